Background: an optimization exercise with open tools, aiming at small area, a short achievable clock period and few clock cycles. Do not read the settings as production practice.
The RTL was checked by simulation tests, not by an equivalence proof against the original design.
Order is by start time. A run may have started before the one above it ended, and the first run may already hold edits.
The series may have gaps, and a smaller design here may also do less where the tests do not look.
Power figures rest on the tool's default switching activity, not on a simulated workload.

==> flow/design.v <==
`timescale 1ns / 1ps
module ALU(a,b,aluop,instr_e,ao);
input [31:0] a,b,instr_e;
input [3:0] aluop;
output [31:0] ao;
wire [4:0] shamt;
assign shamt=instr_e[10:6];
wire [31:0] tmp[15:0];
assign tmp[0]=b;
assign tmp[1]=a+b;
assign tmp[2]=a-b;
assign tmp[3]=a|b;
assign tmp[4]=a&b;
assign tmp[5]=$unsigned(b)<<$unsigned(shamt);
assign tmp[6]=$unsigned(b)>>$unsigned(shamt);
assign tmp[7]=$signed(b)>>>$unsigned(shamt);
assign tmp[8]=$unsigned(b)<<$unsigned(a[4:0]);
assign tmp[9]=$unsigned(b)>>$unsigned(a[4:0]);
assign tmp[10]=$signed(b)>>>$unsigned(a[4:0]);
assign tmp[11]=a^b;
assign tmp[12]=~(a|b);
assign tmp[13]=($signed(a)<$signed(b))?32'b1:32'b0;
assign tmp[14]=($unsigned(a)<$unsigned(b))?32'b1:32'b0;
assign tmp[15]=b;
assign ao=tmp[aluop]; 
endmodule
`timescale 1ns / 1ps
module AT(instr_d,tuse_rs,tuse_rt,res_d);
input [31:0] instr_d;
output reg[1:0] tuse_rs,tuse_rt;
output reg [2:0] res_d;
wire [5:0] op,funct;
assign op=instr_d[31:26];
assign funct=instr_d[5:0];
always@(*)
	begin
		if(op==6'b000000&&(funct==6'b100001||funct==6'b100011||funct==6'b010011||funct==6'b010001
		||funct==6'b011000||funct==6'b011001||funct==6'b011010||funct==6'b011011||funct==6'b100000||funct==6'b100010
		||funct==6'b000100||funct==6'b000110||funct==6'b000111||funct==6'b100100||funct==6'b100101||funct==6'b100110||funct==6'b100111
		||funct==6'b101010||funct==6'b101011)
		||op==6'b001101||op==6'b100011||op==6'b101011||op==6'b100100||op==6'b100000||op==6'b100101||op==6'b100001||op==6'b101001||op==6'b101000||op==6'b001000||op==6'b001001||op==6'b001100||op==6'b001110
		||op==6'b001010||op==6'b001011)
			tuse_rs<=1;
		else if(op==6'b000000&&(funct==6'b001000||funct==6'b001001 )|| op==6'b000100||op==6'b000111||op==6'b000110||op==6'b000001||op==6'b000101)
			tuse_rs<=0;
		else
		   tuse_rs<=3;
		if(op==6'b000000&&(funct==6'b100001||funct==6'b100011||funct==6'b100000||funct==6'b100010
		||funct==6'b011000||funct==6'b011001||funct==6'b011010||funct==6'b011011
		||funct==6'b000000||funct==6'b000011||funct==6'b000010||funct==6'b000100||funct==6'b000110||funct==6'b000111
		||funct==6'b100100||funct==6'b100101||funct==6'b100110||funct==6'b100111||funct==6'b101010||funct==6'b101011))
			tuse_rt<=1;
		else if(op==6'b000100||op==6'b000101)
			tuse_rt<=0;
		else if(op==6'b101011||op==6'b101000||op==6'b101001)
			tuse_rt<=2;
		else
			tuse_rt<=3;
		if(op==6'b000000&&(funct==6'b100001||funct==6'b100011||funct==6'b010010||funct==6'b010000||funct==6'b100000||funct==6'b100010
		   ||funct==6'b000000||funct==6'b000011||funct==6'b000010||funct==6'b000100||funct==6'b000110||funct==6'b000111
			||funct==6'b100100||funct==6'b100101||funct==6'b100110||funct==6'b100111||funct==6'b101010||funct==6'b101011)
		||op==6'b001101||op==6'b001000||op==6'b001001||op==6'b001100||op==6'b001110||op==6'b001010||op==6'b001011)
			res_d<=1;
		else if(op==6'b000011||op==6'b000000&&funct==6'b001001)
			res_d<=3;
		else if(op==6'b100011||op==6'b100001||op==6'b100101||op==6'b100000||op==6'b100100)
			res_d<=2;
		else if(op==6'b001111)
			res_d<=4;
		else
			res_d<=0;
	end
endmodule
`timescale 1ns / 1ps
module CMP(a,b,cmpout,lez,ltz,gtz,gez);
input [31:0]a,b;
output [31:0] cmpout;
output lez,ltz,gtz,gez;
assign cmpout=(a==b)?32'h1:32'h0;
assign lez=$signed(a)<=0;
assign ltz=$signed(a)<0;
assign gtz=$signed(a)>0;
assign gez=$signed(a)>=0;
endmodule
`timescale 1ns / 1ps
module CTRL(instr,
				branch,npcop,extop,regdst,otherctrl,aluop,alusrc,memwrite,memtoreg,regwrite,isbeq,isbne,
				mdop,start,usemd,wordmode);
input [31:0] instr;
output [1:0] mdop;
output start,usemd;
output reg branch,memwrite,regwrite;
output reg[1:0] npcop,extop,regdst,otherctrl,alusrc,memtoreg;
output reg [3:0]aluop;
output isbeq,isbne;
output [2:0]wordmode;
wire [5:0] op,funct;
wire [4:0] rt;
assign rt=instr[20:16];
assign op=instr[31:26];
assign funct=instr[5:0];
assign isbeq=(op==6'b000100);
assign isbne=(op==6'b000101);
assign usemd=(op==6'b000000&&(funct==6'b010000||funct==6'b010010||funct==6'b010001||funct==6'b010011
              ||funct==6'b011000||funct==6'b011001||funct==6'b011010||funct==6'b011011));
assign start=(op==6'b000000&&(funct==6'b011000||funct==6'b011001||funct==6'b011010||funct==6'b011011));
assign  mdop=((op==6'b000000)&&funct==6'b011011)?3:
				  ((op==6'b000000)&&funct==6'b011010)?2:
				  ((op==6'b000000)&&funct==6'b011001)?1:
				  0;
assign wordmode=(op==6'b100011||op==6'b101011)?0:
                (op==6'b100001||op==6'b101001)?1:
					 (op==6'b100101)?2:
					 (op==6'b100000||op==6'b101000)?3:
					 4;
always @(*)
	begin
		branch<=0; npcop<=0; extop<=0; regdst<=0; otherctrl<=0; aluop<=0;
		alusrc=0; memwrite<=0; memtoreg<=0; regwrite<=0;
		if(op==6'b000000 &&(funct==6'b100001||funct==6'b100000))
			begin
				branch<=0; npcop<=0; extop<=0; regdst<=0; otherctrl<=0; aluop<=1; 
				alusrc=0; memwrite<=0; memtoreg<=2; regwrite<=1;
			end
		else if(op==6'b000000 && (funct==6'b100011||funct==6'b100010))
			begin
				branch<=0; npcop<=0; extop<=0; regdst<=0; otherctrl<=0; aluop<=2; 
				alusrc=0; memwrite<=0; memtoreg<=2; regwrite<=1;
			end
		else if(op==6'b000000&&(funct==6'b100100||funct==6'b100101||funct==6'b100110||funct==6'b100111))
			begin
				branch<=0; npcop<=0; extop<=0; regdst<=0; otherctrl<=0;  
				alusrc=0; memwrite<=0; memtoreg<=2; regwrite<=1;
				if(funct==6'b100100)
					aluop<=4;
				else if(funct==6'b100101)
					aluop<=3;
				else if(funct==6'b100110)
					aluop<=11;
				else if(funct==6'b100111)
					aluop<=12;
			end
		else if(op==6'b000000 && funct==6'b001000)
			begin
				branch<=1; npcop<=2; extop<=0; regdst<=0; otherctrl<=0; aluop<=0; 
				alusrc=0; memwrite<=0; memtoreg<=0; regwrite<=0;
			end
		else if(op==6'b001101||op==6'b001100||op==6'b001110)
			begin
				branch<=0; npcop<=0; extop<=0; regdst<=1; otherctrl<=0; 
				alusrc=1; memwrite<=0; memtoreg<=2; regwrite<=1;
				if(op==6'b001101)
					aluop<=3;
				else if(op==6'b001100)
					aluop<=4;
				else if(op==6'b001110)
					aluop<=11;
			end
		else if(op==6'b001000||op==6'b001001)
			begin
				branch<=0; npcop<=0; extop<=1; regdst<=1; otherctrl<=0; aluop<=1; 
				alusrc=1; memwrite<=0; memtoreg<=2; regwrite<=1;
			end
		else if(op==6'b100011||op==6'b100100||op==6'b100000||op==6'b100101||op==6'b100001)
			begin
				branch<=0; npcop<=0; extop<=1; regdst<=1; otherctrl<=0; aluop<=1; 
				alusrc=1; memwrite<=0; memtoreg<=1; regwrite<=1;
			end
		else if(op==6'b101011||op==6'b101000||op==6'b101001)
			begin
				branch<=0; npcop<=0; extop<=1; regdst<=0; otherctrl<=0; aluop<=1; 
				alusrc=1; memwrite<=1; memtoreg<=0; regwrite<=0;
			end
		else if(op==6'b000100||op==6'b000111||op==6'b000110||op==6'b000001||op==6'b000101)
			begin
				branch<=1; npcop<=0; extop<=1; regdst<=0; otherctrl<=0; aluop<=0; 
				alusrc=0; memwrite<=0; memtoreg<=0; regwrite<=0;
			end	
		else if(op==6'b001111)
			begin
				branch<=0; npcop<=0; extop<=2; regdst<=1; otherctrl<=0; aluop<=0; 
				alusrc=1; memwrite<=0; memtoreg<=2; regwrite<=1;
			end
		else if(op==6'b000011)
			begin
				branch<=1; npcop<=1; extop<=0; regdst<=2; otherctrl<=0; aluop<=0; 
				alusrc=0; memwrite<=0; memtoreg<=0; regwrite<=1;
			end
		else if (op==6'b000010)
			begin
				branch<=1; npcop<=1; extop<=0; regdst<=0; otherctrl<=0; aluop<=0; 
				alusrc=0; memwrite<=0; memtoreg<=0; regwrite<=0;
			end
		else if(op==6'b000000&&funct==6'b001001)
			begin
				branch<=1; npcop<=2; extop<=0; regdst<=0; otherctrl<=0; aluop<=0; 
				alusrc=0; memwrite<=0; memtoreg<=0; regwrite<=1;
			end
		else if(start) 
			begin
				branch<=0; npcop<=0; extop<=0; regdst<=0; otherctrl<=0; aluop<=0; 
				alusrc=0; memwrite<=0; memtoreg<=0; regwrite<=0;
			end
		else if(op==6'b000000 &&(funct==6'b010000||funct==6'b010010) )
			begin
				branch<=0; npcop<=0; extop<=0; regdst<=0; otherctrl<=0; aluop<=0; 
				alusrc=0; memwrite<=0; memtoreg<=2; regwrite<=1;
			end
		else if(op==6'b000000 &&(funct==6'b010001 && funct ==6'b010011))
			begin
				branch<=0; npcop<=0; extop<=0; regdst<=0; otherctrl<=0; aluop<=0; 
				alusrc=0; memwrite<=0; memtoreg<=0; regwrite<=0;
			end
		else if(op==6'b000000&&(funct==6'b000000||funct==6'b000010||funct==6'b000011||funct==6'b000100||funct==6'b000110
		        ||funct==6'b000111))
			begin
				branch<=0; npcop<=0; extop<=0; regdst<=0; otherctrl<=0; 
				alusrc=0; memwrite<=0; memtoreg<=2; regwrite<=1;
				if(funct==6'b000000) aluop<=5;
				else if(funct==6'b000011 ) aluop<=7;
				else if(funct==6'b000010 )aluop<=6;
				else if(funct==6'b000100) aluop<=8;
				else if(funct==6'b000110) aluop<=9;
				else if(funct==6'b000111) aluop<=10;
			end
		else if(op==6'b000000&&(funct==6'b101010||funct==6'b101011))
			begin
				branch<=0; npcop<=0; extop<=0; regdst<=0; otherctrl<=0;  
				alusrc=0; memwrite<=0; memtoreg<=2; regwrite<=1;
				if(funct==6'b101010)
					aluop<=13;
				else if(funct==6'b101011)
					aluop<=14;
			end
		else if(op==6'b001010||op==6'b001011)
			begin
				branch<=0; npcop<=0; extop<=1; regdst<=1; otherctrl<=0; 
				alusrc=1; memwrite<=0; memtoreg<=2; regwrite<=1;
				if(op==6'b001010)
					aluop<=13;
				else if(op==6'b001011)
					aluop<=14;
			end
		else 
			begin
				branch<=0; npcop<=0; extop<=0; regdst<=0; otherctrl<=0; aluop<=0; 
				alusrc=0; memwrite<=0; memtoreg<=0; regwrite<=0;
			end
	end
endmodule
`timescale 1ns / 1ps
module EXT(imm,extop,extout);
input [15:0]imm;
input [1:0] extop;
output [31:0] extout;
wire [31:0]tmp[3:0];
assign tmp[0]={16'b0,imm};
assign tmp[1]={{16{imm[15]}},imm};
assign tmp[2]={imm,16'b0};
assign tmp[3]=32'b0;
assign extout=tmp[extop];
endmodule
`timescale 1ns / 1ps
module FORWARD(abus,resbus,forwardbus);
input [39:0] abus;
input [8:0] resbus;
output [12:0] forwardbus;
wire [4:0] a1_d,a2_d,a1_e,a2_e,a2_m,a3_e,a3_m,a3_w;
assign a1_d=abus[4:0];
assign a2_d=abus[9:5];
assign a1_e=abus[14:10];
assign a2_e=abus[19:15];
assign a2_m=abus[24:20];
assign a3_e=abus[29:25];
assign a3_m=abus[34:30];
assign a3_w=abus[39:35];
wire[2:0] res_e,res_m,res_w;
assign res_e=resbus[2:0];
assign res_m=resbus[5:3];
assign res_w=resbus[8:6];
wire [2:0] fv1dctrl,fv2dctrl,faluaectrl,falubectrl;
wire fdmmctrl;
assign forwardbus[2:0]=fv1dctrl;
assign forwardbus[5:3]=fv2dctrl;
assign forwardbus[8:6]=faluaectrl;
assign forwardbus[11:9]=falubectrl;
assign forwardbus[12]=fdmmctrl;
assign fv1dctrl=(res_e==3 && a1_d==a3_e && a1_d!=0)?4:
					 (res_e==4 && a1_d==a3_e &&a1_d!=0)?3:
					 (res_m==1 && a1_d==a3_m && a1_d!=0)?2:
					 (res_m==3 && a1_d==a3_m && a1_d!=0)?1:
					 0;
assign fv2dctrl=(res_e==3 && a2_d==a3_e && a2_d!=0)?4:
					 (res_e==4 && a2_d==a3_e &&a2_d!=0)?3:
					 (res_m==1 && a2_d==a3_m && a2_d!=0)?2:
					 (res_m==3 && a2_d==a3_m && a2_d!=0)?1:
					 0;
assign faluaectrl=(res_m==3 &&a1_e==a3_m&&a1_e!=0)?3:
					   (res_m==1 &&a1_e==a3_m&&a1_e!=0)?2:
						(res_w!=0 && a1_e==a3_w&&a1_e!=0)?1:
						0;
assign falubectrl=(res_m==3 &&a2_e==a3_m&&a2_e!=0)?3:
					   (res_m==1 &&a2_e==a3_m&&a2_e!=0)?2:
						(res_w!=0 && a2_e==a3_w&&a2_e!=0)?1:
						0;
assign fdmmctrl=(res_w!=0 && a2_m==a3_w &&a2_m!=0)?1:0;											
endmodule
`timescale 1ns / 1ps
module NPC(pc4,extout,instr,rd1,npcop,npcout);
input [31:0] pc4,extout,instr,rd1;
input [1:0] npcop;
output [31:0] npcout;
wire [31:0]tmp[3:0];
wire [31:0]offset,pc;
assign pc=pc4-4;
assign offset={extout[29:0],2'b00};
assign tmp[0]=pc4+offset;
assign tmp[1]={pc[31:28],instr[25:0],2'b00};
assign tmp[2]=rd1;
assign tmp[3]=32'b0;
assign npcout=tmp[npcop];
endmodule
`timescale 1ns / 1ps
module STALL(tuse_rs,tuse_rt,resbus,abus,stall);
input [1:0] tuse_rs,tuse_rt;
input [39:0] abus;
input [8:0] resbus;
output stall;
wire [4:0] a1_d,a2_d,a3_e,a3_m,a3_w;
assign a1_d=abus[4:0];
assign a2_d=abus[9:5];
assign a3_e=abus[29:25];
assign a3_m=abus[34:30];
assign a3_w=abus[39:35];
wire[2:0] res_e,res_m,res_w;
assign res_e=resbus[2:0];
assign res_m=resbus[5:3];
assign res_w=resbus[8:6];
wire stall_rs01e,stall_rs02e,stall_rs12e,stall_rs01m;
wire stall_rt01e,stall_rt02e,stall_rt12e,stall_rt01m;
wire stall_rs,stall_rt;
assign stall_rs01e=(tuse_rs==0)&&(res_e==1)&&(a1_d==a3_e)&&(a1_d!=0);
assign stall_rs02e=(tuse_rs==0)&&(res_e==2)&&(a1_d==a3_e)&&(a1_d!=0);
assign stall_rs12e=(tuse_rs==1)&&(res_e==2)&&(a1_d==a3_e)&&(a1_d!=0);
assign stall_rs01m=(tuse_rs==0)&&(res_m==2)&&(a1_d==a3_m)&&(a1_d!=0);
assign stall_rs=stall_rs01e|stall_rs02e|stall_rs12e|stall_rs01m;
assign stall_rt01e=(tuse_rt==0)&&(res_e==1)&&(a2_d==a3_e)&&(a2_d!=0);
assign stall_rt02e=(tuse_rt==0)&&(res_e==2)&&(a2_d==a3_e)&&(a2_d!=0);
assign stall_rt12e=(tuse_rt==1)&&(res_e==2)&&(a2_d==a3_e)&&(a2_d!=0);
assign stall_rt01m=(tuse_rt==0)&&(res_m==2)&&(a2_d==a3_m)&&(a2_d!=0);
assign stall_rt=stall_rt01e|stall_rt02e|stall_rt12e|stall_rt01m;
assign stall=stall_rs|stall_rt;
endmodule
`timescale 1ns / 1ps
module Dpipe (clk,clr,en,
				instr_i,pc8_i,
				instr_d,pc8_d);
input clk,clr,en;
input [31:0] instr_i,pc8_i;
output reg [31:0]instr_d,pc8_d;
always@(posedge clk)
	begin
		if(clr)
			begin
				instr_d<=0; pc8_d<=0;
			end
		else if(en)
			begin
				instr_d<=instr_d; pc8_d<=pc8_d;
			end
		else 
			begin
				instr_d<=instr_i; pc8_d<=pc8_i;
			end
	end
endmodule
`timescale 1ns / 1ps
module Epipe(clk,clr,
res_d,instr_d,a1_d,a2_d,a3_d,v1_d,v2_d,oth_d,pc8_d,
res_e,instr_e,a1_e,a2_e,a3_e,v1_e,v2_e,oth_e,pc8_e);
input clk,clr;
input [2:0] res_d;
input [31:0] instr_d,v1_d,v2_d,oth_d,pc8_d;
input [4:0] a1_d,a2_d,a3_d;
output reg[2:0] res_e;
output reg[31:0] instr_e,v1_e,v2_e,oth_e,pc8_e;
output reg [4:0] a1_e,a2_e,a3_e;
always @(posedge clk)
begin
	if (clr)
		begin
			res_e<=0;
			instr_e<=0; v1_e<=0; v2_e<=0; oth_e<=0; pc8_e<=0;
			a1_e<=0;a2_e<=0;a3_e<=0;
		end
	else 
		begin
			res_e<=res_d;
			instr_e<=instr_d; v1_e<=v1_d; v2_e<=v2_d; oth_e<=oth_d; pc8_e<=pc8_d;
			a1_e<=a1_d;a2_e<=a2_d;a3_e<=a3_d;
		end
end
endmodule
`timescale 1ns / 1ps
module Mpipe(clk,clr,
res_e,instr_e,a2_e,a3_e,v2_e,ao_e,pc8_e,
res_m,instr_m,a2_m,a3_m,v2_m,ao_m,pc8_m);
input clk,clr;
input [2:0] res_e;
input [4:0] a2_e,a3_e;
input [31:0] instr_e,v2_e,ao_e,pc8_e;
output reg [2:0] res_m;
output reg [4:0] a2_m,a3_m;
output reg [31:0] instr_m,v2_m,ao_m,pc8_m;
always @(posedge clk)
begin
	if (clr)
		begin
			res_m<=0;
			a2_m<=0;a3_m<=0;
			instr_m<=0;v2_m<=0;ao_m<=0;pc8_m<=0;
		end
	else
		begin
			res_m<=res_e;
			a2_m<=a2_e;a3_m<=a3_e;
			instr_m<=instr_e;v2_m<=v2_e;ao_m<=ao_e;pc8_m<=pc8_e;
		end
end
endmodule
`timescale 1ns / 1ps
module Wpipe(clk,clr,
res_m,instr_m,a3_m,ao_m,dr_m,pc8_m,
res_w,instr_w,a3_w,ao_w,dr_w,pc8_w);
input clk,clr;
input [2:0] res_m;
input [4:0] a3_m;
input [31:0] instr_m,ao_m,dr_m,pc8_m;
output reg[2:0] res_w;
output reg[4:0] a3_w;
output reg[31:0] instr_w,ao_w,dr_w,pc8_w;
always @(posedge clk)
begin
	if(clr)
		begin
			res_w<=0;
			a3_w<=0;
			instr_w<=0;ao_w<=0;dr_w<=0;pc8_w<=0;
		end
	else
		begin
			res_w<=res_m;
			a3_w<=a3_m;
			instr_w<=instr_m;ao_w<=ao_m;dr_w<=dr_m;pc8_w<=pc8_m;
		end
end
endmodule
`timescale 1ns / 1ps
module GRF(clk,clr,we,a1,a2,a3,wd,rd1,rd2);
input clk,clr,we;
input [31:0] wd;
input [4:0] a1,a2,a3;
output [31:0] rd1,rd2;
reg[31:0] regmem[31:0];
integer i;
always@(posedge clk)
	begin
		if(clr)
			for(i=0;i<32;i=i+1)
				regmem[i]<=0;
		else if(we==1&&a3!=0)
			begin
				regmem[a3]<=wd;
			end
	end
assign rd1=(a1==a3&&we==1&&a1!=0)?wd:regmem[a1];
assign rd2=(a2==a3&&we==1&&a2!=0)?wd:regmem[a2];
endmodule
`timescale 1ns / 1ps
module IFU (clk,clr,stall,branch,npcout,instr,pc8,i_addr,i_data);
input clk,clr,stall,branch;
input [31:0] npcout;
output [31:0] instr,pc8;
output [31:0] i_addr;
input [31:0] i_data;
reg [31:0]pc;
always @(posedge clk)
begin
	if (clr)
		pc<=32'h00003000;
	else if(stall)
		pc<=pc;
	else if (branch)
		pc<=npcout;
	else
		pc<=pc+4;
end
assign i_addr=pc;
assign instr=i_data;
assign pc8=pc+8;
endmodule
`timescale 1ns / 1ps
module dmcut(dmout,ao_w,dr_w,wordmode);
input [31:0] dmout,ao_w;
input [2:0] wordmode;
output reg [31:0] dr_w;
wire [31:0] word[1:0];
assign word[0]=(ao_w[1]==1)?{16'b0,dmout[31:16]}:{16'b0,dmout[15:0]};
assign word[1]=(ao_w[1:0]==0)?{24'b0,dmout[7:0]}:
               (ao_w[1:0]==1)?{24'b0,dmout[15:8]}:
					(ao_w[1:0]==2)?{24'b0,dmout[23:16]}:
					{24'b0,dmout[31:24]};
always@(*)
	begin
		if(wordmode==0)
			dr_w<=dmout;
		else if(wordmode==1)
			dr_w<={{16{word[0][15]}},word[0][15:0]};
		else if(wordmode==2)
			dr_w<={16'b0,word[0][15:0]};
		else if(wordmode==3)
			dr_w<={{24{word[1][7]}},word[1][7:0]};
		else if(wordmode==4)
			dr_w<={24'b0,word[1][7:0]};
		else dr_w<=32'h17231181;
	end
endmodule
`timescale 1ns / 1ps
module dmdecode(wordmode,addr,be);
input [31:0] addr;
input [2:0]wordmode;
output reg [3:0]be;
always @(*)
	begin
		be=4'b0000;
		if(wordmode==0)
			be<=4'b1111;
		else if(wordmode==2||wordmode==1)
			begin
				be[0]<=(addr[1])==0?1:0;
				be[1]<=(addr[1])==0?1:0;
				be[2]<=(addr[1])==1?1:0;
				be[3]<=(addr[1])==1?1:0;
			end
		else if(wordmode==4||wordmode==3)
			begin
				be[0]<=(addr[1:0])==0?1:0;
				be[1]<=(addr[1:0])==1?1:0;
				be[2]<=(addr[1:0])==2?1:0;
				be[3]<=(addr[1:0])==3?1:0;
			end
	end
endmodule
`timescale 1ns / 1ps
module multdiv(clk,clr,a,b,a1,start,mode,we,busy,hi,lo);
input [31:0] a,b;
input  a1;
input start,we,clk,clr;
input  [1:0] mode;
output reg busy ;
output reg [31:0] hi,lo;
reg [1:0] op;
reg neg_q,neg_r,bzero;
reg [31:0] m;       
reg [32:0] acc;     
reg [31:0] q;       
reg [5:0] count;
wire isdiv=op[1];
wire sgn=(mode==0)||(mode==2);
wire [31:0] absa=(sgn&&a[31])?(~a+1):a;
wire [31:0] absb=(sgn&&b[31])?(~b+1):b;
wire [32:0] madd=acc+{1'b0,m};
wire [32:0] dsh={acc[31:0],q[31]};
wire [32:0] dsub=dsh-{1'b0,m};
wire [63:0] prod={acc[31:0],q};
wire [63:0] nprod=~prod+1;
always@(posedge clk)
	begin
		if (clr)
			begin
				busy<=0; hi<=0; lo<=0; count<=0;
				op<=0; neg_q<=0; neg_r<=0; bzero<=0; m<=0; acc<=0; q<=0;
			end
		else if(start&&!busy)
			begin
				busy<=1;
				op<=mode;
				m<=absb;
				q<=absa;
				acc<=0;
				count<=32;
				bzero<=(b==0);
				if(mode==0||mode==1)
					begin
						neg_q<=sgn&&(a[31]^b[31]);
						neg_r<=0;
					end
				else
					begin
						neg_q<=sgn&&(a[31]^b[31])&&(b!=0);
						neg_r<=sgn&&a[31];
					end
			end
		else if(busy&&count!=0)
			begin
				count<=count-1;
				if(!isdiv)
					begin
						if(q[0])
							{acc,q}<={madd,q}>>1;
						else
							{acc,q}<={acc,q}>>1;
					end
				else
					begin
						if(!dsub[32])
							begin
								acc<=dsub;
								q<={q[30:0],1'b1};
							end
						else
							begin
								acc<=dsh;
								q<={q[30:0],1'b0};
							end
					end
			end
		else if(busy)
			begin
				busy<=0;
				if(!isdiv)
					{hi,lo}<=neg_q?nprod:prod;
				else
					begin
						lo<=neg_q?(~q+1):q;
						hi<=neg_r?(~acc[31:0]+1):acc[31:0];
					end
			end
		else if(we==1)
			begin
				if(a1==1)
					lo<=a;
				else
					hi<=a;
			end
	end
endmodule
`timescale 1ns / 1ps
module Datapath(clk,clr,stall,abus,resbus,forwardbus,res_d,
					branch,npcop,extop,regdst,otherctrl,aluop,alusrc,memwrite,memtoreg,regwrite,isbeq,isbne,
					instr_d,instr_e,instr_m,instr_w,usemd,start,mdop,wordmode_m,wordmode_w,
					i_addr,i_data,d_addr,d_wdata,d_be,d_we,d_rdata,wb_we,wb_reg,wb_data,wb_pc);
output [31:0] instr_d,instr_e,instr_m,instr_w;
output [39:0] abus;
output [8:0] resbus;
input clk,clr,stall;
input [12:0] forwardbus;
input [2:0]res_d;
input branch,memwrite,regwrite,isbeq,usemd,start,isbne;
input [1:0] npcop,extop,regdst,otherctrl,memtoreg,alusrc,mdop;
input  [2:0]wordmode_m,wordmode_w;
input [3:0] aluop;
output [31:0] i_addr;
input [31:0] i_data;
output [31:0] d_addr,d_wdata;
output [3:0] d_be;
output d_we;
input [31:0] d_rdata;
output wb_we;
output [4:0] wb_reg;
output [31:0] wb_data,wb_pc;
wire [4:0] a1_d,a2_d,a1_e,a2_e,a2_m,a3_e,a3_m,a3_w;
assign abus[4:0]=a1_d;
assign abus[9:5]=a2_d;
assign abus[14:10]=a1_e;
assign abus[19:15]=a2_e;
assign abus[24:20]=a2_m;
assign abus[29:25]=a3_e;
assign abus[34:30]=a3_m;
assign abus[39:35]=a3_w;
wire[2:0] res_e,res_m,res_w;
assign resbus[2:0]=res_e;
assign resbus[5:3]=res_m;
assign resbus[8:6]=res_w;
wire [2:0] fv1dctrl,fv2dctrl,faluaectrl,falubectrl;
wire fdmmctrl;
assign fv1dctrl=forwardbus[2:0];
assign fv2dctrl=forwardbus[5:3];
assign faluaectrl=forwardbus[8:6];
assign falubectrl=forwardbus[11:9];
assign fdmmctrl=forwardbus[12];
wire [31:0] regdata,fv1d,fv2d,other,faluae,falube,malub,fdmm;
wire [4:0] regaddr;
wire [31:0] instr_i,pc8_i; 
wire branchlogic,zero;
wire [31:0] pc8_d; 
wire [31:0]rd1,rd2,pc4_d,extout,npcout,zero32;
wire busy,newstall;
wire [31:0] v1_e,v2_e,pc8_e,oth_e,ao_e;
wire [31:0]v2_m,ao_m,pc8_m,dr_m;
wire lez,ltz,gtz,gez,isblez,isbltz,isbgtz,isbgez;
wire [31:0] ao_w, dr_w,pc8_w;
assign newstall=((start|busy)&usemd);
IFU ifu(.clk(clk),.clr(clr),.stall(stall|newstall),.branch(branchlogic),.npcout(npcout),.instr(instr_i),.pc8(pc8_i),.i_addr(i_addr),.i_data(i_data));
assign zero=zero32[0];
assign branchlogic=(branch&isbeq&zero)|(branch&isbne&~zero)|(branch&isbgtz&gtz)|(branch&isbgez&gez)|(branch&isbltz&ltz)|(branch&isblez&lez)|(branch&~isbeq&~isblez&~isbltz&~isbgez&~isbgtz&~isbne);
Dpipe dpipe(.clk(clk),.clr(clr),.en(stall|newstall),
				.instr_i(instr_i),.pc8_i(pc8_i),
				.instr_d(instr_d),.pc8_d(pc8_d));
wire [4:0] rs,rt,rd;
wire [5:0] op;
wire [15:0] imm;
assign rs=instr_d[25:21];
assign rt=instr_d[20:16];
assign rd=instr_d[15:11];
assign imm=instr_d[15:0];
assign op=instr_d[31:26];
assign a1_d=rs;
assign a2_d=rt;
assign isbgez=(op==6'b000001)&&rt==1;
assign isbgtz=(op==6'b000111);
assign isblez=(op==6'b000110);
assign isbltz=(op==6'b000001)&&rt==0;
assign pc4_d=pc8_d-4;
GRF grf(.clk(clk),.clr(clr),.we(regwrite),.a1(rs),.a2(rt),.a3(a3_w),.wd(regdata),.rd1(rd1),.rd2(rd2));
NPC npc(.pc4(pc4_d),.extout(extout),.instr(instr_d),.rd1(fv1d),.npcop(npcop),.npcout(npcout));
EXT ext(.imm(imm),.extop(extop),.extout(extout));
CMP cmp(.a(fv1d),.b(fv2d),.cmpout(zero32),.lez(lez),.ltz(ltz),.gtz(gtz),.gez(gez));
assign fv1d=(fv1dctrl==4)?pc8_e:
				(fv1dctrl==3)?oth_e:
				(fv1dctrl==2)?ao_m:
				(fv1dctrl==1)?pc8_m:
				rd1;
assign fv2d=(fv2dctrl==4)?pc8_e:
				(fv2dctrl==3)?oth_e:
				(fv2dctrl==2)?ao_m:
				(fv2dctrl==1)?pc8_m:
				rd2;
assign regaddr=(regdst==0)?rd:
					(regdst==1)?rt:
					5'd31;
assign other=(otherctrl==0)?extout:32'hffffffff;
Epipe epipe (.clk(clk),.clr(clr|stall|newstall),
		 .res_d(res_d),.instr_d(instr_d),.v1_d(fv1d),.v2_d(fv2d),.a1_d(a1_d),.a2_d(a2_d),.a3_d(regaddr),.oth_d(other),.pc8_d(pc8_d),
		 .res_e(res_e),.instr_e(instr_e),.v1_e(v1_e),.v2_e(v2_e),.a1_e(a1_e),.a2_e(a2_e),.a3_e(a3_e),.oth_e(oth_e),.pc8_e(pc8_e));
wire [31:0] hi,lo,aluout;
wire mdwe;
assign mdwe=(instr_e[31:26]==0&&(instr_e[5:0]==6'b010001||instr_e[5:0]==6'b010011));
ALU alu(.a(faluae),.b(malub),.aluop(aluop),.ao(aluout),.instr_e(instr_e));	
multdiv md (.clk(clk),.clr(clr),.a(faluae),.b(falube),.a1(instr_e[1]),.start(start),.mode(mdop),.we(mdwe),.busy(busy),.hi(hi),.lo(lo));
assign faluae=(faluaectrl==3)?pc8_m:
				  (faluaectrl==2)?ao_m:
				  (faluaectrl==1)?regdata:
				  v1_e;
assign falube=(falubectrl==3)?pc8_m:
				  (falubectrl==2)?ao_m:
				  (falubectrl==1)?regdata:
				  v2_e;		
assign malub=(alusrc==1)?oth_e:falube;		
assign ao_e=(instr_e[31:26]==0&&instr_e[5:0]==6'b010000)?hi:
            (instr_e[31:26]==0&&instr_e[5:0]==6'b010010)?lo:
				aluout;
wire [2:0]newres_e;
assign newres_e=(res_e==4)?1:res_e;
Mpipe mpipe(.clk(clk),.clr(clr),
				.res_e(newres_e),.instr_e(instr_e),.v2_e(falube),.a2_e(a2_e),.ao_e(ao_e),.pc8_e(pc8_e),.a3_e(a3_e),
				.res_m(res_m),.instr_m(instr_m),.v2_m(v2_m),.a2_m(a2_m),.ao_m(ao_m),.pc8_m(pc8_m),.a3_m(a3_m));
wire[3:0] be;
dmdecode decode(.wordmode(wordmode_m),.addr(ao_m),.be(be));
assign d_addr=ao_m;
assign d_we=memwrite;
assign d_be=be;
assign d_wdata=(be==4'b1111)?fdmm:
               (be==4'b0011||be==4'b1100)?{fdmm[15:0],fdmm[15:0]}:
               {4{fdmm[7:0]}};
assign dr_m=d_rdata;
assign fdmm=(fdmmctrl==1)?regdata:v2_m;
wire [31:0]dmout;
Wpipe wpipe(.clk(clk),.clr(clr),
				.res_m(res_m),.instr_m(instr_m),.ao_m(ao_m),.dr_m(dr_m),.pc8_m(pc8_m),.a3_m(a3_m),
				.res_w(res_w),.instr_w(instr_w),.ao_w(ao_w),.dr_w(dmout),.pc8_w(pc8_w),.a3_w(a3_w));
dmcut dm_cut(.dmout(dmout),.ao_w(ao_w),.dr_w(dr_w),.wordmode(wordmode_w));
assign regdata=(memtoreg==2)?ao_w:
					(memtoreg==1)?dr_w:
					pc8_w;
assign wb_we=regwrite&&(a3_w!=0);
assign wb_reg=a3_w;
assign wb_data=regdata;
assign wb_pc=pc8_w-8;
endmodule
`timescale 1ns / 1ps
module CPU(clk,clr,i_addr,i_data,d_addr,d_wdata,d_be,d_we,d_rdata,wb_we,wb_reg,wb_data,wb_pc);
input clk,clr;
output [31:0] i_addr;
input [31:0] i_data;
output [31:0] d_addr,d_wdata;
output [3:0] d_be;
output d_we;
input [31:0] d_rdata;
output wb_we;
output [4:0] wb_reg;
output [31:0] wb_data,wb_pc;
wire [31:0] instr_d,instr_e,instr_m,instr_w;
wire [39:0] abus;
wire [8:0] resbus;
wire stall,isbeq,isbne;
wire [12:0] forwardbus;
wire [2:0]res_d;
wire branch,memwrite,regwrite,usemd,start;
wire [1:0] npcop,extop,regdst,otherctrl,memtoreg,alusrc,mdop;
wire  [2:0] wordmode_m,wordmode_w;
wire [3:0]aluop;
wire [1:0] tuse_rs,tuse_rt;
Datapath datapath (.clk(clk),.clr(clr),.stall(stall),.abus(abus),.resbus(resbus),.forwardbus(forwardbus),.res_d(res_d),
						.branch(branch),.npcop(npcop),.extop(extop),.regdst(regdst),.otherctrl(otherctrl),.aluop(aluop),.alusrc(alusrc),.memwrite(memwrite),.memtoreg(memtoreg),.regwrite(regwrite),.isbeq(isbeq),
						.instr_d(instr_d),.instr_e(instr_e),.instr_m(instr_m),.instr_w(instr_w),.mdop(mdop),.start(start),.usemd(usemd),.wordmode_m(wordmode_m),.wordmode_w(wordmode_w),.isbne(isbne),
						.i_addr(i_addr),.i_data(i_data),.d_addr(d_addr),.d_wdata(d_wdata),.d_be(d_be),.d_we(d_we),.d_rdata(d_rdata),
						.wb_we(wb_we),.wb_reg(wb_reg),.wb_data(wb_data),.wb_pc(wb_pc));
FORWARD forward(abus,resbus,forwardbus);
STALL st(tuse_rs,tuse_rt,resbus,abus,stall);
AT at(instr_d,tuse_rs,tuse_rt,res_d);
CTRL ctrld(.instr(instr_d),
				.branch(branch),.npcop(npcop),.extop(extop),.regdst(regdst),
				.otherctrl(otherctrl),.isbeq(isbeq),.usemd(usemd),.isbne(isbne));
CTRL ctrle(.instr(instr_e),
				.aluop(aluop),.alusrc(alusrc),.mdop(mdop),.start(start));
CTRL ctrlm(.instr(instr_m),
				.memwrite(memwrite),.wordmode(wordmode_m));
CTRL ctrlw(.instr(instr_w),
				.memtoreg(memtoreg),.regwrite(regwrite),.wordmode(wordmode_w));
endmodule
`timescale 1ns / 1ps
module mips(clk,reset,i_addr,i_data,d_addr,d_wdata,d_be,d_we,d_rdata,wb_we,wb_reg,wb_data,wb_pc);
input clk;
input reset;
output [31:0] i_addr;
input [31:0] i_data;
output [31:0] d_addr,d_wdata;
output [3:0] d_be;
output d_we;
input [31:0] d_rdata;
output wb_we;
output [4:0] wb_reg;
output [31:0] wb_data,wb_pc;
CPU cpu(clk,reset,i_addr,i_data,d_addr,d_wdata,d_be,d_we,d_rdata,wb_we,wb_reg,wb_data,wb_pc);
endmodule
==> flow/run.sh <==
#!/bin/bash
# synth_recipe.tcl (not shown) runs the flow's synth.tcl, then flattens the netlist and writes it again
# the make line also repeats each setting of config.mk as NAME=value (left out here)
make -C /OpenROAD-flow-scripts/flow DESIGN_CONFIG=/design/flow/config.mk WORK_HOME=/design/flow/orfs CLKGATE_MAP_FILE= SYNTH_SCRIPT=/design/flow/synth_recipe.tcl finish
==> flow/config.mk <==
export PLATFORM = sky130hd
export DESIGN_NAME = mips
export DESIGN_NICKNAME = mips
export VERILOG_FILES = /design/flow/design.v
export SDC_FILE = /design/flow/constraint.sdc
export NUM_CORES = 4
export LEC_CHECK = 0
export CAP_MARGIN = 20
export CORE_MARGIN = 2
export CORE_UTILIZATION = 40
export PLACE_DENSITY = 0.6
export SLEW_MARGIN = 20
==> flow/constraint.sdc <==
create_clock -name core_clock -period 10.0 [get_ports {clk}]
set_input_delay 2.0000 -clock core_clock [delete_from_list [all_inputs] [get_ports {clk}]]
set_output_delay 2.0000 -clock core_clock [all_outputs]
set_load 0.01 [all_outputs]
==> results of run 1 <==
-- cell families after synthesis --
kind of cell / Yosys count / synth area share
AND/OR/NAND/NOR: 3829 / 0.1663
AO/OA/AOI/OAI: 2426 / 0.1536
flip-flops: 1701 / 0.4251
buffers and inverters: 1195 / 0.04629
multiplexers: 986 / 0.1501
XOR/XNOR: 398 / 0.03345
adder cells (fa/ha/maj): 206 / 0.02509
other: 1 / 0.00003599
-- cells in the final DEF, fill, tap and decap left out, drive strengths merged, types with 177 or more instances in the layout --
master / n
ha: 201
clkdlybuf4s50: 235
buf: 387
mux2i: 446
edfxtp: 1024
xnor2: 248
a211oi: 226
nor2: 1876
mux4: 450
a21oi: 625
nor3: 210
dfxtp: 677
inv: 257
clkbuf: 284
nor2b: 238
nand2: 717
o21ai: 450
o22ai: 177
-- final cells by class --
class                           instances  area, µm²
Inverter                              250      940.9
Multi-Input combinational cell       7877      56160
Fill cell                           24652     141600
Antenna cell                           32      80.08
Sequential cell                      1701      44340
Clock buffer                          284       5677
Clock inverter                         81      809.5
Tap cell                             3402       4257
Timing Repair Buffer                  622       5365
-- layer usage --
| layer | up-vias | GRT usage |
|---|---|---|
| met3 | 2324 | 0.1150 |
| li1 | 39444 | - |
| met2 | 7952 | 0.6405 |
| met4 | 20 | 0.3800 |
| met5 | - | 0 |
| met1 | 47935 | 0.5025 |
-- power groups by stage --
stage                     Sequential (W)  Combinational, W  Clock [W]
after global placement           0.00831           0.00607          0
after CTS                        0.00817           0.00606    0.00751
after global routing             0.00821           0.00641    0.00777
after detailed placement         0.00832           0.00604          0
final                            0.00820           0.00633    0.00751
after floorplan                  0.00807           0.00322          0
-- tightest hold or removal path: cells and delay by family, from the launching register on --
kind | cells | cell delay [ns]
compound gates | 1 | 0.05
flops | 1 | 0.30
simple gates | 1 | 0.06
-- per-stage QoR --
stage	cells	utilization
6_report	14249	0.4537
5_1_grt	14221	0.4535
4_1_cts	14217	0.4533
3_5_place_dp	13852	0.4283
3_3_place_gp	13851	0.4282
2_1_floorplan	10773	-
-- path summary, 6_finish.rpt --
kind | from | end | cells past startpoint
worst min register to register | cpu.datapath.md.hi[26] | cpu.datapath.md.hi[26] | 2
worst min-delay path | cpu.datapath.md.hi[26] | cpu.datapath.md.hi[26] | 2
worst max register to register | cpu.datapath.wpipe.ao_w[1] | cpu.datapath.mpipe.ao_m[30] | 25
worst max-delay path | cpu.datapath.wpipe.ao_w[1] | cpu.datapath.mpipe.ao_m[30] | 25
==> results.cfg, run 1 <==
[drt]
drt_wl_total_um = 582100
ant_nets = 0
dr_wl_met3_um = 68380
drtPass1Iterations = 9
dr.max_layer_used = met5
drt-met1-wl_um = 199900
drc = 0
num_vias = 97675
viasPerCell = 6.855
wl_per_cell_um = 40.85
wl_met2_um = 248800
drt_iter0_markers = 15539

[pwr]
power_density_nw_per_um2 = 187.4
total_power_w = 0.02204
p_sw_w = 0.008073
pwr-share-comb = 0.287
clkPwrFrac = 0.341
ir_worst_vdd_v = 0.0001758
internal_power_w = 0.01397
sw_frac_of_total = 0.3662
seqPwrFrac = 0.372
p_leak_nw = 42.21

[global_routing]
antenna_found_initial = 69
grt_pass1_vias = 92267
grt-ovfl-total = 0
grt_use_total = 0.4272
grt_pass1_wl_um = 781200
grt_max_degree = 184

[clock_tree]
post_cts_buffers = 0
clock_path_buffers = 4
cts_buffers = 204
cts_hold_buffers = 0
clk_pin_slew_ns = 0.06
cts.htree.levels = 4
cts-resized-gates = 0
cts_sinks = 1701
cts_root_buf = clkbuf_16
clkLatencyLatePin_ns = 0.93
cts_tree = yes

[setup_path]
crit_family = compound AO/OA/AOI/OAI gates
cp_num_buf_inv = 1
path_class = reg -> reg
worst_setup_path_start_kind = flop
crit_path_end_kind = flop
r2r_slack_ns = 1.40
cp_max_fo = 20
worstPathArrival_ns = 9.29
cp_data_required_time_ns = 10.69
cp_slowest_cell = dfxtp_1
cp_slowest_stage_delay_ns = 0.89

[placed_design]
globalplace.congestion = 1.065
dp_hpwl_um = 404000
io_buffers = 236
dpl_worst_slack_ns = 1.537
placed_area_um2 = 111000

[sta]
drv_slew = 0
max_freq_mhz = 116.3
holdWs_ns = 0.4629
grt_setup_unrepaired = no
finalHoldViolCount = 0
setup_viol = 0
fin_worst_skew_ns = 0.1049
tns_ns = 0
worstMarginPinSlew_ns = 1.343
max_slew_margin = 0.09052
period_minus_slack_ns = 8.600
finalWorstSetupSlack_ns = 1.400
finalCritPeriodShare = 0.8600

[yosys]
netlist_area_um2 = 104200
netlist_top_cells_area = edfxtp_1, dfxtp_1, mux4_2, nor2_1, mux2i_1
yosysMostFrequentCell = nor2_1
yosysUniqueCellTypes = 108
synth-edff-count = 1024
ys.flop_type = edfxtp_1
ys_seq_elements = 1701
yosysTopAreaCell = edfxtp_1
ys_seq_area_frac = 0.4251
async_flop_share = 0
yosys-top-cells-count = nor2_1, edfxtp_1, nand2_1, dfxtp_1, clkbuf_1
postSynthCellCount = 10742
synth_area_per_cell_um2 = 9.701
synth_top_area_frac = 0.2951
yosys_warnings = 14

[floorplan]
die_x_um = 514.4
io_pins = 237
initial_core_util = 0.4020
dieArea_um2 = 264600
row_count = 187
die-height_um = 514.4
core-area_um2 = 259200

[cells_and_area]
syn_to_final_growth_pct = 12.88
top_register = cpu.datapath.grf.regmem
largest_reg_flops = 1024
layout-drive-gt1-share = 0.1384
largest_registers = cpu.datapath.grf.regmem (1024), cpu.datapath.md.acc (33)
stdcell_area_um2 = 117600
fin_nets = 10928

[hold_path]
hold_path.class = reg -> reg

[status]
outcome = finished clean

[run]
max_cap_violations = 0
Testbench counts, summed over its fixed seeds: cycles 80,694.
==> run 2: changes to the inputs <==
==> flow/design.v (replaced) <==
`timescale 1ns / 1ps
module GRF(clk,clr,s1l,s1h,s2l,s2h,a3,wd,rd1,rd2);
input clk,clr;
input [3:0] s1l,s2l;          
input [7:0] s1h,s2h;          
input [4:0] a3;               
input [31:0] wd;
output reg [31:0] rd1,rd2;
reg clr_d;
always @(posedge clk)
	clr_d<=clr;
wire [31:0] r [0:31];
assign r[0]=32'b0;
genvar g;
generate
	for(g=1;g<32;g=g+1)
		begin : rg
			reg [31:0] q;
			always @(posedge clk)
				if(clr_d||a3==g)
					q<=wd;
			assign r[g]=q;
		end
endgenerate
integer i;
always @(*)
	begin
		rd1=32'b0;
		rd2=32'b0;
		for(i=1;i<32;i=i+1)
			begin
				rd1=rd1|({32{s1l[i%4]&s1h[i/4]}}&r[i]);
				rd2=rd2|({32{s2l[i%4]&s2h[i/4]}}&r[i]);
			end
	end
endmodule
`timescale 1ns / 1ps
module multdiv(clk,clr,a,b,start,mode,mthi,mtlo,busy,last,hi,lo);
input clk,clr;
input [31:0] a,b;
input start,mthi,mtlo;
input [1:0] mode;           
output busy,last;
output [31:0] hi,lo;
reg s_idle,s_mul,s_mfix,s_dneg,s_div,s_dcor,s_dfq,s_dfr;
reg [32:0] h;               
reg [31:0] l;               
reg [31:0] m;               
reg [5:0] cnt;
reg sgn,mfix,nq,nr,sbr;
reg one0,two0,neg0,one1,two1,neg1;      
assign hi=h[31:0];
assign lo=l;
assign busy=~s_idle;
wire [37:0] mx={{6{sgn&m[31]}},m};
wire [37:0] X=({38{s_mul|s_mfix|s_dcor}}&{{5{h[32]}},h})
             |({38{s_div}}&{{4{h[32]}},h,l[31]})
             |({38{s_dneg|s_dfq}}&{6'b0,~l})
             |({38{s_dfr}}&{6'b0,~h[31:0]});
wire yone=s_mul?one0:(s_mfix|s_div|s_dcor);
wire ytwo=s_mul&two0;
wire yinv=s_mul?neg0:s_div?~(sbr^h[32]):(s_dcor&sbr);
wire [37:0] Y=(({38{yone}}&mx)|({38{ytwo}}&{mx[36:0],1'b0}))^{38{yinv}};
wire zinv=s_mul&neg1;
wire [37:0] Z=(({38{s_mul&one1}}&{mx[35:0],2'b0})|({38{s_mul&two1}}&{mx[34:0],3'b0}))^{38{zinv}};
wire cin=zinv|s_dneg|s_dfq|s_dfr;
wire [37:0] cs_s=X^Y^Z;
wire [37:0] cs_c=(X&Y)|(X&Z)|(Y&Z);
wire [38:0] Tx={cs_s,1'b1}+{cs_c[36:0],yinv,cin};
wire [37:0] T=Tx[38:1];
wire [31:0] ma=sbr?~m:m;
wire [31:0] smear;           
assign smear[31]=ma[31];
genvar i;
generate
	for(i=30;i>=0;i=i-1) begin : sm
		assign smear[i]=smear[i+1]|ma[i];
	end
endgenerate
wire [31:0] mask={1'b1,~smear[31:1]};       
wire [31:0] acc8={h[23:0],l[31:24]};
wire skip=(cnt[5:3]!=0)&&(h[32:24]==0)&&((acc8&mask)==0);
wire rneg=T[37];
wire smode=(mode==2'd0)||(mode==2'd2);
wire sa=smode&a[31];
wire sb=smode&b[31];
wire azero=(a==0);
wire bzero=(b==0);
wire go=s_idle&start;
wire d0res=go&mode[1]&bzero;                             
wire mulgo=go&~mode[1]&~azero&~bzero;
wire divgo=go&mode[1]&~azero&~bzero;
wire dstep=s_div&~skip;
wire dskip=s_div&skip;
wire mulend=s_mul&(cnt[2:0]==3'd0);
wire divend=s_div&(skip?(cnt==6'd8):(cnt==6'd1));
wire fixgo=(divend&~(dstep&rneg))|s_dcor;                
wire dcorgo=divend&dstep&rneg;
assign last=s_mfix|(mulend&~mfix)|(s_dcor&~nq&~nr)|(s_dfq&~nr)|s_dfr;
wire h_a=(d0res|(s_idle&~start&mthi))&~clr;
wire h_t=s_mfix|s_dfr|s_dcor|dstep;
wire h_keep=~(clr|go|h_a|s_mul|h_t|dskip);
wire [32:0] h_n=({33{h_a}}&{1'b0,a})|({33{s_mul}}&T[36:4])|({33{h_t}}&T[32:0])
               |({33{dskip}}&{1'b0,acc8})|({33{h_keep}}&h);
wire l_a=(mulgo|divgo|(s_idle&~start&mtlo))&~clr;
wire l_keep=~(clr|go|l_a|s_mul|s_dneg|s_dfq|s_div);
wire [31:0] l_n=({32{l_a}}&a)|({32{d0res&~clr}})|({32{s_mul}}&{T[3:0],l[31:4]})
               |({32{s_dneg|s_dfq}}&T[31:0])|({32{dstep}}&{l[30:0],~rneg})|({32{dskip}}&{l[23:0],8'b0})
               |({32{l_keep}}&l);
wire [3:0] ln=go?a[3:0]:l[7:4];
wire bpn=go?1'b0:l[3];
always @(posedge clk)
	begin
		h<=clr?33'b0:h_n;
		l<=clr?32'b0:l_n;
		one0<=ln[0]^bpn;
		two0<=(ln[1]&~ln[0]&~bpn)|(~ln[1]&ln[0]&bpn);
		neg0<=ln[1]&~(ln[0]&bpn);
		one1<=ln[2]^ln[1];
		two1<=(ln[3]&~ln[2]&~ln[1])|(~ln[3]&ln[2]&ln[1]);
		neg1<=ln[3]&~(ln[2]&ln[1]);
		if(clr)
			begin
				s_idle<=1'b1; s_mul<=1'b0; s_mfix<=1'b0; s_dneg<=1'b0;
				s_div<=1'b0; s_dcor<=1'b0; s_dfq<=1'b0; s_dfr<=1'b0;
			end
		else
			begin
				s_mul<=mulgo|(s_mul&~mulend);
				s_mfix<=mulend&mfix;
				s_dneg<=divgo&sa;
				s_div<=(divgo&~sa)|s_dneg|(s_div&~divend);
				s_dcor<=dcorgo;
				s_dfq<=fixgo&nq;
				s_dfr<=(fixgo&~nq&nr)|(s_dfq&nr);
				s_idle<=(s_idle&~mulgo&~divgo)|(mulend&~mfix)|s_mfix|(fixgo&~nq&~nr)|(s_dfq&~nr)|s_dfr;
			end
		if(go)
			begin
				m<=b; sgn<=smode; cnt<=mode[1]?6'd32:6'd7;
				mfix<=(mode==2'd1)&&a[31];
				sbr<=sb; nq<=sa^sb; nr<=sa;
			end
		else
			begin
				if(s_mul|dstep) cnt<=cnt-1'b1;
				if(dskip) cnt<=cnt-6'd8;
			end
	end
endmodule
`timescale 1ns / 1ps
module mips(clk,reset,i_addr,i_data,d_addr,d_wdata,d_be,d_we,d_rdata,wb_we,wb_reg,wb_data,wb_pc);
input clk;
input reset;
output [31:0] i_addr;
input [31:0] i_data;
output [31:0] d_addr,d_wdata;
output [3:0] d_be;
output d_we;
input [31:0] d_rdata;
output wb_we;
output [4:0] wb_reg;
output [31:0] wb_data,wb_pc;
reg [31:0] seq_r,tgt_r;               
reg tk_r;
reg [31:0] ir_d,pc_d;                 
reg [3:0] p1l,p2l;                    
reg [7:0] p1h,p2h;
reg [31:0] a_e,b_e,pc_e;
reg [15:0] imm_e;
reg [4:0] dst_e;
reg fa_m,fa_w,fb_m,fb_w;
reg useimm_e;
reg [1:0] ext_e;                      
reg [6:0] rsel_e;                     
reg sub_e;
reg [1:0] lop_e;                      
reg [1:0] sop_e;                      
reg shv_e;                            
reg ld_e,st_e;
reg [1:0] msz_e;                      
reg lu_e;                             
reg md_e,mthi_e,mtlo_e;
reg [1:0] mdop_e;
reg [31:0] ao_m,sd_m,pc_m;
reg [3:0] be_m;
reg we_m,ld_m,lu_m;
reg [1:0] msz_m;
reg [4:0] dst_m;
reg [31:0] wd_w,pc_w;
reg [4:0] dst_w;
reg wbwe_w;
wire [5:0] op=ir_d[31:26];
wire [5:0] fn=ir_d[5:0];
wire [4:0] rs=ir_d[25:21];
wire [4:0] rt=ir_d[20:16];
wire [4:0] rd=ir_d[15:11];
wire rtype=(op==6'd0);
wire i_sll =rtype&&fn==6'h00;
wire i_srl =rtype&&fn==6'h02;
wire i_sra =rtype&&fn==6'h03;
wire i_sllv=rtype&&fn==6'h04;
wire i_srlv=rtype&&fn==6'h06;
wire i_srav=rtype&&fn==6'h07;
wire i_jr  =rtype&&fn==6'h08;
wire i_jalr=rtype&&fn==6'h09;
wire i_mfhi=rtype&&fn==6'h10;
wire i_mthi=rtype&&fn==6'h11;
wire i_mflo=rtype&&fn==6'h12;
wire i_mtlo=rtype&&fn==6'h13;
wire i_md  =rtype&&(fn[5:2]==4'b0110);           
wire i_addu=rtype&&(fn==6'h20||fn==6'h21);
wire i_subu=rtype&&(fn==6'h22||fn==6'h23);
wire i_and =rtype&&fn==6'h24;
wire i_or  =rtype&&fn==6'h25;
wire i_xor =rtype&&fn==6'h26;
wire i_nor =rtype&&fn==6'h27;
wire i_slt =rtype&&fn==6'h2a;
wire i_sltu=rtype&&fn==6'h2b;
wire i_shift=i_sll|i_srl|i_sra|i_sllv|i_srlv|i_srav;
wire i_rlog=i_and|i_or|i_xor|i_nor;
wire i_regimm=(op==6'h01);
wire i_j   =(op==6'h02);
wire i_jal =(op==6'h03);
wire i_beq =(op==6'h04);
wire i_bne =(op==6'h05);
wire i_blez=(op==6'h06);
wire i_bgtz=(op==6'h07);
wire i_addi=(op==6'h08)||(op==6'h09);
wire i_slti=(op==6'h0a);
wire i_sltiu=(op==6'h0b);
wire i_andi=(op==6'h0c);
wire i_ori =(op==6'h0d);
wire i_xori=(op==6'h0e);
wire i_lui =(op==6'h0f);
wire i_lb  =(op==6'h20);
wire i_lh  =(op==6'h21);
wire i_lw  =(op==6'h23);
wire i_lbu =(op==6'h24);
wire i_lhu =(op==6'h25);
wire i_sb  =(op==6'h28);
wire i_sh  =(op==6'h29);
wire i_sw  =(op==6'h2b);
wire i_load=i_lb|i_lh|i_lw|i_lbu|i_lhu;
wire i_store=i_sb|i_sh|i_sw;
wire i_ilog=i_andi|i_ori|i_xori;
wire i_br=i_beq|i_bne|i_blez|i_bgtz|i_regimm;
wire usemd=i_md|i_mfhi|i_mflo|i_mthi|i_mtlo;
wire urs_d=i_br|i_jr|i_jalr;
wire urt_d=i_beq|i_bne;
wire urs_e=i_addu|i_subu|i_rlog|i_slt|i_sltu|i_sllv|i_srlv|i_srav|i_md|i_mthi|i_mtlo
          |i_addi|i_slti|i_sltiu|i_ilog|i_load|i_store;
wire urt_e=i_addu|i_subu|i_rlog|i_slt|i_sltu|i_shift|i_md|i_store;
wire [4:0] dst=(i_addu|i_subu|i_rlog|i_slt|i_sltu|i_shift|i_mfhi|i_mflo|i_jalr)?rd:
               (i_addi|i_slti|i_sltiu|i_ilog|i_lui|i_load)?rt:
               i_jal?5'd31:5'd0;
wire [31:0] rf1,rf2;
GRF grf(.clk(clk),.clr(reset),.s1l(p1l),.s1h(p1h),.s2l(p2l),.s2h(p2h),.a3(dst_w),.wd(wd_w),.rd1(rf1),.rd2(rf2));
wire rs_nz=(rs!=0), rt_nz=(rt!=0);
wire rs_e=rs_nz&&(rs==dst_e), rt_e=rt_nz&&(rt==dst_e);
wire rs_m=rs_nz&&(rs==dst_m), rt_m=rt_nz&&(rt==dst_m);
wire rs_w=rs_nz&&(rs==dst_w), rt_w=rt_nz&&(rt==dst_w);
wire [31:0] rv1=rs_w?wd_w:rf1;
wire [31:0] rv2=rt_w?wd_w:rf2;
wire [31:0] fv1=(rs_m&&!ld_m)?ao_m:rv1;
wire [31:0] fv2=(rt_m&&!ld_m)?ao_m:rv2;
reg fast_e;
wire [31:0] efast;
wire esign,ezero;
wire e_rs=rs_e&&fast_e;
wire md_last;
wire md_busy;
wire stall=(urs_d&&((rs_e&&!(fast_e&&(i_blez|i_bgtz|i_regimm|i_jr|i_jalr)))||(rs_m&&ld_m)))
          ||(urt_d&&(rt_e||(rt_m&&ld_m)))
          ||(urs_e&&rs_e&&ld_e)||(urt_e&&rt_e&&ld_e)
          ||(usemd&&(md_e||(md_busy&&!md_last)));
wire eq=(fv1==fv2);
wire ltz=e_rs?esign:fv1[31];
wire eqz=e_rs?ezero:(fv1==0);
wire taken=i_j|i_jal|i_jr|i_jalr
          |(i_beq&eq)|(i_bne&~eq)|(i_blez&(ltz|eqz))|(i_bgtz&~ltz&~eqz)
          |(i_regimm&(rt[0]^ltz));
wire [31:0] pc4_d=pc_d+32'd4;
wire [31:0] btgt=pc4_d+{{14{ir_d[15]}},ir_d[15:0],2'b00};
wire [31:0] jtgt={pc_d[31:28],ir_d[25:0],2'b00};
wire [31:0] tgt=(i_jr|i_jalr)?(e_rs?efast:fv1):(i_j|i_jal)?jtgt:btgt;
wire [31:0] link=pc_d+32'd8;
wire [31:0] pc=tk_r?tgt_r:seq_r;
wire [31:0] pc4=pc+32'd4;
always @(posedge clk)
	begin
		if(reset)
			begin seq_r<=32'h00003000; tk_r<=1'b0; end
		else
			begin seq_r<=stall?pc:pc4; tk_r<=taken&~stall; end
		tgt_r<=tgt;
	end
assign i_addr=pc;
always @(posedge clk)
	if(reset)
		begin
			ir_d<=32'b0; p1l<=4'b0001; p1h<=8'b00000001; p2l<=4'b0001; p2h<=8'b00000001;
		end
	else if(!stall)
		begin
			ir_d<=i_data;
			p1l<=4'b0001<<i_data[22:21]; p1h<=8'b00000001<<i_data[25:23];
			p2l<=4'b0001<<i_data[17:16]; p2h<=8'b00000001<<i_data[20:18];
		end
always @(posedge clk)
	if(!stall)
		pc_d<=pc;
always @(posedge clk)
	begin
		a_e<=(i_jal|i_jalr)?link:i_lui?32'b0:fv1;
		b_e<=fv2;
		pc_e<=pc_d;
		imm_e<=ir_d[15:0];
		fa_m<=rs_e; fa_w<=rs_m&&!rs_e;
		fb_m<=rt_e; fb_w<=rt_m&&!rt_e;
		if(i_jal|i_jalr|i_lui)
			begin fa_m<=1'b0; fa_w<=1'b0; end
		fast_e<=i_addu|i_subu|i_addi|i_rlog|i_ilog|i_lui|i_jal|i_jalr;
		useimm_e<=i_addi|i_slti|i_sltiu|i_ilog|i_lui|i_load|i_store|i_jal|i_jalr;
		ext_e<=(i_addi|i_slti|i_sltiu|i_load|i_store)?2'd1:i_lui?2'd2:(i_jal|i_jalr)?2'd3:2'd0;
		rsel_e[1]<=i_slt|i_slti;
		rsel_e[2]<=i_sltu|i_sltiu;
		rsel_e[3]<=i_rlog|i_ilog|i_lui|i_jal|i_jalr;
		rsel_e[4]<=i_shift;
		rsel_e[5]<=i_mfhi;
		rsel_e[6]<=i_mflo;
		rsel_e[0]<=~(i_slt|i_slti|i_sltu|i_sltiu|i_rlog|i_ilog|i_lui|i_jal|i_jalr|i_shift|i_mfhi|i_mflo);
		sub_e<=i_subu|i_slt|i_slti|i_sltu|i_sltiu;
		lop_e<=(i_and|i_andi)?2'd0:(i_xor|i_xori)?2'd2:i_nor?2'd3:2'd1;
		sop_e<=fn[1:0];
		shv_e<=fn[2];
		msz_e<=(i_lw|i_sw)?2'd0:(i_lh|i_lhu|i_sh)?2'd1:2'd2;
		lu_e<=i_lbu|i_lhu;
		mdop_e<=fn[1:0];
	end
always @(posedge clk)
	if(reset||stall)
		begin
			dst_e<=0; ld_e<=0; st_e<=0; md_e<=0; mthi_e<=0; mtlo_e<=0;
		end
	else
		begin
			dst_e<=dst; ld_e<=i_load; st_e<=i_store; md_e<=i_md; mthi_e<=i_mthi; mtlo_e<=i_mtlo;
		end
wire [31:0] A=fa_m?ao_m:fa_w?wd_w:a_e;
wire [31:0] Bf=fb_m?ao_m:fb_w?wd_w:b_e;
wire [31:0] immx=(ext_e==2'd1)?{{16{imm_e[15]}},imm_e}:(ext_e==2'd2)?{imm_e,16'b0}:
                 (ext_e==2'd0)?{16'b0,imm_e}:32'b0;
wire [31:0] B=useimm_e?immx:Bf;
wire [33:0] sumx={1'b0,A,1'b1}+{1'b0,B^{32{sub_e}},sub_e};
wire [32:0] sum=sumx[33:1];
wire sltu_r=~sum[32];
wire slt_r=(A[31]^B[31])?A[31]:sum[31];
reg [31:0] logic_r;
always @(*)
	case(lop_e)
		2'd0: logic_r=A&B;
		2'd1: logic_r=A|B;
		2'd2: logic_r=A^B;
		default: logic_r=~(A|B);
	endcase
wire [4:0] shamt=shv_e?A[4:0]:imm_e[10:6];
wire left=(sop_e==2'd0);
wire fill=(sop_e==2'd3)&B[31];
reg [31:0] shin;
integer k;
always @(*)
	for(k=0;k<32;k=k+1) shin[k]=left?B[31-k]:B[k];
wire [63:0] shx={{32{fill}},shin}>>shamt;
reg [31:0] shift_r;
always @(*)
	for(k=0;k<32;k=k+1) shift_r[k]=left?shx[31-k]:shx[k];
wire [31:0] md_hi,md_lo;
multdiv md(.clk(clk),.clr(reset),.a(A),.b(Bf),.start(md_e),.mode(mdop_e),.mthi(mthi_e),.mtlo(mtlo_e),
           .busy(md_busy),.last(md_last),.hi(md_hi),.lo(md_lo));
wire [31:0] res=({32{rsel_e[0]}}&sum[31:0])|{31'b0,(rsel_e[1]&slt_r)|(rsel_e[2]&sltu_r)}
               |({32{rsel_e[3]}}&logic_r)|({32{rsel_e[4]}}&shift_r)
               |({32{rsel_e[5]}}&md_hi)|({32{rsel_e[6]}}&md_lo);
assign efast=({32{rsel_e[0]}}&sum[31:0])|({32{rsel_e[3]}}&logic_r);
wire [31:0] bx=B^{32{sub_e}};
wire [31:0] zc={A[30:0]|bx[30:0],sub_e};
wire sumzero=&(~(A^bx^zc));
assign esign=rsel_e[0]?sum[31]:logic_r[31];
assign ezero=rsel_e[0]?sumzero:~|logic_r;
wire [1:0] ea=sum[1:0];
wire [3:0] be=(msz_e==2'd0)?4'b1111:
              (msz_e==2'd1)?(ea[1]?4'b1100:4'b0011):
              (4'b0001<<ea);
wire [31:0] sdat=(msz_e==2'd0)?Bf:(msz_e==2'd1)?{2{Bf[15:0]}}:{4{Bf[7:0]}};
always @(posedge clk)
	begin
		ao_m<=res; sd_m<=sdat; be_m<=be; pc_m<=pc_e; msz_m<=msz_e; lu_m<=lu_e;
	end
always @(posedge clk)
	if(reset)
		begin dst_m<=0; we_m<=0; ld_m<=0; end
	else
		begin dst_m<=dst_e; we_m<=st_e; ld_m<=ld_e; end
assign d_addr=ao_m;
assign d_wdata=sd_m;
assign d_be=be_m;
assign d_we=we_m;
wire [15:0] half=ao_m[1]?d_rdata[31:16]:d_rdata[15:0];
wire [7:0] bsel=ao_m[0]?half[15:8]:half[7:0];
wire [31:0] ldat=(msz_m==2'd0)?d_rdata:
                 (msz_m==2'd1)?{{16{half[15]&~lu_m}},half}:
                 {{24{bsel[7]&~lu_m}},bsel};
always @(posedge clk)
	pc_w<=pc_m;
always @(posedge clk)
	if(reset)
		begin dst_w<=0; wbwe_w<=0; wd_w<=0; end
	else
		begin dst_w<=dst_m; wbwe_w<=(dst_m!=0); wd_w<=ld_m?ldat:ao_m; end
assign wb_we=wbwe_w;
assign wb_reg=dst_w;
assign wb_data=wd_w;
assign wb_pc=pc_w;
endmodule
--- a/flow/config.mk
+++ b/flow/config.mk
@@ -7,6 +7,8 @@
 export LEC_CHECK = 0
+export ABC_CLOCK_PERIOD_IN_PS = 4500
 export CAP_MARGIN = 20
 export CORE_MARGIN = 2
-export CORE_UTILIZATION = 40
+export CORE_UTILIZATION = 42
 export PLACE_DENSITY = 0.6
+export SETUP_SLACK_MARGIN = 5
 export SLEW_MARGIN = 20
==> results.cfg, run 2 <==
[status]
outcome = finished clean

[floorplan]
row_count = 164
die-height_um = 453.3
dieArea_um2 = 205400
core-area_um2 = 200100
die_x_um = 453.3
io_pins = 237
initial_core_util = 0.4237

[cells_and_area]
layout_commonest_cell = edfxtp_1
top_register = grf.rg.q
final_cell_count_no_fill = 11015
syn_to_final_growth_pct = 16.46
layout-drive-gt1-share = 0.1364
largest_reg_flops = 992
final_cell_mix = edfxtp_1, a22oi_1, nand2_1
fin_nets = 8524
multi_input_area_um2 = 39890
largest_registers = grf.rg.q (992), md.h (33)
stdcell_area_um2 = 98720
register_area_um2 = 42660
nFillCells = 17955

[placed_design]
globalplace.congestion = 1.079
dp_hpwl_um = 282400
io_buffers = 236
dp_cells = 10587
placed_area_um2 = 90480

[setup_path]
worst_setup_path_start_kind = flop
crit_family = simple AND/OR/NAND/NOR gates
path_class = reg -> reg
cp_max_fo = 45
cp_num_buf_inv = 3
worstPathArrival_ns = 6.07
critPathLaunch = p2l[1]
crit_top_cell = buf_4
crit_path_end_kind = flop
path_cells = buf_4 > and2_2 > buf_4 > a22oi_1 > o211ai_1 > nor4b_1 > buf_4 > a211oi_2 > xnor2_1 > nor4_2 > nand4_1 > nor4_2 > a211oi_2 > nor4b_2 > a211o_1
cp_data_required_time_ns = 10.75
cp_slowest_cell = buf_4
rr_startpoint = p2l[1]
cp_slowest_stage_delay_ns = 0.66

[global_routing]
grtUsageMet1 = 0.5321
grt_use_total = 0.4084
grt_max_degree = 82
grt.busiest_layer = met2
grtUsageMet2 = 0.5485
grt_pass1_wl_um = 591100
grt_pass1_vias = 73464
antenna_found_initial = 43
grt-ovfl-total = 0
grt_use_met3 = 0.1767

[clock_tree]
clkLatencyLatePin_ns = 0.87
cts_hold_buffers = 0
cts_tree = yes
cts_sinks = 1591
cts.htree.levels = 4
cts_buffers = 173
clock_path_buffers = 3
cts_root_buf = clkbuf_16
clk_pin_slew_ns = 0.06

[hold_path]
min-delay-start = pc_m[6]
hold_path.class = reg -> reg

[yosys]
yosysMostFrequentCell = edfxtp_1
postSynthCellCount = 8071
yosysTopAreaCell = edfxtp_1
netlist_area_um2 = 84770
yosys-top-cells-count = edfxtp_1, a22oi_1, nand2_1, dfxtp_1, a21oi_1
netlist_top_cells_area = edfxtp_1, dfxtp_1, a22oi_1, ha_1, a21oi_1
synth-edff-count = 1067
yosys_warnings = 3
synth_area_per_cell_um2 = 10.50
ys_seq_elements = 1591
async_flop_share = 0
synth_top_area_frac = 0.3780
yosysUniqueCellTypes = 109
ys.flop_type = edfxtp_1
ys_seq_area_frac = 0.5017

[drt]
wl_per_cell_um = 39.77
drc = 0
drtPass1Iterations = 14
drt_iter0_markers = 17610
drt_wl_total_um = 438000
num_vias = 80217
viasPerCell = 7.283
ant_nets = 0

[sta]
fin_worst_skew_ns = 0.05168
finalCritPeriodShare = 0.5322
finalHoldViolCount = 0
tns_ns = 0
max_freq_mhz = 187.9
period_minus_slack_ns = 5.322
setup_viol = 0
holdWs_ns = 0.3156
worstMarginPinSlew_ns = 1.365
grt_setup_unrepaired = yes
drv_slew = 0
max_slew_margin = 0.08995

[pwr]
sw_frac_of_total = 0.4048
ir_worst_vdd_v = 0.0001940
internal_power_w = 0.01529
clkPwrFrac = 0.254
p_leak_nw = 36.08
seqPwrFrac = 0.371
pwr-share-comb = 0.374
p_sw_w = 0.01040
total_power_w = 0.02569
power_density_nw_per_um2 = 260.3

[run]
max_cap_violations = 0
-- run 2: power by group through the flow --
stage	Combinational, W	Clock (W)	Sequential, W
final	0.00962	0.00653	0.00954
after global routing	0.00970	0.00677	0.00961
after CTS	0.00885	0.00652	0.00947
after detailed placement	0.00860	0	0.00959
after global placement	0.00858	0	0.00959
after floorplan	0.00416	0	0.00945
-- run 2: through the flow --
stage,worst slack (ns),utilization
2_1_floorplan,5.007,-
3_5_place_dp,3.473,0.4523
4_1_cts,4.896,0.4862
5_1_grt,4.894,0.4932
6_report,4.678,0.4934
3_3_place_gp,3.466,0.4521
-- run 2: repair_timing --
| item | in CTS | in global routing |
|---|---|---|
| resized for setup | 156 | 175 |
| setup endpoints to repair | 103 | 115 |
| buffers inserted | 26 | 43 |
| cloned | 4 | 9 |
| pin swaps | 21 | 49 |
-- run 2: layout make-up --
cell class	instances	share of cell area
clock buffer	220	0.04801
timing repair buffer	614	0.05973
multi-input combinational	5494	0.4040
antenna	21	0.0005323
clock inverter	103	0.009607
tap	2656	0.03366
inverter	316	0.01227
sequential	1591	0.4322
-- run 2: cells by family (layout without fill, tap and decap cells) --
kind of cell,after synthesis,in the layout,synth area share
buffers and inverters,987,1253,0.04642
AND/OR/NAND/NOR,1986,1987,0.1158
flip-flops,1591,1591,0.5017
other,0,21,0
multiplexers,283,283,0.04015
XOR/XNOR,326,326,0.03368
AO/OA/AOI/OAI,2629,2629,0.2192
adder cells (fa/ha/maj),269,269,0.04304
-- run 2: routing by layer --
| layer | vias to the layer above | part of all wire |
|---|---|---|
| met4 | 30 | 0.081 |
| met3 | 1899 | 0.17 |
| met5 | - | 0.00083 |
| met2 | 8041 | 0.39 |
| met1 | 38792 | 0.36 |
| li1 | 31455 | - |
-- run 2: worst paths after layout --
check | end | slack, ns | depth (start not counted)
setup / recovery | tk_r | 4.68 | 15
hold / removal | pc_w[6] | 0.32 | 0
setup reg to reg | tk_r | 4.68 | 15
hold reg to reg | pc_w[6] | 0.32 | 0
Testbench counts for the RTL of run 2, summed over its fixed seeds: cycles 52,416.

[afterwards: timing with drivers on the ports]
Ports are ideal in the flow. The routed layouts listed here were re-timed in OpenROAD.
Step 1 assumes that a clkbuf_16 drives the clock port and a buf_2 every other input.
Step 2 adds t to the input delays and takes it off the output delays; t is the mean of the earliest and latest rising clock arrival at the registers after step 1. Input paths then give back, and output paths get back, about the clock's delay inside the block.
Slacks: ideal / step 1 / step 2; pairs: ideal / step 1.
| run | shift t [ns] | setup slack, ns | slew at the worst register clock pin (ns) |
|---|---|---|---|
| run 1 | 0.996 | 1.400 / 1.400 / 1.400 | 0.07 / 0.07 |
| run 2 | 0.943 | 4.678 / 4.678 / 4.678 | 0.08 / 0.08 |
After both steps setup and hold are still met in every run listed.
